Source: an optimization exercise on an open RTL-to-GDS flow (aim: small area). Production flows keep margins and buffers that such runs may drop.
Only simulation tests tie the RTL to the original design; equivalence was not proved.
Order is by start time. A run may have started before the one above it ended, and the first run may already hold edits.
The series may have gaps, and a smaller design here may also do less where the tests do not look.
The clock input has no modelled driver; a real chip could not lean on it and would need a root buffer or a full tree.

$ cat flow/config.mk
export PLATFORM = sky130hd
export DESIGN_NAME = top
export DESIGN_NICKNAME = top
export VERILOG_FILES = /design/flow/design.v
export SDC_FILE = /design/flow/constraint.sdc
export NUM_CORES = 4
export LEC_CHECK = 0
export CAP_MARGIN = 20
export CORE_MARGIN = 2
export CORE_UTILIZATION = 40
export SLEW_MARGIN = 20
$ cat flow/constraint.sdc
create_clock -name core_clock -period 10.0 [get_ports {clk}]
set_input_delay 2.0000 -clock core_clock [delete_from_list [all_inputs] [get_ports {clk}]]
set_output_delay 2.0000 -clock core_clock [all_outputs]
set_load 0.01 [all_outputs]
$ cat flow/design.v
`timescale 1ns / 1ps
module FlipFlop(clk, rst, en, qbar, d, q);
input wire d;
input clk;
input rst;
input en;
output reg q, qbar;
always @(posedge clk or posedge rst)begin
    if (rst) begin
        q <= 1'b0;
        qbar <= 1'b0;
    end
    else if (en) begin
        q <= d;
        qbar <= ~q;
    end
end
endmodule
`timescale 1ns / 1ps
module clockdivider(
    input clk,
    input rst,
    output reg newclk,
    output wire tick
    );
    integer num;
assign tick = (num == 15) & ~newclk;
always @(posedge clk or posedge rst) begin
    if (rst) begin
        num <= 0;
        newclk <= 1'b0;
    end
    else if (num == 15)begin
        num <= 0;
        newclk <= ~newclk;
    end
    else
        num <= num + 1;
end
endmodule
`timescale 1ns / 1ps
module Clockslow(
    input clk,
    input rst,
    output reg newclk,
    output wire tick
    );
    integer num;
assign tick = (num == 163) & ~newclk;
always @(posedge clk or posedge rst) begin
    if (rst) begin
        num <= 0;
        newclk <= 1'b0;
    end
    else if (num == 163)begin
        num <= 0;
        newclk <= ~newclk;
    end
    else
        num <= num + 1;
end
endmodule
`timescale 1ns / 1ps
module debouncer(
    input btn,
    input clk,
    input rst,
    input en,
    output wire btnsig,
    output wire press
    );
    wire q0, q1, q1d, q2;
    FlipFlop zero(
    .clk(clk),
    .rst(rst),
    .en(en),
    .d(btn),
    .q(q0),
    .qbar());
    FlipFlop one(
    .clk(clk),
    .rst(rst),
    .en(en),
    .d(q0),
    .q(q1),
    .qbar());
    FlipFlop two(
    .clk(clk),
    .rst(rst),
    .en(en),
    .d(q1),
    .q(q1d),
    .qbar(q2));
    assign btnsig = q2 & q1;
    assign press = en & q0 & ~q1d & ~btnsig;
endmodule
`timescale 1ns / 1ps
module scorekeeper(
    input wire clk,
    input wire [2:0] switch,
    input wire btn,
    input wire rst,
    output reg [3:0] ones,
    output reg [3:0] tens,
    output reg [3:0] hundreds
    );
    always @(posedge clk or posedge rst)begin
        if (rst)begin
            ones <= 4'd0;
            tens <= 4'd0;
            hundreds <= 4'd0;
        end   
        else if (btn) begin
        case(switch)
        3'b001 : begin
            if (ones == 9)begin
                ones <= 0;
                if (tens == 9)begin
                    tens <= 0;
                    hundreds <= hundreds + 1;
                end
                else
                    tens <= tens + 1;
            end
            else
                ones <= ones + 1;
        end
        3'b010 : begin
        if (ones == 8) begin
                ones <= 0;
                if (tens == 9)begin
                    tens <= 0;
                    hundreds <= hundreds + 1;
                end
                else
                    tens <= tens + 1;
        end
        else if (ones == 9) begin
                ones <= 1;
                if (tens == 9)begin
                    tens <= 0;
                    hundreds <= hundreds + 1;
                end
                else
                    tens <= tens + 1;
        end
        else
            ones <= ones + 2;
        end
        3'b100 : begin
            if (ones == 7) begin
                    ones <= 0;
                    if (tens == 9)begin
                        tens <= 0;
                        hundreds <= hundreds + 1;
                    end
                    else
                        tens <= tens + 1;
            end
            else if (ones == 8) begin
                    ones <= 1;
                    if (tens == 9)begin
                        tens <= 0;
                        hundreds <= hundreds + 1;
                    end
                    else
                        tens <= tens + 1;
            end
            else if (ones == 9) begin
                    ones <= 2;
                    if (tens == 9)begin
                        tens <= 0;
                        hundreds <= hundreds + 1;
                    end
                    else
                        tens <= tens + 1;
            end
            else
                ones <= ones + 3;
        end
        3'b111 : begin
            if (ones == 0)begin
                if (tens ^ hundreds) begin
                    ones <= 9;
                    if (tens == 0) begin
                        tens <= 9;
                        hundreds <= hundreds - 1;
                    end
                else
                    tens <= tens - 1;
                end
            end
            else
                ones <= ones -1;
        end
        default : ;
    endcase
    end
end
endmodule
`timescale 1ns / 1ps
module display(
    input clk,
    input rst,
    input en,
    input [3:0] ones,
    input [3:0] tens,
    input [3:0] hundreds,
    output reg [3:0] digit,
    output reg [6:0] number    
    );
    reg [1:0] digcontrol;
    wire [1:0] nextcontrol = digcontrol + 2'd1;
    reg [6:0] oneval, tenval, hunval;
    parameter digzero = 7'b1000000;
    parameter digone = 7'b1111001;
    parameter digtwo = 7'b0100100;
    parameter digthree = 7'b0110000;
    parameter digfour = 7'b0011001;
    parameter digfive = 7'b0010010;
    parameter digsix = 7'b0000010;
    parameter digseven = 7'b1111000;
    parameter digeight = 7'b0000000;
    parameter dignine = 7'b0011000;
    parameter digblank = 7'b1111111;
    always@ (ones)
    begin
        case(ones)
            4'd0 : oneval = digzero;
            4'd1 : oneval = digone;
            4'd2 : oneval = digtwo;
            4'd3 : oneval = digthree;
            4'd4 : oneval = digfour;
            4'd5 : oneval = digfive;
            4'd6 : oneval = digsix;
            4'd7 : oneval = digseven;
            4'd8 : oneval = digeight;
            4'd9 : oneval = dignine;
            default : oneval = digblank;
         endcase
     end
    always@ (tens)
    begin
        case(tens)
            4'd0 : tenval = digzero;
            4'd1 : tenval = digone;
            4'd2 : tenval = digtwo;
            4'd3 : tenval = digthree;
            4'd4 : tenval = digfour;
            4'd5 : tenval = digfive;
            4'd6 : tenval = digsix;
            4'd7 : tenval = digseven;
            4'd8 : tenval = digeight;
            4'd9 : tenval = dignine;
            default : tenval = digblank;
         endcase
     end
    always@ (hundreds)
    begin
        case(hundreds)
            4'd0 : hunval = digzero;
            4'd1 : hunval = digone;
            4'd2 : hunval = digtwo;
            4'd3 : hunval = digthree;
            4'd4 : hunval = digfour;
            4'd5 : hunval = digfive;
            4'd6 : hunval = digsix;
            4'd7 : hunval = digseven;
            4'd8 : hunval = digeight;
            4'd9 : hunval = dignine;
            default : hunval = digblank;
         endcase
     end
    always @(posedge clk or posedge rst)begin
        if (rst) begin
            digcontrol <= 2'b00;
            number <= 7'b0000000;
            digit <= 4'b0000;
        end
        else if (en) begin
            digcontrol <= nextcontrol;
            case(nextcontrol)
                2'b00 : begin number <= oneval; digit <= 4'b1110; end
                2'b01 : begin number <= tenval; digit <= 4'b1101; end
                2'b10 : begin number <= hunval; digit <= 4'b1011; end
                2'b11 : begin number <= 7'b1000000; digit <= 4'b0111; end
            endcase
        end
    end
endmodule
`timescale 1ns / 1ps
module top(
    input clk,
    input btnC,
    input [0:2] sw,
    input btnU,
    output [6:0] seg,
    output [3:0] an,
    output [0:2] led
    );
    wire newclk, slowclk, scantick, slowtick, press;
    wire [3:0] ones, tens, hundreds;
    wire b1, b2, b3;
    clockdivider NewClockGen(
    .clk(clk),
    .rst(btnU),
    .newclk(newclk),
    .tick(scantick)
    );
    Clockslow NewSlowClock(
    .clk(clk),
    .rst(btnU),
    .newclk(slowclk),
    .tick(slowtick));
    debouncer one(
    .btn(btnC),
    .clk(clk),
    .rst(btnU),
    .en(slowtick),
    .btnsig(b1),
    .press(press));
    scorekeeper Counter(
    .clk(clk),
    .switch(sw),
    .btn(press),
    .rst(btnU),
    .ones(ones),
    .tens(tens),
    .hundreds(hundreds)
    );
    display SegControl(
    .clk(clk),
    .rst(btnU),
    .en(scantick),
    .ones(ones),
    .tens(tens),
    .hundreds(hundreds),
    .digit(an),
    .number(seg)
    );
    assign led[0] = sw[0];
    assign led[1] = sw[1];
    assign led[2] = sw[2];
endmodule
$ cat flow/run.sh
#!/bin/bash
# synth_recipe.tcl (not shown) runs the flow's synth.tcl, then flattens the netlist and writes it again
# the make line also repeats each setting of config.mk as NAME=value (left out here)
make -C /OpenROAD-flow-scripts/flow DESIGN_CONFIG=/design/flow/config.mk WORK_HOME=/design/flow/orfs CLKGATE_MAP_FILE= SYNTH_SCRIPT=/design/flow/synth_recipe.tcl finish
==> impl_metrics.json, run 1 <==
{
  "status": "no timing/DRC/antenna violations",
  "htreeDepth": 3,
  "syn_area_sq_mm": 0.00580,
  "fin_nets": 672,
  "syn-num-nets": 668,
  "dp.cells": 802,
  "async_flop_share": 1.00,
  "rsz0062_at_grt": "false",
  "min_period_over_period": 0.545,
  "cts_hold_buf": 0,
  "yosysWarnings": 5,
  "area_delta_synth_final_pct": 10.0,
  "crit_required_ps": 8000,
  "first_pass_iters": 5,
  "drtIter0Drc": 335,
  "yosysTopAreaCell": "dfrtp_1",
  "start_kind": "primary input",
  "finalHoldViolations": 0,
  "multi_input_area_sq_mm": 0.00321,
  "io_pins": 20,
  "cts_buffers": 9,
  "final_cell_count_no_fill": 818,
  "cp_cell_sequence": "clkdlybuf4s50_1, clkdlybuf4s50_1",
  "setup_tns_ps": 0,
  "slew_violations": 0,
  "holdCritPathClass": "reg2reg",
  "hpwl_microns": 9050,
  "end_kind": "output pin",
  "dieWidth_microns": 124,
  "dominantRegCellSynth": "dfrtp_1",
  "yosysMostFrequentCell": "dfrtp_1",
  "tritoncts": "yes",
  "syn_area_per_cell_sq_um": 9.21,
  "clkTransAtPathRegs_ps": 70,
  "arrival_ps": 3450,
  "synth_top_area_share": 0.410,
  "grt_pass1_vias": 4582,
  "yosysUniqueCellTypes": 61,
  "place_congestion": 0.932,
  "post-route-drc-count": 0,
  "fp-row-count": 43,
  "route.met2.wl_microns": 5840,
  "slowest_delay_ps": 800,
  "setup_violations": 0,
  "detail_route.wl_per_cell_microns": 15.7,
  "cpMaxStageDelayCell": "clkdlybuf4s50_1",
  "drt-met1-wl_microns": 6140,
  "fp.dieArea_sq_mm": 0.0155,
  "regArea_sq_mm": 0.00238,
  "path_class": "in2out",
  "coreArea_sq_mm": 0.0140,
  "route.detailed.vias_per_inst": 5.66,
  "track_usage": 0.172,
  "num_antenna_cells": 0,
  "clock_path_buffers": 2,
  "post_cts_resized": 0,
  "portBuffers": 19,
  "max_freq_mhz": 184,
  "slew_headroom": 0.423,
  "synth.yosys.seq_area_share": 0.410,
  "fin_skew_ps": 8.97,
  "grt_antenna_before_repair": 0,
  "worstSkewPairLatency_ps": 350,
  "layout-drive-gt1-share": 0.0502,
  "wl_microns": 12800,
  "final.fill_count": 1348,
  "r2r_slack_ps": 7270,
  "period_needed_ps": 5450,
  "clock_sinks": 95,
  "cts_root_buffer": "clkbuf_16",
  "grt-ovfl-total": 0,
  "worst_pin_slew_ps": 862,
  "synth_edf_count": 0,
  "die_y_microns": 124,
  "syn_inst": 629,
  "path_buf_inv": 2,
  "grt_pass1_wl_microns": 22200,
  "netlist_top_cells_count": "dfrtp_1 (95), nand2_1 (74), xnor2_1 (45), nor2_1 (43)",
  "start_util": 0.413,
  "vias": 4626,
  "cp_common_cell": "clkdlybuf4s50_1",
  "cts_setup_buffers": 0,
  "grt_max_degree": 57,
  "path_delay_family": "buffers and inverters",
  "maxCapViolations": 0,
  "synth_area_leaders": "dfrtp_1 (41%), ha_1 (7.1%), xnor2_1 (6.8%)",
  "ys_seq_elements": 95,
  "crit_path_max_fanout": 17,
  "routed.top_layer": "met4",
  "wl_met3_microns": 541,
  "ant_nets": 0
}
path summary, 6_finish.rpt:
| kind | start | end | cells after the start |
|---|---|---|---|
| worst min-delay path | SegControl.number[4]$_DFFE_PP0P_ | SegControl.number[4]$_DFFE_PP0P_ | 1 |
| min in group asynchronous | btnU | NewClockGen.num[27]$_DFF_PP0_ | 2 |
| max in group asynchronous | btnU | NewSlowClock.num[21]$_DFF_PP0_ | 3 |
| worst min register to register | SegControl.number[4]$_DFFE_PP0P_ | SegControl.number[4]$_DFFE_PP0P_ | 1 |
| worst max-delay path | sw[0] | led[0] | 2 |
| worst max register to register | NewSlowClock.num[0]$_DFF_PP0_ | Counter.hundreds[0]$_DFFE_PP0P_ | 7 |
state kept, by name, summed over array words and instances, names as in the netlist:
register / cells
Counter.ones: 4
one.two.q: 1
NewClockGen.newclk: 1
NewSlowClock.newclk: 1
SegControl.number: 7
NewSlowClock.num: 32
SegControl.digcontrol: 2
Counter.hundreds: 4
SegControl.digit: 4
Counter.tens: 4
NewClockGen.num: 32
one.two.qbar: 1
one.one.q: 1
one.zero.q: 1
cells by family (layout without fill, tap and decap cells):
| group | Yosys count | after routing | synth area share |
|---|---|---|---|
| xor gates and xnor gates | 70 | 70 | 0.106 |
| muxes | 9 | 9 | 0.0166 |
| AOI/OAI and AO/OA | 121 | 121 | 0.131 |
| adders and majority gates | 33 | 33 | 0.0712 |
| DFF | 95 | 95 | 0.410 |
| buffers and inverters | 46 | 55 | 0.0365 |
| and+or+nand+nor | 255 | 255 | 0.228 |
per-stage QoR:
step           utilization  cell area (sq um)  setup slack (ps)  hold WS (ps)
3_3_place_gp         0.433               6080              4610           448
4_1_cts              0.454               6380              4560           481
6_report             0.454               6380              4550           480
3_5_place_dp         0.433               6080              4560           457
2_1_floorplan            -               5800              5520           435
5_1_grt              0.454               6380              4490           493
metal layers:
metal | GRT usage | up-vias
met5 | 0 | -
met4 | 0.0747 | 0
met3 | 0.0292 | 26
met2 | 0.264 | 107
met1 | 0.240 | 2256
li1 | - | 2237
layout by cell type, fill, tap and decap left out, types with 7 or more instances in the layout:
cell,n
ha_1,33
nor2_1,43
nor4_1,15
clkbuf_16,9
dfrtp_1,95
inv_1,17
nor2b_1,7
nand2_1,74
o21ai_0,33
xnor2_1,45
and3_1,16
a21oi_1,31
nor3_1,12
clkdlybuf4s50_1,19
o22ai_1,7
nand4_1,16
a31oi_1,9
nand3_1,33
xor2_1,25
area by class of cell:
class | instances | area share
inverters | 19 | 0.0114
flip-flops and latches | 95 | 0.373
clock inverters | 6 | 0.0108
well taps | 180 | 0.0353
multi-input cells | 488 | 0.503
repair buffers | 20 | 0.0310
clock buffers | 10 | 0.0359
Power of run 1 is not shown: the default activity estimate is doubtful for this run.
==> run 2: changes to the inputs <==
==> flow/design.v (replaced) <==
`timescale 1ns / 1ps
module top(
    input clk,
    input btnC,
    input [0:2] sw,
    input btnU,
    output [6:0] seg,
    output [3:0] an,
    output [0:2] led
    );
    reg [6:0] u;
    reg [5:0] c;
    reg q0, q1, q1d, b;
    reg [2:0] pend;
    reg valid;
    reg [3:0] O, T, H;
    wire scantick = &u[4:0];
    wire pre = (u[2:0] == 3'd3);
    wire slowtick = pre & c[5] & c[3];
    wire bn = q0 & ~q1d;
    wire press = slowtick & bn & ~b;
    always @(posedge clk or posedge btnU) begin
        if (btnU) begin
            u <= 7'd16;
            c <= 6'd20;
            q0 <= 1'b0;
            q1 <= 1'b0;
            q1d <= 1'b0;
            b <= 1'b0;
            pend <= 3'd0;
            valid <= 1'b0;
        end
        else begin
            u <= u + 7'd1;
            if (pre)
                c <= slowtick ? 6'd0 : c + 6'd1;
            if (slowtick) begin
                q0 <= btnC;
                q1 <= q0;
                q1d <= q1;
                b <= bn;
            end
            if (press)
                pend <= sw;
            else if (scantick)
                pend <= 3'd0;
            if (scantick)
                valid <= 1'b1;
        end
    end
    always @(posedge clk or posedge btnU) begin
        if (btnU) begin
            O <= 4'd0;
            T <= 4'd0;
            H <= 4'd0;
        end
        else if (scantick) begin
            case (pend)
            3'b001, 3'b010, 3'b100 : begin
                if (O + {2'b00, pend[2] | pend[1], pend[2] | pend[0]} > 4'd9) begin
                    O <= O + {2'b00, pend[2] | pend[1], pend[2] | pend[0]} - 4'd10;
                    if (T == 4'd9) begin
                        T <= 4'd0;
                        H <= H + 4'd1;
                    end
                    else
                        T <= T + 4'd1;
                end
                else
                    O <= O + {2'b00, pend[2] | pend[1], pend[2] | pend[0]};
            end
            3'b111 : begin
                if (O != 4'd0)
                    O <= O - 4'd1;
                else if (T != H) begin
                    O <= 4'd9;
                    if (T == 4'd0) begin
                        T <= 4'd9;
                        H <= H - 4'd1;
                    end
                    else
                        T <= T - 4'd1;
                end
            end
            default : ;
            endcase
        end
    end
    wire [1:0] d = u[6:5];
    reg [3:0] v;
    always @(*) begin
        if (!valid)
            v = 4'd8;
        else case (d)
            2'd0 : v = O;
            2'd1 : v = T;
            2'd2 : v = H;
            default : v = 4'd0;
        endcase
    end
    reg [6:0] pat;
    always @(*) begin
        case (v)
            4'd0 : pat = 7'b1000000;
            4'd1 : pat = 7'b1111001;
            4'd2 : pat = 7'b0100100;
            4'd3 : pat = 7'b0110000;
            4'd4 : pat = 7'b0011001;
            4'd5 : pat = 7'b0010010;
            4'd6 : pat = 7'b0000010;
            4'd7 : pat = 7'b1111000;
            4'd8 : pat = 7'b0000000;
            4'd9 : pat = 7'b0011000;
            default : pat = 7'b1111111;
        endcase
    end
    assign seg = pat;
    assign an = valid ? ~(4'b0001 << d) : 4'b0000;
    assign led = sw;
endmodule
==> run 2 against run 1 <==
  * Via count is 61% lower
  * Core utilization up 0.67 points
  * Largest cell class unchanged
  * Global-route usage down 1.6 points
  * Critical path type unchanged
  * Hold slack got worse by 41 ps
  * Clock-buffer cell count down 4
  * Maximum frequency up 8.5%
  * Sequential share of layout area fell by 6.3 points
  * Clock skew down 2.9 ps
  * Still clean on timing, DRC and antenna
  * Cell count shrank 58%
  * Area after synthesis shrank 59%
==> impl_metrics.json, run 2 <==
{
  "status": "no timing/DRC/antenna violations",
  "area_delta_synth_final_pct": 12.9,
  "layout-drive-gt1-share": 0.112,
  "route.detailed.vias_per_inst": 5.27,
  "maxCapViolations": 0,
  "async_flop_share": 1.00,
  "r2r_end": "T[3]$_DFFE_PP0P_",
  "synth_top_area_share": 0.316,
  "hold_start": "u[0]$_DFF_PP0_",
  "holdCritPathClass": "reg2reg",
  "final_cell_mix": "dfrtp_1 (30), inv_1 (20), nand2_1 (20)",
  "cp_cell_sequence": "clkdlybuf4s50_1, clkdlybuf4s50_1",
  "path_class": "in2out",
  "post-route-drc-count": 0,
  "final.fill_count": 599,
  "end_kind": "output pin",
  "grt-ovfl-total": 0,
  "synth.yosys.seq_area_share": 0.349,
  "top_regs": "u: 7 flops, c: 6 flops",
  "drtIter0Drc": 62,
  "ant_nets": 0,
  "layout.cells.most_common": "dfrtp_1",
  "syn_area_sq_mm": 0.00237,
  "crit_path_max_fanout": 2,
  "fin_nets": 288,
  "portBuffers": 19,
  "r2r-start": "pend[2]$_DFFE_PP0P_",
  "fin_skew_ps": 6.09,
  "syn_area_per_cell_sq_um": 9.46,
  "hpwl_microns": 3260,
  "clock_sinks": 33,
  "path_delay_family": "buffers and inverters",
  "reg2reg_depth": 8,
  "hold_end": "u[0]$_DFF_PP0_",
  "path_buf_inv": 2,
  "start_util": 0.408,
  "netlist_top_cells_count": "dfrtp_1 (30), inv_1 (20), nand2_1 (20), o21ai_0 (15)",
  "yosysMostFrequentCell": "dfrtp_1",
  "worst_pin_slew_ps": 444,
  "dieWidth_microns": 81.1,
  "synth_edf_count": 0,
  "tritoncts": "yes",
  "cts_buffers": 5,
  "max_freq_mhz": 199,
  "cp_common_cell": "clkdlybuf4s50_1",
  "yosysUniqueCellTypes": 57,
  "r2r_slack_ps": 7340,
  "largest_reg_flops": 7,
  "slew_headroom": 0.702,
  "ys_seq_elements": 33,
  "fp-row-count": 28,
  "crit_required_ps": 8000,
  "top_register": "u",
  "cts_setup_buffers": 0,
  "clkTransAtPathRegs_ps": 70,
  "setup_tns_ps": 0,
  "grt_max_degree": 34,
  "vias": 1802,
  "fp.dieArea_sq_mm": 0.00657,
  "detail_route.wl_per_cell_microns": 12.8,
  "num_antenna_cells": 0,
  "arrival_ps": 3020,
  "place_congestion": 0.777,
  "min_period_over_period": 0.502,
  "grt_antenna_before_repair": 0,
  "finalHoldViolations": 0,
  "worst_slack_ps": 4980,
  "start_kind": "primary input",
  "htreeDepth": 2,
  "slowest_delay_ps": 540,
  "coreArea_sq_mm": 0.00582,
  "synth_area_leaders": "dfrtp_1 (32%), ha_1 (7.4%), xnor2_1 (5.2%)",
  "setup_violations": 0,
  "period_needed_ps": 5020,
  "dominantRegCellSynth": "dfrtp_1",
  "preCtsSetupSlack_ps": 4990,
  "grt_pass1_wl_microns": 7850,
  "slew_violations": 0,
  "syn-num-nets": 273,
  "yosysTopAreaCell": "dfrtp_1",
  "grt_pass1_vias": 1669,
  "wl_microns": 4380,
  "yosysWarnings": 1,
  "worstSkewPairLatency_ps": 290,
  "post_cts_resized": 0,
  "io_pins": 20,
  "cts_hold_buf": 0,
  "rsz0062_at_grt": "false",
  "die_y_microns": 81.1,
  "worstHoldPathCells": 1,
  "cpMaxStageDelayCell": "clkdlybuf4s50_1",
  "cts_root_buffer": "clkbuf_8",
  "syn_inst": 251,
  "track_usage": 0.156,
  "first_pass_iters": 4,
  "clock_path_buffers": 2
}
[run 2: cell families (layout without fill, tap and decap cells)]
kind of cell | count (synthesis) | after routing | share of synthesized area
AND/OR/NAND/NOR | 79 | 79 | 0.180
AO/OA/AOI/OAI | 56 | 56 | 0.169
flip-flops | 33 | 33 | 0.349
buffers and inverters | 33 | 49 | 0.0632
XOR/XNOR | 18 | 18 | 0.0727
adder cells (fa/ha/maj) | 16 | 16 | 0.0906
multiplexers | 16 | 16 | 0.0759
[run 2: through the flow]
stage / hold WS [ps] / util / std cells / cell area [sq um]
2_1_floorplan: 415 / - / 251 / 2370
3_3_place_gp: 438 / 0.447 / 334 / 2600
3_5_place_dp: 436 / 0.447 / 334 / 2600
4_1_cts: 446 / 0.461 / 342 / 2680
5_1_grt: 471 / 0.461 / 342 / 2680
6_report: 438 / 0.461 / 342 / 2680
[run 2: cell type report]
class	instances	area, sq um	share of cell area
repair buffers	20	198	0.0738
multi-input cells	185	1400	0.521
well taps	75	93.8	0.0350
flip-flops and latches	33	830	0.310
clock buffers	6	72.6	0.0271
clock inverters	2	10.0	0.00373
inverters	21	81.3	0.0303
[run 2: how the worst max path moves through the flow]
| stage | end | from | slack (ps) | cells after the start |
|---|---|---|---|---|
| 6_report | led[2] | sw[2] | 4980 | 2 |
| 3_5_place_dp | led[2] | sw[2] | 4990 | 2 |
| 5_1_grt | led[2] | sw[2] | 4940 | 2 |
| 4_1_cts | led[2] | sw[2] | 4980 | 2 |
| 2_1_floorplan | led[0] | sw[0] | 5880 | 1 |
| 3_3_place_gp | led[0] | sw[0] | 4990 | 2 |
[run 2: metal layers]
metal,GRT usage,vias to the layer above,wire length (microns)
met2,0.246,34,1980
met5,0,-,0
met4,0.0407,0,57
met3,0.0433,6,180
li1,-,915,-
met1,0.211,847,2170
Power of run 2 is not shown: the default activity estimate is doubtful for this run.
==> run 3: changes to the inputs <==
==> flow/design.v (replaced) <==
`timescale 1ns / 1ps
module top(
    input clk,
    input btnC,
    input [0:2] sw,
    input btnU,
    output [6:0] seg,
    output [3:0] an,
    output [0:2] led
    );
    reg [6:0] u;
    reg [5:0] c;
    reg q0, q1, q1d, b;
    reg [2:0] p;
    reg [3:0] O, T, H;
    wire scantick = &u[4:0];
    wire pre = ~u[2] & u[1] & u[0];
    wire slowtick = pre & c[5] & c[3];
    wire bn = q0 & ~q1d;
    wire press = slowtick & bn & ~b;
    wire w2 = sw[0], w1 = sw[1], w0 = sw[2];
    wire [2:0] op;
    assign op[2] = w2 & w1 & w0;
    assign op[1] = ~w0 & (w2 ^ w1);
    assign op[0] = ~w1 & (w2 ^ w0);
    wire dec = p[2];
    wire [4:0] s = {1'b0, O} + {1'b0, dec, dec, dec | p[1], dec | p[0]};
    wire carryO = ~dec & s[3] & (s[2] | s[1]);     
    wire zeroDec = dec & ~s[4];                     
    wire ne = |(T ^ H);
    wire borrowO = zeroDec & ne;
    wire [3:0] On;
    assign On[3] = ~carryO & (zeroDec ? ne : s[3]);
    assign On[2] = ~carryO & ~zeroDec & s[2];
    assign On[1] = carryO ? s[2] : (~zeroDec & s[1]);
    assign On[0] = zeroDec ? ne : s[0];
    wire T9 = T[3] & T[0];
    wire T0 = ~(T[3] | T[2] | T[1] | T[0]);
    wire [3:0] Tn = carryO ? (T9 ? 4'd0 : T + 4'd1) :
                    borrowO ? (T0 ? 4'd9 : T - 4'd1) : T;
    wire [3:0] Hn = (carryO & T9) ? H + 4'd1 :
                    (borrowO & T0) ? H - 4'd1 : H;
    always @(posedge clk or posedge btnU) begin
        if (btnU) begin
            u <= 7'd16;
            c <= 6'd20;
            q0 <= 1'b0;
            q1 <= 1'b0;
            q1d <= 1'b0;
            b <= 1'b0;
            p <= 3'b111;
            O <= 4'd0;
            T <= 4'd0;
            H <= 4'd0;
        end
        else begin
            u <= u + 7'd1;
            if (pre)
                c <= slowtick ? 6'd0 : c + 6'd1;
            if (slowtick) begin
                q0 <= btnC;
                q1 <= q0;
                q1d <= q1;
                b <= bn;
            end
            if (press)
                p <= op;
            else if (scantick)
                p <= 3'b000;
            if (scantick) begin
                O <= On;
                T <= Tn;
                H <= Hn;
            end
        end
    end
    wire valid = ~(p[2] & p[1]);
    wire [1:0] d = u[6:5];
    reg [3:0] v;
    always @(*) begin
        if (!valid)
            v = 4'd8;
        else case (d)
            2'd0 : v = O;
            2'd1 : v = T;
            2'd2 : v = H;
            default : v = 4'd0;
        endcase
    end
    reg [6:0] pat;
    always @(*) begin
        case (v)
            4'd0 : pat = 7'b1000000;
            4'd1 : pat = 7'b1111001;
            4'd2 : pat = 7'b0100100;
            4'd3 : pat = 7'b0110000;
            4'd4 : pat = 7'b0011001;
            4'd5 : pat = 7'b0010010;
            4'd6 : pat = 7'b0000010;
            4'd7 : pat = 7'b1111000;
            4'd8 : pat = 7'b0000000;
            4'd9 : pat = 7'b0011000;
            default : pat = 7'b1111111;
        endcase
    end
    assign seg = pat;
    assign an = valid ? ~(4'b0001 << d) : 4'b0000;
    assign led = sw;
endmodule
==> run 3 against run 2 <==
  * Clock skew up 1.6 ps
  * Routed wire length down 3.4%
  * First-iteration DRC count up 32%
  * Highest routed layer unchanged
  * Global-route usage down 0.16 points
==> impl_metrics.json, run 3 <==
{
  "status": "no timing/DRC/antenna violations",
  "syn_area_sq_mm": 0.00221,
  "grt_pass1_vias": 1668,
  "grt_pass1_wl_microns": 7560,
  "utilization": 0.463,
  "fin_skew_ps": 7.68,
  "yosysTopAreaCell": "dfrtp_1",
  "slew_headroom": 0.607,
  "setup_tns_ps": 0,
  "synth_top_area_share": 0.294,
  "holdCritPathClass": "reg2reg",
  "slew_violations": 0,
  "r2r_slack_ps": 6480,
  "reg2reg_depth": 16,
  "start_kind": "primary input",
  "grt_antenna_before_repair": 0,
  "syn_area_per_cell_sq_um": 9.18,
  "largest_reg_flops": 7,
  "dieWidth_microns": 78.4,
  "yosysMostFrequentCell": "nand2_1",
  "rsz0062_at_grt": "false",
  "finalHoldViolations": 0,
  "ys_seq_elements": 32,
  "path_class": "in2out",
  "fin_nets": 280,
  "r2r_end": "H[3]$_DFFE_PP0P_",
  "synth_edf_count": 0,
  "synth.yosys.seq_area_share": 0.365,
  "synth_area_leaders": "dfrtp_1 (29%), ha_1 (9.6%), dfstp_2 (7.1%)",
  "crit_path_max_fanout": 4,
  "max_freq_mhz": 195,
  "clkTransAtPathRegs_ps": 60,
  "final_cell_mix": "nand2_1 (30), dfrtp_1 (26), clkdlybuf4s50_1 (19)",
  "vias": 1671,
  "cp_cell_sequence": "clkdlybuf4s50_1, clkdlybuf4s50_1",
  "cts_root_buffer": "clkbuf_8",
  "yosysUniqueCellTypes": 55,
  "drtIter0Drc": 82,
  "hold_end": "q1d$_DFFE_PP0P_",
  "post-route-drc-count": 0,
  "arrival_ps": 3120,
  "area_delta_synth_final_pct": 13.7,
  "portBuffers": 19,
  "clock_sinks": 32,
  "cts_setup_buffers": 0,
  "num_antenna_cells": 0,
  "coreArea_sq_mm": 0.00544,
  "async_flop_share": 1.00,
  "grt_max_degree": 33,
  "first_pass_iters": 4,
  "detail_route.wl_per_cell_microns": 12.9,
  "fp.dieArea_sq_mm": 0.00614,
  "worstHoldPathCells": 2,
  "clock_path_buffers": 2,
  "path_depth": 2,
  "setup_violations": 0,
  "syn_inst": 241,
  "worst_pin_slew_ps": 589,
  "cts_hold_buf": 0,
  "cpMaxStageDelayCell": "clkdlybuf4s50_1",
  "fp-row-count": 27,
  "route.detailed.vias_per_inst": 5.09,
  "postPlaceCellArea_sq_mm": 0.00243,
  "layout-drive-gt1-share": 0.109,
  "track_usage": 0.154,
  "min_period_over_period": 0.512,
  "post_cts_resized": 0,
  "hpwl_microns": 3210,
  "path_delay_family": "buffers and inverters",
  "netlist_top_cells_count": "nand2_1 (30), dfrtp_1 (26), a21oi_1 (17), ha_1 (17), inv_1 (16)",
  "slowest_delay_ps": 570,
  "cp_common_cell": "clkdlybuf4s50_1",
  "die_y_microns": 78.4,
  "top_register": "u",
  "maxCapViolations": 0,
  "grt-ovfl-total": 0,
  "hold_start": "q1$_DFFE_PP0P_",
  "worstSkewPairLatency_ps": 280,
  "crit_required_ps": 8000,
  "ant_nets": 0,
  "r2r-start": "p[2]$_DFFE_PP1P_",
  "place_congestion": 0.784,
  "path_buf_inv": 2,
  "yosysWarnings": 1,
  "top_regs": "u: 7 flops, c: 6 flops",
  "cts_buffers": 5,
  "htreeDepth": 2,
  "dominantRegCellSynth": "dfrtp_1",
  "wl_microns": 4230,
  "end_kind": "output pin",
  "tritoncts": "yes",
  "period_needed_ps": 5120,
  "io_pins": 20,
  "layout.cells.most_common": "nand2_1",
  "syn-num-nets": 266,
  "stdcell_area_sq_mm": 0.00252,
  "start_util": 0.407,
  "final.fill_count": 524
}
run 3: stage by stage:
step | cells | hold slack [ps] | setup WS (ps)
6_report | 328 | 479 | 4880
4_1_cts | 328 | 481 | 4880
2_1_floorplan | 241 | 439 | 5880
3_5_place_dp | 320 | 468 | 4870
5_1_grt | 328 | 506 | 4850
3_3_place_gp | 320 | 456 | 4890
run 3: worst max-delay path by stage:
stage	slack, ps	start	to
after floorplan	5880	sw[0]	led[0]
after global placement	4890	sw[2]	led[2]
after CTS	4880	sw[2]	led[2]
after global routing	4850	sw[2]	led[2]
after detailed placement	4870	sw[2]	led[2]
final	4880	sw[2]	led[2]
run 3: final cells by class:
cell class	instances	area, sq um	area share
multi-input cells	180	1270	0.505
clock buffers	8	90.1	0.0358
inverters	16	60.1	0.0239
repair buffers	20	198	0.0786
flip-flops and latches	32	808	0.321
well taps	72	90.1	0.0358
run 3: layer usage:
| metal | routed length (microns) | share of wire | track usage |
|---|---|---|---|
| met4 | 43 | 0.010 | 0.0474 |
| met3 | 108 | 0.026 | 0.0345 |
| met2 | 2010 | 0.47 | 0.259 |
| met5 | 0 | 0 | 0 |
| met1 | 2080 | 0.49 | 0.199 |
run 3: cell families after synthesis:
logic type,synth area share
AO/OA/AOI/OAI,0.143
adder cells (fa/ha/maj),0.114
AND/OR/NAND/NOR,0.212
flip-flops,0.365
multiplexers,0.0413
XOR/XNOR,0.0633
buffers and inverters,0.0611
run 3: worst min-delay path: stages (launching register included):
cell and delay (ps):
dfrtp_1 350, nand2_1 50, nand2_1 50
Power of run 3 is not shown: the default activity estimate is doubtful for this run.
==> run 4: changes to the inputs <==
==> flow/design.v (replaced) <==
`timescale 1ns / 1ps
module top(
    input clk,
    input btnC,
    input [0:2] sw,
    input btnU,
    output [6:0] seg,
    output [3:0] an,
    output [0:2] led
    );
    reg [6:0] u;
    reg [5:0] c;
    reg q0, q1, q1d, b;
    reg [2:0] p;
    reg [3:0] O, T, H;
    wire scantick = &u[4:0];
    wire pre = ~u[2] & u[1] & u[0];
    wire slowtick = pre & c[5] & c[3];
    wire bn = q0 & ~q1d;
    wire press = slowtick & bn & ~b;
    wire w2 = sw[0], w1 = sw[1], w0 = sw[2];
    wire [2:0] op;
    assign op[2] = w2 & w1 & w0;
    assign op[1] = ~w0 & (w2 ^ w1);
    assign op[0] = ~w1 & (w2 ^ w0);
    wire [2:0] e = p & {3{scantick}};
    wire dec = e[2];
    wire [4:0] s = {1'b0, O} + {1'b0, dec, dec, dec | e[1], dec | e[0]};
    wire carryO = ~dec & s[3] & (s[2] | s[1]);     
    wire zeroDec = dec & ~s[4];                     
    wire ne = |(T ^ H);
    wire borrowO = zeroDec & ne;
    wire [3:0] On;
    assign On[3] = ~carryO & (zeroDec ? ne : s[3]);
    assign On[2] = ~carryO & ~zeroDec & s[2];
    assign On[1] = carryO ? s[2] : (~zeroDec & s[1]);
    assign On[0] = zeroDec ? ne : s[0];
    wire T9 = T[3] & T[0];
    wire T0 = ~(T[3] | T[2] | T[1] | T[0]);
    wire ci = carryO & T9;                           
    wire bi = borrowO & T0;                          
    wire [3:0] st = T + {borrowO, borrowO, borrowO, carryO | borrowO};
    wire [3:0] Tn = {st[3] & ~ci, st[2] & ~bi, st[1] & ~ci & ~bi, st[0]};
    wire [3:0] Hn = H + {bi, bi, bi, ci | bi};
    always @(posedge clk or posedge btnU) begin
        if (btnU) begin
            u <= 7'd16;
            c <= 6'd20;
            q0 <= 1'b0;
            q1 <= 1'b0;
            q1d <= 1'b0;
            b <= 1'b0;
            p <= 3'b110;
            O <= 4'd0;
            T <= 4'd0;
            H <= 4'd0;
        end
        else begin
            u <= u + 7'd1;
            if (pre)
                c <= slowtick ? 6'd0 : c + 6'd1;
            if (slowtick) begin
                q0 <= btnC;
                q1 <= q0;
                q1d <= q1;
                b <= bn;
            end
            if (press)
                p <= op;
            else if (scantick)
                p <= 3'b000;
            O <= On;
            T <= Tn;
            H <= Hn;
        end
    end
    wire valid = ~(p[2] & p[1]);
    wire [1:0] d = u[6:5];
    wire [3:0] v = d[1] ? (d[0] ? 4'd0 : H) : (d[0] ? T : O);
    wire blank = d[1] & ~d[0] & H[3] & (H[2] | H[1]);
    wire [6:0] pat;
    assign pat[0] = ~v[3] & ~v[2] & ~v[1] & v[0] | v[2] & ~v[1] & ~v[0];
    assign pat[1] = v[2] & (v[1] ^ v[0]);
    assign pat[2] = ~v[2] & v[1] & ~v[0];
    assign pat[3] = ~v[2] & ~v[1] & v[0] | v[2] & ~v[1] & ~v[0] | v[2] & v[1] & v[0];
    assign pat[4] = v[0] | v[2] & ~v[1];
    assign pat[5] = ~v[3] & ~v[2] & v[0] | ~v[2] & v[1] | v[1] & v[0];
    assign pat[6] = ~v[3] & ~v[2] & ~v[1] | v[2] & v[1] & v[0];
    assign seg = {7{valid}} & ({7{blank}} | pat);
    assign an = valid ? ~(4'b0001 << d) : 4'b0000;
    assign led = sw;
endmodule
==> flow/flow/run.sh (new file) <==
#!/bin/bash
# Own layout flow: the standard flow, with
#  - synthesis mapped for area (flow/area.abc, no half/full-adder cells),
#  - port buffers of the smallest buffer cell,
#  - a smaller clock tree (one level of clkbuf cells, no dummy loads).
# Each tool's output goes to a log file in the work folder.
set -euo pipefail
W=$PWD
R=$W/orfs/results/$FLOW_PLATFORM/top/base

bash standard.sh synth > std_synth.log 2>&1
cp $R/1_2_yosys.v std_1_2_yosys.v
grep -oE "sky130_fd_sc_hd__(df|sdf|edf)[a-z]+_[0-9]+ +[^ ]+" std_1_2_yosys.v \
  | sed -E 's/_[0-9]+ / /' | sort > std_regs.txt

# 2. the same flow with the area synthesis
sed -e "s#SYNTH_SCRIPT=[^ ]*#SYNTH_SCRIPT=$W/flow/my_synth.tcl ADDER_MAP_FILE=#" standard.sh > own.sh
rm -f $R/1_2_yosys.v $R/1_2_yosys.sdc $R/1_synth.odb $R/1_synth.sdc
export OWN_ABC_SCRIPT=$W/flow/area.abc
bash own.sh synth > own_synth.log 2>&1
grep -oE "sky130_fd_sc_hd__(df|sdf|edf)[a-z]+_[0-9]+ +[^ ]+" $R/1_2_yosys.v \
  | sed -E 's/_[0-9]+ / /' | sort > own_regs.txt
if ! cmp -s std_regs.txt own_regs.txt; then
  echo "registers differ from the standard synthesis" >&2
  exit 1
fi

# 3. the rest of the standard flow
export BUFFER_PORTS_ARGS="-buffer_cell sky130_fd_sc_hd__buf_1"
export CTS_ARGS="-sink_clustering_enable -repair_clock_nets -dont_use_dummy_load -buf_list sky130_fd_sc_hd__clkbuf_4 -root_buf sky130_fd_sc_hd__clkbuf_4"
bash own.sh finish > own_finish.log 2>&1
test -s out/final.def
==> flow/flow/area.abc (new file) <==
strash
dch
amap
mfs2
strash
dch
amap
mfs2
strash
dch
amap
==> flow/flow/my_synth.tcl (new file) <==
# The standard synthesis (synth_recipe.tcl), except that abc maps with
# flow/area.abc instead of ORFS's speed script.  Registers are untouched.
proc synth {args} { yosys synth -nofsm -noshare {*}$args }
proc abc {args} {
  set i [lsearch -exact $args -script]
  if {$i >= 0} { set args [lreplace $args $i [expr {$i + 1}] -script $::env(OWN_ABC_SCRIPT)] }
  yosys abc {*}$args
}
source $::env(SCRIPTS_DIR)/synth.tcl
# left out here: clear keep_hierarchy, flatten, clean up, hide names made inside functions, write 1_2_yosys.v
==> flow/standard.sh (new file) <==
#!/bin/bash
# synth_recipe.tcl (not shown) runs the flow's synth.tcl, then flattens the netlist and writes it again
# the make line also repeats each setting of config.mk as NAME=value (left out here)
make -C /OpenROAD-flow-scripts/flow DESIGN_CONFIG=/design/flow/config.mk WORK_HOME=/design/flow/orfs CLKGATE_MAP_FILE= SYNTH_SCRIPT=/design/flow/synth_recipe.tcl "${@:-finish}"
removed: flow/run.sh
==> run 4 against run 3 <==
  * Still clean
  * Maximum frequency up 17%
  * Register-to-register slack got worse by 460 ps
  * Cell count fell by 11%
  * Largest cell class is now registers
==> impl_metrics.json, run 4 <==
{
  "max_freq_mhz": 229,
  "syn-num-nets": 224,
  "hpwl_microns": 2590,
  "layout.cells.most_common": "nor2_1",
  "place_congestion": 0.762,
  "tritoncts": "yes",
  "regArea_sq_um": 807,
  "cpMaxStageDelayCell": "a222oi_1",
  "rsz0062_at_grt": "false",
  "yosysUniqueCellTypes": 25,
  "hold_start": "u[0]$_DFF_PP0_",
  "io_pins": 20,
  "grt_antenna_before_repair": 0,
  "vias": 1473,
  "netlist_top_cells_count": "nor2_1 (41), clkinv_1 (35), dfrtp_1 (27), o21ai_0 (22), nand2_1 (18)",
  "setup_tns_ps": 0,
  "wl_microns": 3380,
  "slowest_delay_ps": 570,
  "arrival_ps": 2370,
  "period_needed_ps": 4370,
  "worstSkewPairLatency_ps": 340,
  "r2r-start": "u[0]$_DFF_PP0_",
  "route.detailed.vias_per_inst": 5.06,
  "worst_pin_slew_ps": 746,
  "area_delta_synth_final_pct": 9.61,
  "fin_nets": 249,
  "syn_area_sq_mm": 0.00171,
  "crit_required_ps": 8000,
  "hold_end": "u[0]$_DFF_PP0_",
  "top_register": "u",
  "start_util": 0.420,
  "multi_input_area_sq_um": 744,
  "crit_start": "u[5]$_DFF_PP0_",
  "status": "no timing/DRC/antenna violations",
  "yosysMostFrequentCell": "nor2_1",
  "yosysTopAreaCell": "dfrtp_1",
  "cts_hold_buf": 0,
  "setup_violations": 0,
  "r2r_slack_ps": 6020,
  "synth_top_area_share": 0.396,
  "fp.dieArea_sq_mm": 0.00480,
  "worstHoldPathCells": 1,
  "synth_adder_area_share": 0,
  "synth_compound_area_frac": 0.246,
  "cts_root_buffer": "clkbuf_4",
  "top_regs": "u: 7 flops, c: 6 flops",
  "first_pass_iters": 4,
  "synth-simple-area-share": 0.191,
  "dominantRegCellSynth": "dfrtp_1",
  "htreeDepth": 2,
  "grt_pass1_wl_microns": 6190,
  "final_cell_mix": "nor2_1 (41), clkinv_1 (35), dfrtp_1 (27)",
  "path_class": "reg2out",
  "largest_reg_flops": 7,
  "dieWidth_microns": 69.3,
  "cp_cell_sequence": "clkinv_1, nor2_1, a222oi_1, nand2_1, o21ai_0, a21oi_1, o31ai_1, buf_1",
  "post_cts_resized": 0,
  "grt_pass1_vias": 1400,
  "finalHoldViolations": 0,
  "synth_area_leaders": "dfrtp_1 (40%), nor2_1 (9.0%), clkinv_1 (7.7%)",
  "clock_sinks": 32,
  "track_usage": 0.158,
  "holdCritPathClass": "reg2reg",
  "end_kind": "output pin",
  "detail_route.wl_per_cell_microns": 11.6,
  "slew_violations": 0,
  "crit_path_max_fanout": 7,
  "clock_path_buffers": 2,
  "portBuffers": 19,
  "reg2reg_depth": 22,
  "ant_nets": 0,
  "muxShareOfSynthArea": 0,
  "drtIter0Drc": 107,
  "final.fill_count": 416,
  "num_antenna_cells": 0,
  "r2r_end": "H[3]$_DFF_PP0_",
  "synth_top_family_by_area": "compound AO/OA/AOI/OAI gates",
  "fp-row-count": 23,
  "yosysWarnings": 1,
  "synth.yosys.seq_area_share": 0.473,
  "min_period_over_period": 0.437,
  "post-route-drc-count": 0,
  "synth-xor-area-share": 0,
  "syn_inst": 218,
  "async_flop_share": 1.00,
  "grt_max_degree": 33,
  "cts_setup_buffers": 0,
  "syn_area_per_cell_sq_um": 7.82,
  "slew_headroom": 0.499,
  "grt-ovfl-total": 0,
  "ys_seq_elements": 32,
  "fin_skew_ps": 24.1,
  "cts_buffers": 5,
  "synth_edf_count": 0,
  "coreArea_sq_mm": 0.00406,
  "maxCapViolations": 0,
  "clkTransAtPathRegs_ps": 80,
  "start_kind": "flop",
  "die_y_microns": 69.3,
  "layout-drive-gt1-share": 0.0498
}
[run 4: cell types whose count changed in the layout (fill, tap and decap cells not counted), sizes merged, moves of 10 or more]
cell,change
nor2,+25
o22ai,+12
ha,-17
nand2,-13
clkinv,+35
xor2,-10
clkdlybuf4s50,-19
buf,+20
inv,-16
[run 4: cells by family after synthesis]
logic type / count (synthesis)
buf+inv: 38
flops: 32
simple gates: 78
compound gates: 70
[run 4: worst max path at each step]
| stage | to | slack (ps) | cells past startpoint |
|---|---|---|---|
| finish | seg[5] | 5630 | 8 |
| global route | H[3]$_DFF_PP0_ | 5370 | 22 |
| CTS | seg[5] | 5630 | 8 |
| detailed placement | led[2] | 5690 | 2 |
| global placement | led[2] | 5700 | 2 |
| floorplan | led[0] | 5880 | 1 |
[run 4: stage by stage]
step           std cells  area, sq um  setup slack, ps   util  hold WS (ps)
2_1_floorplan        218         1710             5880      -           443
3_3_place_gp         286         1830             5700  0.451           460
3_5_place_dp         286         1830             5690  0.451           456
4_1_cts              291         1870             5630  0.461           477
5_1_grt              291         1870             5370  0.461           498
6_report             291         1870             5630  0.461           472
[run 4: worst max-delay path, delay by kind of cell, from the launching register on]
kind / cells / cell delay [ps]
AO/OA/AOI/OAI: 4 / 1130
buffers and inverters: 2 / 280
flip-flops: 1 / 450
AND/OR/NAND/NOR: 2 / 190
[run 4: cell type report]
type | count | share of cell area
clock buffers | 5 | 0.0201
inverters | 35 | 0.0703
multi-input cells | 148 | 0.398
flip-flops and latches | 32 | 0.432
well taps | 50 | 0.0335
repair buffers | 21 | 0.0462
[run 4: per-layer routing]
metal | vias to the layer above | share of wire | GRT usage
met1 | 639 | 0.53 | 0.225
met3 | 5 | 0.040 | 0.0523
met2 | 28 | 0.42 | 0.226
li1 | 801 | - | -
met4 | 0 | 0.012 | 0.0523
met5 | - | 0 | 0
Power of run 4 is not shown: the default activity estimate is doubtful for this run.
==> run 5: changes to the inputs <==
--- a/flow/design.v
+++ b/flow/design.v
@@ -15,7 +15,8 @@
     reg [3:0] O, T, H;
     wire scantick = &u[4:0];
     wire pre = ~u[2] & u[1] & u[0];
-    wire slowtick = pre & c[5] & c[3];
+    wire slowtick = pre & c[0] & c[2] & ~c[3] & ~c[5];
+    wire cfb = c[5] ^ ~(c[4] | (c[3] & c[1]));
     wire bn = q0 & ~q1d;
     wire press = slowtick & bn & ~b;
     wire w2 = sw[0], w1 = sw[1], w0 = sw[2];
@@ -45,7 +46,7 @@
     always @(posedge clk or posedge btnU) begin
         if (btnU) begin
             u <= 7'd16;
-            c <= 6'd20;
+            c <= 6'b001111;
             q0 <= 1'b0;
             q1 <= 1'b0;
             q1d <= 1'b0;
@@ -57,8 +58,7 @@
         end
         else begin
             u <= u + 7'd1;
-            if (pre)
-                c <= slowtick ? 6'd0 : c + 6'd1;
+            c <= {c[4:0], cfb};
             if (slowtick) begin
                 q0 <= btnC;
                 q1 <= q0;
--- a/flow/flow/run.sh
+++ b/flow/flow/run.sh
@@ -2,7 +2,8 @@
 # Own layout flow: the standard flow, with
 #  - synthesis mapped for area (flow/area.abc, no half/full-adder cells),
 #  - port buffers of the smallest buffer cell,
-#  - a smaller clock tree (one level of clkbuf cells, no dummy loads).
+#  - a smaller clock tree (clkbuf_4 cells, no dummy loads),
+#  - placement that is not timing driven (the design has slack to spare).
 # Each tool's output goes to a log file in the work folder.
 set -euo pipefail
 W=$PWD
@@ -26,6 +27,8 @@
 fi
 
 # 3. the rest of the standard flow
+export GPL_TIMING_DRIVEN=0
+export PRE_GLOBAL_PLACE_TCL=$W/flow/pre_place.tcl
 export BUFFER_PORTS_ARGS="-buffer_cell sky130_fd_sc_hd__buf_1"
 export CTS_ARGS="-sink_clustering_enable -repair_clock_nets -dont_use_dummy_load -buf_list sky130_fd_sc_hd__clkbuf_4 -root_buf sky130_fd_sc_hd__clkbuf_4"
 bash own.sh finish > own_finish.log 2>&1
==> flow/flow/pre_place.tcl (new file) <==
# Remove the buffers synthesis put on the pass-through wires (led = sw);
# global_place.tcl then buffers every port, as in the standard flow.
remove_buffers
==> run 5 against run 4 <==
  * Register-to-register slack got worse by 470 ps
  * Non-clock buffer count decreased by 2
  * Hold slack got worse by 130 ps
  * Worst setup slack got worse by 77 ps
  * Largest cell class unchanged
==> impl_metrics.json, run 5 <==
{
  "grt_pass1_vias": 1248,
  "syn-num-nets": 207,
  "cpMaxStageDelayCell": "dfrtp_1",
  "worst_pin_slew_ps": 878,
  "die_y_microns": 68.2,
  "period_needed_ps": 4450,
  "fin_skew_ps": 31.8,
  "start_util": 0.416,
  "holdCritPathClass": "reg2reg",
  "reg2reg_depth": 23,
  "grt_antenna_before_repair": 0,
  "largest_reg_flops": 7,
  "grt-ovfl-total": 0,
  "clkTransAtPathRegs_ps": 110,
  "cts_hold_buf": 0,
  "yosysTopAreaCell": "dfrtp_1",
  "start_kind": "flop",
  "vias": 1430,
  "crit_start": "u[0]$_DFF_PP0_",
  "worstSkewPairLatency_ps": 350,
  "max_freq_mhz": 225,
  "ant_nets": 0,
  "detail_route.wl_per_cell_microns": 12.0,
  "setup_violations": 0,
  "syn_inst": 201,
  "arrival_ps": 4690,
  "clock_path_buffers": 2,
  "fp.dieArea_sq_mm": 0.00466,
  "syn_area_per_cell_sq_um": 8.21,
  "synth_top_area_share": 0.379,
  "status": "no timing/DRC/antenna violations",
  "num_antenna_cells": 0,
  "first_pass_iters": 4,
  "track_usage": 0.158,
  "rsz0062_at_grt": "false",
  "fin_nets": 230,
  "use_met3": 0.0444,
  "top_register": "u",
  "hpwl_microns": 2480,
  "path_delay_family": "simple AND/OR/NAND/NOR gates",
  "syn_area_sq_mm": 0.00165,
  "synth_compound_area_frac": 0.246,
  "io_pins": 20,
  "synth-simple-area-share": 0.175,
  "top_regs": "u: 7 flops, c: 6 flops",
  "path_depth": 23,
  "slew_headroom": 0.415,
  "dieWidth_microns": 68.2,
  "ys_seq_elements": 32,
  "wl_microns": 3260,
  "synth_adder_area_share": 0,
  "grt_max_degree": 33,
  "final_cell_mix": "clkinv_1 (32), nor2_1 (31), dfrtp_1 (25)",
  "end_kind": "flop",
  "route.detailed.vias_per_inst": 5.26,
  "synth.yosys.seq_area_share": 0.491,
  "post_cts_resized": 0,
  "portBuffers": 19,
  "grtUsageMet1": 0.203,
  "final.fill_count": 415,
  "synth_edf_count": 0,
  "drtIter0Drc": 103,
  "r2r_slack_ps": 5550,
  "netlist_top_cells_count": "clkinv_1 (33), nor2_1 (31), dfrtp_1 (25), o21ai_0 (19), a21oi_1 (18)",
  "post-route-drc-count": 0,
  "use_met2": 0.243,
  "clock_sinks": 32,
  "crit_required_ps": 10250,
  "slowest_delay_ps": 360,
  "cp_cell_sequence": "clkinv_1, nor2b_1, and3_1, nand2_1, nor2_1, clkinv_1, o21ai_0, nand2_1, o21ai_0, clkinv_1, o22ai_1, a21oi_1, a211oi_1, clkinv_1, nor3_1, nor2_1, nor2_1, clkinv_1, nor2_1, a21oi_1, o22ai_1, nor2_1, a21oi_1",
  "layout.cells.most_common": "clkinv_1",
  "slew_violations": 0,
  "setup_tns_ps": 0,
  "grt_pass1_wl_microns": 5380,
  "cts_root_buffer": "clkbuf_4",
  "crit_path_max_fanout": 8,
  "fp-row-count": 23,
  "worstHoldPathCells": 0,
  "synth_area_leaders": "dfrtp_1 (38%), dfstp_2 (11%), clkinv_1 (7.5%)",
  "yosysUniqueCellTypes": 25,
  "endpoint": "H[3]$_DFF_PP0_",
  "path_buf_inv": 5,
  "dominantRegCellSynth": "dfrtp_1",
  "place_congestion": 0.773,
  "synth-xor-area-share": 0,
  "maxCapViolations": 0,
  "area_delta_synth_final_pct": 9.55,
  "synth_top_family_by_area": "compound AO/OA/AOI/OAI gates",
  "htreeDepth": 2,
  "min_period_over_period": 0.445,
  "layout-drive-gt1-share": 0.0631,
  "r2r-start": "u[0]$_DFF_PP0_",
  "cts_buffers": 5,
  "r2r_end": "H[3]$_DFF_PP0_",
  "yosysMostFrequentCell": "clkinv_1",
  "async_flop_share": 1.00,
  "cts_setup_buffers": 0,
  "path_class": "reg2reg",
  "finalHoldViolations": 0,
  "tritoncts": "yes",
  "yosysWarnings": 1,
  "coreArea_sq_mm": 0.00397,
  "muxShareOfSynthArea": 0,
  "busiest_layer": "met2"
}
==> run 5: kinds of logic after synthesis <==
family / count (synthesis)
AND/OR/NAND/NOR: 66
AO/OA/AOI/OAI: 67
buffers and inverters: 36
flip-flops: 32
==> run 5: area by class of cell <==
class | instances | area (sq um) | share of cell area
repair buffers | 19 | 71.3 | 0.0394
clock buffers | 5 | 37.5 | 0.0208
well taps | 50 | 62.6 | 0.0346
flip-flops and latches | 32 | 810 | 0.448
inverters | 33 | 125 | 0.0692
multi-input cells | 133 | 702 | 0.388
==> run 5: metrics by stage <==
stage               utilization  cells  setup slack (ps)  hold WS, ps  cell area [sq um]
floorplan                     -    201              5880          354               1650
global placement          0.444    267              5590          358               1760
detailed placement        0.446    267              5660          356               1770
CTS                       0.455    272              5560          337               1810
global route              0.455    272              4950          347               1810
finish                    0.455    272              5550          345               1810
==> run 5: worst min path at each step <==
stage                   start              to  slack, ps
6_report       c[4]$_DFF_PP0_  c[5]$_DFF_PP0_        340
4_1_cts        c[4]$_DFF_PP0_  c[5]$_DFF_PP0_        340
3_5_place_dp   c[0]$_DFF_PP1_  c[1]$_DFF_PP1_        360
2_1_floorplan  c[1]$_DFF_PP1_  c[2]$_DFF_PP1_        350
5_1_grt        c[4]$_DFF_PP0_  c[5]$_DFF_PP0_        350
3_3_place_gp   c[2]$_DFF_PP1_  c[3]$_DFF_PP1_        360
==> run 5: per-layer routing <==
layer,vias up,share of wire
met2,32,0.44
li1,748,-
met5,-,0
met1,643,0.49
met3,7,0.045
met4,0,0.019
Power of run 5 is not shown: the default activity estimate is doubtful for this run.
==> run 6: changes to the inputs <==
==> flow/flow/area.abc (replaced) <==
strash
&get -n
&deepsyn -T 10
&put
dch
amap
mfs2
strash
dch
amap
mfs2
strash
dch
amap
==> flow/flow/my_synth.tcl (replaced) <==
# The standard synthesis (synth_recipe.tcl), except that abc maps with
# flow/area.abc instead of ORFS's speed script, and with ripple-carry adders.
# Registers are untouched.
proc synth {args} { yosys synth -nofsm -noshare {*}$args }
proc abc {args} {
  set i [lsearch -exact $args -script]
  if {$i >= 0} { set args [lreplace $args $i [expr {$i + 1}] -script $::env(OWN_ABC_SCRIPT)] }
  yosys abc {*}$args
}
# Without this, ORFS maps carry chains with a Kogge-Stone adder (extra-map
# lcu_kogge_stone.v), which is larger than a ripple carry.
set ::env(SYNTH_OPERATIONS_ARGS) "-noshare"
source $::env(SCRIPTS_DIR)/synth.tcl
# left out here: clear keep_hierarchy, flatten, clean up, hide names made inside functions, write 1_2_yosys.v
==> run 6 against run 5 <==
  * Maximum frequency decreased by 9.1%
  * Area after synthesis down 2.0%
  * Largest cell class unchanged
  * Die area down 1.9%
  * Still clean
  * Non-clock buffer count is the same
  * Routed wire length shrank 5.3%
  * Sequential cell count did not move
  * Sequential share of layout area is 1.0 points higher
  * Core utilization is 0.71 points lower
==> impl_metrics.json, run 6 <==
{
  "cts_buffers": 5,
  "worst_pin_slew_ps": 777,
  "final.fill_count": 388,
  "syn-num-nets": 201,
  "fp-row-count": 23,
  "tritoncts": "yes",
  "vias": 1364,
  "layout.cells.most_common": "clkinv_1",
  "die_y_microns": 67.6,
  "grt_antenna_before_repair": 0,
  "syn_area_sq_mm": 0.00162,
  "stdcell_area_sq_mm": 0.00177,
  "htreeDepth": 2,
  "largest_reg_flops": 7,
  "io_pins": 20,
  "maxCapViolations": 0,
  "netlist_top_cells_count": "clkinv_1 (37), nor2_1 (29), dfrtp_1 (25), nand2_1 (18), o21ai_0 (18)",
  "first_pass_iters": 4,
  "async_flop_share": 1.00,
  "post-route-drc-count": 0,
  "worst_slack_ps": 5110,
  "area_delta_synth_final_pct": 9.29,
  "preCtsSetupSlack_ps": 5460,
  "cts_root_buffer": "clkbuf_4",
  "clock_path_buffers": 2,
  "fin_skew_ps": 26.7,
  "yosysWarnings": 1,
  "ys_seq_elements": 32,
  "setup_violations": 0,
  "start_util": 0.410,
  "layout-drive-gt1-share": 0.0602,
  "final_cell_mix": "clkinv_1 (36), nor2_1 (29), dfrtp_1 (25)",
  "num_antenna_cells": 0,
  "finalHoldViolations": 0,
  "grt-ovfl-total": 0,
  "min_period_over_period": 0.489,
  "crit_path_max_fanout": 6,
  "synth.yosys.seq_area_share": 0.501,
  "max_freq_mhz": 205,
  "path_class": "reg2out",
  "cts_hold_buf": 0,
  "synth_area_leaders": "dfrtp_1 (39%), dfstp_2 (11%), clkinv_1 (8.6%)",
  "fp.dieArea_sq_mm": 0.00457,
  "grt_max_degree": 33,
  "yosysTopAreaCell": "dfrtp_1",
  "crit_required_ps": 8000,
  "top_regs": "u: 7 flops, c: 6 flops",
  "period_needed_ps": 4890,
  "top_register": "u",
  "postPlaceCellArea_sq_mm": 0.00173,
  "slew_headroom": 0.482,
  "post_cts_resized": 0,
  "rsz0062_at_grt": "false",
  "portBuffers": 19,
  "hold_ws_ps": 357,
  "route.detailed.vias_per_inst": 5.13,
  "hpwl_microns": 2410,
  "place_congestion": 0.809,
  "grt_pass1_vias": 1200,
  "fin_nets": 224,
  "syn_inst": 195,
  "dominantRegCellSynth": "dfrtp_1",
  "holdCritPathClass": "reg2reg",
  "slew_violations": 0,
  "clkTransAtPathRegs_ps": 110,
  "grt_pass1_wl_microns": 5200,
  "setup_tns_ps": 0,
  "ant_nets": 0,
  "synth_edf_count": 0,
  "clock_sinks": 32,
  "syn_area_per_cell_sq_um": 8.29,
  "yosysMostFrequentCell": "clkinv_1",
  "status": "no timing/DRC/antenna violations",
  "wl_microns": 3090,
  "end_kind": "output pin",
  "dieWidth_microns": 67.6,
  "coreArea_sq_mm": 0.00394,
  "synth_top_area_share": 0.387,
  "drtIter0Drc": 152,
  "track_usage": 0.157,
  "cts_setup_buffers": 0,
  "detail_route.wl_per_cell_microns": 11.6,
  "worstSkewPairLatency_ps": 340,
  "start_kind": "flop",
  "yosysUniqueCellTypes": 27,
  "arrival_ps": 2890
}
==> run 6: worst paths after layout <==
check / endpoint / startpoint / cells after the start / slack (ps)
hold reg to reg: c[3]$_DFF_PP1_ / c[2]$_DFF_PP1_ / 0 / 360
max in group asynchronous: c[2]$_DFF_PP1_ / btnU / 2 / 7970
setup reg to reg: H[3]$_DFF_PP0_ / u[0]$_DFF_PP0_ / 21 / 5820
min in group asynchronous: u[3]$_DFF_PP0_ / btnU / 2 / 1660
setup / recovery: seg[0] / u[6]$_DFF_PP0_ / 10 / 5110
hold / removal: c[3]$_DFF_PP1_ / c[2]$_DFF_PP1_ / 0 / 360
==> run 6: critical path, cell delays in order (launching register included) <==
cell      delay (ps)
dfrtp_1          420
clkinv_1         100
nor2_1            80
a222oi_1         730
or2_0            230
nand2_1           80
or3_1            360
o211ai_1         120
o21bai_1         170
o21a_1           150
buf_1            150
==> run 6: layout make-up <==
class                           count  area [sq um]  share of cell area
Inverter                           37           140              0.0793
Tap cell                           50          62.6              0.0354
Timing Repair Buffer               19          71.3              0.0404
Multi-Input combinational cell    123           646               0.365
Sequential cell                    32           810               0.458
Clock buffer                        5          37.5              0.0212
==> run 6: cell families after synthesis <==
kind of cell,share of synthesized area
and+or+nand+nor,0.163
AOI/OAI and AO/OA,0.231
buffers and inverters,0.0998
DFF,0.501
xor gates and xnor gates,0.00542
==> run 6: metrics by stage <==
| stage | utilization | instances |
|---|---|---|
| floorplan | - | 195 |
| global placement | 0.438 | 261 |
| detailed placement | 0.439 | 261 |
| CTS | 0.448 | 266 |
| global route | 0.448 | 266 |
| finish | 0.448 | 266 |
==> run 6: layer usage <==
layer	vias to the layer above	GRT usage	part of all wire
li1	711	-	-
met1	616	0.189	0.48
met2	31	0.245	0.45
met3	6	0.0683	0.050
met4	0	0.0638	0.017
met5	-	0	0
Power of run 6 is not shown: the default activity estimate is doubtful for this run.
==> run 7: changes to the inputs <==
--- a/flow/design.v
+++ b/flow/design.v
@@ -86,7 +86,7 @@
     assign pat[4] = v[0] | v[2] & ~v[1];
     assign pat[5] = ~v[3] & ~v[2] & v[0] | ~v[2] & v[1] | v[1] & v[0];
     assign pat[6] = ~v[3] & ~v[2] & ~v[1] | v[2] & v[1] & v[0];
-    assign seg = {7{valid}} & ({7{blank}} | pat);
-    assign an = valid ? ~(4'b0001 << d) : 4'b0000;
+    assign seg = {valid & (blank | pat[6]), {6{blank}} | pat[5:0]};
+    assign an = {valid, valid, valid, 1'b1} & ~(4'b0001 << d);
     assign led = sw;
 endmodule
--- a/flow/flow/run.sh
+++ b/flow/flow/run.sh
@@ -1,6 +1,7 @@
 #!/bin/bash
 # Own layout flow: the standard flow, with
-#  - synthesis mapped for area (flow/area.abc, no half/full-adder cells),
+#  - synthesis mapped for area: the best of the flow/abc_*.script mappings,
+#    with ripple-carry adders and no half/full-adder cells,
 #  - port buffers of the smallest buffer cell,
 #  - a smaller clock tree (clkbuf_4 cells, no dummy loads),
 #  - placement that is not timing driven (the design has slack to spare).
@@ -17,7 +18,7 @@
 # 2. the same flow with the area synthesis
 sed -e "s#SYNTH_SCRIPT=[^ ]*#SYNTH_SCRIPT=$W/flow/my_synth.tcl ADDER_MAP_FILE=#" standard.sh > own.sh
 rm -f $R/1_2_yosys.v $R/1_2_yosys.sdc $R/1_synth.odb $R/1_synth.sdc
-export OWN_ABC_SCRIPT=$W/flow/area.abc
+export OWN_FLOW_DIR=$W/flow
 bash own.sh synth > own_synth.log 2>&1
 grep -oE "sky130_fd_sc_hd__(df|sdf|edf)[a-z]+_[0-9]+ +[^ ]+" $R/1_2_yosys.v \
   | sed -E 's/_[0-9]+ / /' | sort > own_regs.txt
==> flow/flow/abc_n1.script (new file) <==
strash
dch
amap
mfs2
strash
dch
amap
mfs2
strash
dch
amap
==> flow/flow/abc_n7.script (new file) <==
strash
dch
amap
mfs2
strash
dch
amap
mfs2
strash
dch
amap
mfs2
strash
dch
amap
mfs2
strash
dch
amap
==> flow/flow/abc_s1.script (new file) <==
strash
&get -n
&deepsyn -T 5 -S 1
&put
dch
amap
mfs2
strash
dch
amap
mfs2
strash
dch
amap
==> flow/flow/abc_s2.script (new file) <==
strash
&get -n
&deepsyn -T 5 -S 2
&put
dch
amap
mfs2
strash
dch
amap
mfs2
strash
dch
amap
==> flow/flow/abc_s3.script (new file) <==
strash
&get -n
&deepsyn -T 5 -S 3
&put
dch
amap
mfs2
strash
dch
amap
mfs2
strash
dch
amap
==> flow/flow/abc_s4.script (new file) <==
strash
&get -n
&deepsyn -T 5 -S 4
&put
dch
amap
mfs2
strash
dch
amap
mfs2
strash
dch
amap
==> flow/flow/abc_s5.script (new file) <==
strash
&get -n
&deepsyn -T 5 -S 5
&put
dch
amap
mfs2
strash
dch
amap
mfs2
strash
dch
amap
==> flow/flow/abc_s6.script (new file) <==
strash
&get -n
&deepsyn -T 5 -S 6
&put
dch
amap
mfs2
strash
dch
amap
mfs2
strash
dch
amap
==> flow/flow/abc_s7.script (new file) <==
strash
&get -n
&deepsyn -T 5 -S 7
&put
dch
amap
mfs2
strash
dch
amap
mfs2
strash
dch
amap
==> flow/flow/abc_s8.script (new file) <==
strash
&get -n
&deepsyn -T 5 -S 8
&put
dch
amap
mfs2
strash
dch
amap
mfs2
strash
dch
amap
==> flow/flow/my_synth.tcl (replaced) <==
# The standard synthesis (synth_recipe.tcl), except for how abc maps the
# logic: it is mapped once with each script flow/abc_*.script (ripple-carry
# adders, no Kogge-Stone) and the mapping with the least cell area is kept.
# Registers are untouched: abc only sees the logic between them.
proc synth {args} { yosys synth -nofsm -noshare {*}$args }
proc abc {args} {
  set scripts [lsort [glob $::env(OWN_FLOW_DIR)/abc_*.script]]
  set i [lsearch -exact $args -script]
  yosys design -save own_pre_abc
  set best_area ""
  set best_script ""
  foreach script $scripts {
    yosys design -load own_pre_abc
    set a [lreplace $args $i [expr {$i + 1}] -script $script]
    yosys abc {*}$a
    set f $::env(OBJECTS_DIR)/own_abc_stat.txt
    yosys tee -q -o $f stat {*}$::own_lib_args
    set fh [open $f r]
    set txt [read $fh]
    close $fh
    if {![regexp {Chip area for module[^:]*:\s*([0-9.]+)} $txt -> area]} { continue }
    if {[regexp {\$lut|\$_} $txt]} { puts "own abc: $script left unmapped cells"; continue }
    puts "own abc: [file tail $script] area $area"
    if {$best_area eq "" || $area < $best_area} {
      set best_area $area
      set best_script $script
      yosys design -save own_best_abc
    }
  }
  if {$best_area eq ""} { error "no abc script mapped the design" }
  puts "own abc: kept [file tail $best_script] with area $best_area"
  yosys design -load own_best_abc
}
set ::own_lib_args {}
foreach lib $::env(LIB_FILES) { lappend ::own_lib_args -liberty $lib }
# Without this, ORFS maps carry chains with a Kogge-Stone adder (extra-map
# lcu_kogge_stone.v), which is larger than a ripple carry.
set ::env(SYNTH_OPERATIONS_ARGS) "-noshare"
source $::env(SCRIPTS_DIR)/synth.tcl
# left out here: clear keep_hierarchy, flatten, clean up, hide names made inside functions, write 1_2_yosys.v
removed: flow/flow/area.abc
==> run 7 against run 6 <==
  * Area after synthesis shrank 1.3%
  * Core utilization grew 1.7 points
  * Critical path depth shrank 2
  * Hold slack gained 9.0 ps
  * Critical endpoint is now seg[5]
  * Global-route usage grew 0.32 points
  * Routed wire length grew 0.52%
  * Still clean on timing, DRC and antenna
  * First-iteration DRC count shrank 70%
==> impl_metrics.json, run 7 <==
{
  "grt_antenna_before_repair": 0,
  "slew_headroom": 0.411,
  "path_class": "reg2out",
  "hpwl_microns": 2330,
  "r2r-start": "u[0]$_DFF_PP0_",
  "fin_nets": 223,
  "syn_area_sq_mm": 0.00160,
  "synth_top_family_by_area": "compound AO/OA/AOI/OAI gates",
  "yosysUniqueCellTypes": 28,
  "area_delta_synth_final_pct": 9.25,
  "r2r_end": "H[3]$_DFF_PP0_",
  "cts_setup_buffers": 0,
  "worstHoldPathCells": 0,
  "io_pins": 20,
  "first_pass_iters": 5,
  "start_kind": "flop",
  "vias": 1343,
  "dieWidth_microns": 67.2,
  "cts_buffers": 5,
  "die_y_microns": 67.2,
  "final.fill_count": 380,
  "clock_path_buffers": 2,
  "layout-drive-gt1-share": 0.0605,
  "synth_edf_count": 0,
  "period_needed_ps": 4560,
  "async_flop_share": 1.00,
  "post-route-drc-count": 0,
  "worst_pin_slew_ps": 876,
  "cts_root_buffer": "clkbuf_4",
  "finalHoldViolations": 0,
  "grt_pass1_vias": 1228,
  "yosysWarnings": 1,
  "setup_tns_ps": 0,
  "status": "no timing/DRC/antenna violations",
  "min_period_over_period": 0.456,
  "fp.dieArea_sq_mm": 0.00451,
  "final_cell_mix": "nor2_1 (37), clkinv_1 (34), dfrtp_1 (25)",
  "syn_area_per_cell_sq_um": 8.22,
  "wl_microns": 3110,
  "tritoncts": "yes",
  "synth.yosys.seq_area_share": 0.507,
  "synth-xor-area-share": 0,
  "setup_violations": 0,
  "track_usage": 0.160,
  "grt_pass1_wl_microns": 5420,
  "largest_reg_flops": 7,
  "reg2reg_depth": 22,
  "max_freq_mhz": 219,
  "fin_skew_ps": 28.9,
  "synth_top_area_share": 0.392,
  "route.detailed.vias_per_inst": 5.11,
  "start_util": 0.426,
  "maxCapViolations": 0,
  "fp-row-count": 22,
  "coreArea_sq_mm": 0.00374,
  "slew_violations": 0,
  "dominantRegCellSynth": "dfrtp_1",
  "portBuffers": 19,
  "netlist_top_cells_count": "nor2_1 (37), clkinv_1 (35), dfrtp_1 (25), o21ai_0 (21), nand2_1 (14)",
  "place_congestion": 0.818,
  "end_kind": "output pin",
  "crit_required_ps": 8000,
  "detail_route.wl_per_cell_microns": 11.8,
  "worstSkewPairLatency_ps": 340,
  "grt-ovfl-total": 0,
  "top_regs": "u: 7 flops, c: 6 flops",
  "syn-num-nets": 200,
  "grt_max_degree": 33,
  "top_register": "u",
  "hold_end": "c[3]$_DFF_PP1_",
  "num_antenna_cells": 0,
  "clock_sinks": 32,
  "hold_start": "c[2]$_DFF_PP1_",
  "clkTransAtPathRegs_ps": 110,
  "synth_compound_area_frac": 0.219,
  "holdCritPathClass": "reg2reg",
  "crit_path_max_fanout": 5,
  "r2r_slack_ps": 5700,
  "synth_area_leaders": "dfrtp_1 (39%), dfstp_2 (12%), nor2_1 (8.7%)",
  "yosysMostFrequentCell": "nor2_1",
  "arrival_ps": 2560,
  "htreeDepth": 2,
  "layout.cells.most_common": "nor2_1",
  "synth-simple-area-share": 0.177,
  "drtIter0Drc": 46,
  "syn_inst": 194,
  "rsz0062_at_grt": "false",
  "ant_nets": 0,
  "yosysTopAreaCell": "dfrtp_1",
  "synth_adder_area_share": 0,
  "ys_seq_elements": 32,
  "cts_hold_buf": 0,
  "post_cts_resized": 0,
  "muxShareOfSynthArea": 0
}
[run 7: worst max-delay path by stage]
stage                           to            from  slack [ps]
finish                      seg[5]  u[5]$_DFF_PP0_        5440
global route        H[3]$_DFF_PP0_  u[0]$_DFF_PP0_        5070
CTS                         seg[5]  u[6]$_DFF_PP0_        5410
detailed placement          led[1]           sw[1]        5670
global placement            led[1]           sw[1]        5670
floorplan                   led[0]           sw[0]        5880
[run 7: kinds of logic after synthesis]
| kind of cell | after synthesis |
|---|---|
| flops | 32 |
| buf+inv | 38 |
| simple gates | 67 |
| compound gates | 57 |
[run 7: critical path: stages (launching register included)]
cell and delay (ps):
dfrtp_1 440, nor2_1 130, a222oi_1 640, clkinv_1 180
a31oi_1 290, nand2b_1 100, a31oi_1 200, o21ai_0 110
buf_1 130
[run 7: metrics by stage]
step                setup WS [ps]  cells  cell area (sq um)  hold WS [ps]   util
floorplan                    5880    194               1600           354      -
global placement             5670    258               1700           356  0.455
detailed placement           5670    258               1710           357  0.456
CTS                          5410    263               1740           364  0.466
global route                 5070    263               1740           380  0.466
finish                       5440    263               1740           366  0.466
[run 7: layout make-up]
type	count	area [sq um]	share of cell area
Sequential cell	32	810	0.464
Multi-Input combinational cell	124	632	0.363
Inverter	35	133	0.0761
Timing Repair Buffer	19	71.3	0.0409
Tap cell	48	60.1	0.0345
Clock buffer	5	37.5	0.0215
[run 7: metal layers]
layer	global-route usage	wire [microns]	up-vias
met5	0	0	-
met4	0.0689	52	0
met3	0.0400	124	7
met2	0.240	1330	27
met1	0.220	1600	595
li1	-	-	714
Power of run 7 is not shown: the default activity estimate is doubtful for this run.
==> run 8: changes to the inputs <==
--- a/flow/flow/run.sh
+++ b/flow/flow/run.sh
@@ -3,7 +3,8 @@
 #  - synthesis mapped for area: the best of the flow/abc_*.script mappings,
 #    with ripple-carry adders and no half/full-adder cells,
 #  - port buffers of the smallest buffer cell,
-#  - a smaller clock tree (clkbuf_4 cells, no dummy loads),
+#  - a smaller clock tree: four clkbuf_4 cells driven by the clock port
+#    (CTS without dummy loads, then flow/post_cts.tcl drops its root buffer),
 #  - placement that is not timing driven (the design has slack to spare).
 # Each tool's output goes to a log file in the work folder.
 set -euo pipefail
@@ -32,5 +33,6 @@
 export PRE_GLOBAL_PLACE_TCL=$W/flow/pre_place.tcl
 export BUFFER_PORTS_ARGS="-buffer_cell sky130_fd_sc_hd__buf_1"
 export CTS_ARGS="-sink_clustering_enable -repair_clock_nets -dont_use_dummy_load -buf_list sky130_fd_sc_hd__clkbuf_4 -root_buf sky130_fd_sc_hd__clkbuf_4"
+export POST_CTS_TCL=$W/flow/post_cts.tcl
 bash own.sh finish > own_finish.log 2>&1
 test -s out/final.def
==> flow/flow/post_cts.tcl (new file) <==
set block [ord::get_db_block]
set root [$block findInst clkbuf_0_clk]
if {$root == "NULL"} { error "no clock root buffer clkbuf_0_clk" }
set in [[$root findITerm A] getNet]
set out [[$root findITerm X] getNet]
set leaves 0
foreach it [$out getITerms] {
  if {[$it getInst] == $root} continue
  if {![string match "sky130_fd_sc_hd__clkbuf*" [[[$it getInst] getMaster] getName]]} {
    error "the clock root buffer drives more than clock buffers"
  }
  incr leaves
}
if {$leaves > 4} { error "$leaves leaf buffers: too many for the clock port to drive" }
foreach it [$out getITerms] {
  if {[$it getInst] == $root} continue
  $it disconnect
  $it connect $in
}
foreach it [$root getITerms] { if {[$it getNet] != "NULL"} { $it disconnect } }
odb::dbInst_destroy $root
odb::dbNet_destroy $out
detailed_placement
check_placement -verbose
estimate_parasitics -placement
report_clock_skew
==> run 8 against run 7 <==
  * First-iteration DRC count shrank 17%
  * Global-route usage down 0.43 points
  * Core utilization decreased by 0.20 points
  * Largest cell class unchanged
==> impl_metrics.json, run 8 <==
{
  "crit_start": "u[5]$_DFF_PP0_",
  "num_antenna_cells": 0,
  "first_pass_iters": 5,
  "holdCritPathClass": "reg2reg",
  "portBuffers": 19,
  "syn_area_per_cell_sq_um": 8.22,
  "fin_skew_ps": 28.7,
  "grt_pass1_wl_microns": 5370,
  "r2r_end": "H[3]$_DFF_PP0_",
  "crit_path_max_fanout": 5,
  "reg2reg_depth": 22,
  "yosysUniqueCellTypes": 28,
  "grt_antenna_before_repair": 0,
  "yosysWarnings": 1,
  "endpoint": "seg[5]",
  "r2r_slack_ps": 5720,
  "synth.yosys.seq_area_share": 0.507,
  "top_regs": "u: 7 flops, c: 6 flops",
  "die_y_microns": 67.2,
  "final_cell_mix": "nor2_1 (37), clkinv_1 (34), dfrtp_1 (25)",
  "setup_violations": 0,
  "clock_sinks": 32,
  "start_util": 0.426,
  "area_delta_synth_final_pct": 8.78,
  "path_class": "reg2out",
  "max_freq_mhz": 227,
  "grt_max_degree": 33,
  "yosysTopAreaCell": "dfrtp_1",
  "fp-row-count": 22,
  "synth_top_family_by_area": "compound AO/OA/AOI/OAI gates",
  "synth_area_leaders": "dfrtp_1 (39%), dfstp_2 (12%), nor2_1 (8.7%)",
  "yosysMostFrequentCell": "nor2_1",
  "rsz0062_at_grt": "false",
  "crit_required_ps": 8000,
  "status": "no timing/DRC/antenna violations",
  "arrival_ps": 2400,
  "detail_route.wl_per_cell_microns": 11.7,
  "top_register": "u",
  "r2r-start": "u[0]$_DFF_PP0_",
  "netlist_top_cells_count": "nor2_1 (37), clkinv_1 (35), dfrtp_1 (25), o21ai_0 (21), nand2_1 (14)",
  "hpwl_microns": 2330,
  "syn_inst": 194,
  "post-route-drc-count": 0,
  "start_kind": "flop",
  "setup_tns_ps": 0,
  "synth_top_area_share": 0.392,
  "maxCapViolations": 0,
  "end_kind": "output pin",
  "track_usage": 0.156,
  "synth_edf_count": 0,
  "slew_violations": 0,
  "fin_nets": 222,
  "slew_headroom": 0.410,
  "wl_microns": 3060,
  "hold_start": "c[2]$_DFF_PP1_",
  "coreArea_sq_mm": 0.00374,
  "syn-num-nets": 200,
  "worst_pin_slew_ps": 877,
  "dominantRegCellSynth": "dfrtp_1",
  "dieWidth_microns": 67.2,
  "synth-xor-area-share": 0,
  "clkTransAtPathRegs_ps": 110,
  "ys_seq_elements": 32,
  "async_flop_share": 1.00,
  "ant_nets": 0,
  "muxShareOfSynthArea": 0,
  "grt-ovfl-total": 0,
  "period_needed_ps": 4400,
  "drtIter0Drc": 38,
  "fp.dieArea_sq_mm": 0.00451,
  "place_congestion": 0.818,
  "min_period_over_period": 0.440,
  "layout-drive-gt1-share": 0.0561,
  "synth_compound_area_frac": 0.219,
  "finalHoldViolations": 0,
  "final.fill_count": 380,
  "io_pins": 20,
  "synth-simple-area-share": 0.177,
  "vias": 1329,
  "worstSkewPairLatency_ps": 170,
  "synth_adder_area_share": 0,
  "layout.cells.most_common": "nor2_1",
  "largest_reg_flops": 7,
  "route.detailed.vias_per_inst": 5.07,
  "grt_pass1_vias": 1215,
  "syn_area_sq_mm": 0.00160
}
run 8: cell counts after synthesis:
Identical to the previous run, type by type.
run 8: worst min-delay path by stage:
stage / endpoint / depth (start not counted)
finish: c[3]$_DFF_PP1_ / 0
floorplan: c[2]$_DFF_PP1_ / 0
detailed placement: c[1]$_DFF_PP1_ / 0
global route: c[1]$_DFF_PP1_ / 0
global placement: c[1]$_DFF_PP1_ / 0
run 8: layout make-up:
| cell class | instances | area [sq um] | share of cell area |
|---|---|---|---|
| flip-flops and latches | 32 | 810 | 0.466 |
| multi-input cells | 124 | 632 | 0.364 |
| well taps | 48 | 60.1 | 0.0346 |
| inverters | 35 | 133 | 0.0764 |
| repair buffers | 19 | 71.3 | 0.0411 |
| clock buffers | 4 | 30.0 | 0.0173 |
run 8: kinds of logic after synthesis:
family / after synthesis
AO/OA/AOI/OAI: 57
flip-flops: 32
buffers and inverters: 38
AND/OR/NAND/NOR: 67
run 8: through the flow:
stage                      util  worst slack, ps  instances  hold slack [ps]  cell area [sq um]
after floorplan               -             5880        194              354               1600
after global placement    0.455             5670        258              356               1700
after detailed placement  0.456             5670        258              357               1710
after global routing      0.464             5070        262              380               1740
final                     0.464             5600        262              366               1740
run 8: worst max-delay path, stage by stage (launching register included):
cell,delay (ps)
dfrtp_1,450
nor2_1,130
a222oi_1,640
clkinv_1,180
a31oi_1,290
nand2b_1,100
a31oi_1,200
o21ai_0,110
buf_1,130
run 8: routing by layer:
metal	GRT usage	wire length (microns)	up-vias
met1	0.220	1590	592
li1	-	-	713
met2	0.240	1330	22
met5	0	0	-
met4	0.0612	29	0
met3	0.0250	117	2
Power of run 8 is not shown: the default activity estimate is doubtful for this run.
==> run 9: changes to the inputs <==
--- a/flow/flow/run.sh
+++ b/flow/flow/run.sh
@@ -2,6 +2,7 @@
 # Own layout flow: the standard flow, with
 #  - synthesis mapped for area: the best of the flow/abc_*.script mappings,
 #    with ripple-carry adders and no half/full-adder cells,
+#  - the reset inverter as an inv_2 (flow/post_synth.tcl),
 #  - port buffers of the smallest buffer cell,
 #  - a smaller clock tree: four clkbuf_4 cells driven by the clock port
 #    (CTS without dummy loads, then flow/post_cts.tcl drops its root buffer),
@@ -20,6 +21,7 @@
 sed -e "s#SYNTH_SCRIPT=[^ ]*#SYNTH_SCRIPT=$W/flow/my_synth.tcl ADDER_MAP_FILE=#" standard.sh > own.sh
 rm -f $R/1_2_yosys.v $R/1_2_yosys.sdc $R/1_synth.odb $R/1_synth.sdc
 export OWN_FLOW_DIR=$W/flow
+export POST_SYNTH_TCL=$W/flow/post_synth.tcl
 bash own.sh synth > own_synth.log 2>&1
 grep -oE "sky130_fd_sc_hd__(df|sdf|edf)[a-z]+_[0-9]+ +[^ ]+" $R/1_2_yosys.v \
   | sed -E 's/_[0-9]+ / /' | sort > own_regs.txt
==> flow/flow/post_synth.tcl (new file) <==
# An inverter or buffer of the smallest kind that drives many pins (the
# reset inverter drives every flip-flop) becomes the inv_2/buf_2 of the
# same footprint class, so that repair_design need not buffer its net.
set block [ord::get_db_block]
foreach inst [$block getInsts] {
  set m [[$inst getMaster] getName]
  if {$m ni {sky130_fd_sc_hd__clkinv_1 sky130_fd_sc_hd__inv_1}} continue
  set out [$inst findITerm Y]
  set net [$out getNet]
  if {$net == "NULL"} continue
  if {[llength [$net getITerms]] - 1 < 16} continue
  puts "own: $m [$inst getName] drives [expr {[llength [$net getITerms]] - 1}] pins: now sky130_fd_sc_hd__inv_2"
  $inst swapMaster [[ord::get_db] findMaster sky130_fd_sc_hd__inv_2]
}
==> run 9 against run 8 <==
  * First-iteration DRC count grew to 2.8 times the previous value
  * Hold slack lost 8.0 ps
  * Synthesized cell count is the same
  * Clock skew shrank 5.7 ps
  * Register-to-register slack is essentially flat
  * Die area is the same
  * Highest routed layer unchanged
==> impl_metrics.json, run 9 <==
{
  "status": "no timing/DRC/antenna violations",
  "clock_sinks": 32,
  "slew_violations": 0,
  "max_freq_mhz": 227,
  "grt_pass1_wl_microns": 5150,
  "syn-num-nets": 200,
  "rsz0062_at_grt": "false",
  "drtIter0Drc": 108,
  "setup_tns_ps": 0,
  "top_register": "u",
  "vias": 1353,
  "detail_route.wl_per_cell_microns": 11.5,
  "grt-ovfl-total": 0,
  "finalHoldViolations": 0,
  "grt_max_degree": 33,
  "crit_path_max_fanout": 5,
  "maxCapViolations": 0,
  "largest_reg_flops": 7,
  "area_delta_synth_final_pct": 8.71,
  "stdcell_area_sq_mm": 0.00173,
  "die_y_microns": 67.2,
  "reg2reg_depth": 22,
  "synth_area_leaders": "dfrtp_1 (39%), dfstp_2 (12%), nor2_1 (8.7%)",
  "yosysUniqueCellTypes": 28,
  "dieWidth_microns": 67.2,
  "yosysWarnings": 1,
  "syn_area_per_cell_sq_um": 8.22,
  "place_congestion": 0.812,
  "layout.cells.most_common": "nor2_1",
  "dominantRegCellSynth": "dfrtp_1",
  "dp.cells": 258,
  "synth_top_area_share": 0.392,
  "final_cell_count_no_fill": 262,
  "clkTransAtPathRegs_ps": 100,
  "fp.dieArea_sq_mm": 0.00451,
  "r2r-start": "u[0]$_DFF_PP0_",
  "top_regs": "u: 7 flops, c: 6 flops",
  "crit_required_ps": 8000,
  "final_cell_mix": "nor2_1 (37), clkinv_1 (34), dfrtp_1 (25)",
  "synth.yosys.seq_area_share": 0.507,
  "crit_start": "u[6]$_DFF_PP0_",
  "end_kind": "output pin",
  "path_class": "reg2out",
  "layout-drive-gt1-share": 0.0561,
  "worstSkewPairLatency_ps": 160,
  "yosysMostFrequentCell": "nor2_1",
  "postPlaceCellArea_sq_mm": 0.00170,
  "grt_pass1_vias": 1149,
  "start_util": 0.426,
  "hpwl_microns": 2340,
  "endpoint": "seg[5]",
  "fp-row-count": 22,
  "arrival_ps": 2410,
  "wl_microns": 3010,
  "route.detailed.vias_per_inst": 5.16,
  "ys_seq_elements": 32,
  "holdCritPathClass": "reg2reg",
  "ant_nets": 0,
  "syn_area_sq_mm": 0.00160,
  "track_usage": 0.149,
  "first_pass_iters": 4,
  "num_antenna_cells": 0,
  "start_kind": "flop",
  "syn_inst": 194,
  "final.fill_count": 404,
  "io_pins": 20,
  "fin_skew_ps": 22.9,
  "coreArea_sq_mm": 0.00374,
  "grt_antenna_before_repair": 0,
  "setup_violations": 0,
  "netlist_top_cells_count": "nor2_1 (37), clkinv_1 (35), dfrtp_1 (25), o21ai_0 (21), nand2_1 (14)",
  "r2r_end": "H[3]$_DFF_PP0_",
  "post-route-drc-count": 0,
  "r2r_slack_ps": 5720,
  "async_flop_share": 1.00,
  "fin_nets": 222,
  "min_period_over_period": 0.441,
  "portBuffers": 19,
  "hold_ws_ps": 358,
  "synth_edf_count": 0,
  "yosysTopAreaCell": "dfrtp_1",
  "period_needed_ps": 4410,
  "slew_headroom": 0.367,
  "worst_pin_slew_ps": 942
}
run 9: cell types whose count changed in the layout (fill, tap and decap cells not counted), sizes merged:
cell / previous run / this run
inv: 0 / 1
clkinv: 35 / 34
run 9: stage by stage:
| step | utilization | setup slack (ps) |
|---|---|---|
| 3_5_place_dp | 0.455 | 5670 |
| 3_3_place_gp | 0.455 | 5670 |
| 5_1_grt | 0.463 | 5070 |
| 6_report | 0.463 | 5590 |
| 2_1_floorplan | - | 5880 |
run 9: worst min path at each step:
stage	startpoint	end	slack (ps)	depth (start not counted)
after floorplan	c[1]$_DFF_PP1_	c[2]$_DFF_PP1_	350	0
after global placement	c[0]$_DFF_PP1_	c[1]$_DFF_PP1_	360	0
after detailed placement	c[1]$_DFF_PP1_	c[2]$_DFF_PP1_	360	0
after global routing	c[4]$_DFF_PP0_	c[5]$_DFF_PP0_	350	0
final	c[4]$_DFF_PP0_	c[5]$_DFF_PP0_	360	0
run 9: logic make-up after synthesis:
group,synth area share
buf+inv,0.0965
flops,0.507
compound gates,0.219
simple gates,0.177
run 9: layout make-up:
class,count,area [sq um],share of cell area
clock buffers,4,30.0,0.0173
inverters,35,131,0.0758
multi-input cells,124,632,0.364
flip-flops and latches,32,810,0.467
well taps,48,60.1,0.0346
repair buffers,19,71.3,0.0411
run 9: critical path, cell delays in order (launching register included):
cell      delay (ps)
dfrtp_1          430
clkinv_1         100
nor2_1            90
a222oi_1         630
clkinv_1         180
a31oi_1          290
nand2b_1         110
a31oi_1          190
o21ai_0          110
buf_1            130
run 9: layer usage:
| layer | GRT usage | part of all wire |
|---|---|---|
| met2 | 0.226 | 0.44 |
| met4 | 0.0434 | 0.013 |
| met5 | 0 | 0 |
| met1 | 0.209 | 0.49 |
| met3 | 0.0383 | 0.055 |
Power of run 9 is not shown: the default activity estimate is doubtful for this run.
==> run 10: changes to the inputs <==
--- a/flow/flow/run.sh
+++ b/flow/flow/run.sh
@@ -1,6 +1,7 @@
 #!/bin/bash
 # Own layout flow: the standard flow, with
-#  - synthesis mapped for area: the best of the flow/abc_*.script mappings,
+#  - synthesis mapped for area: the best of 31 abc mappings (flow/abc_n1.script,
+#    and deepsyn with 30 seeds before it),
 #    with ripple-carry adders and no half/full-adder cells,
 #  - the reset inverter as an inv_2 (flow/post_synth.tcl),
 #  - port buffers of the smallest buffer cell,
@@ -20,9 +21,20 @@
 # 2. the same flow with the area synthesis
 sed -e "s#SYNTH_SCRIPT=[^ ]*#SYNTH_SCRIPT=$W/flow/my_synth.tcl ADDER_MAP_FILE=#" standard.sh > own.sh
 rm -f $R/1_2_yosys.v $R/1_2_yosys.sdc $R/1_synth.odb $R/1_synth.sdc
-export OWN_FLOW_DIR=$W/flow
+# abc scripts: the plain area script, and deepsyn with 30 random seeds
+mkdir -p $W/abc
+cp $W/flow/abc_n1.script $W/abc/
+for S in $(seq 1 30); do
+  { echo strash; echo "&get -n"; echo "&deepsyn -J 20 -S $S"; echo "&put"
+    tail -n +2 $W/flow/abc_n1.script; } > $W/abc/abc_j$S.script
+done
+export OWN_FLOW_DIR=$W/abc
 export POST_SYNTH_TCL=$W/flow/post_synth.tcl
-bash own.sh synth > own_synth.log 2>&1
+if ! bash own.sh synth > own_synth.log 2>&1; then
+  # an abc script failed: map with the plain area script alone
+  rm -f $R/1_2_yosys.v $R/1_2_yosys.sdc $R/1_synth.odb $R/1_synth.sdc
+  OWN_ABC_GLOB=abc_n1.script bash own.sh synth > own_synth_fallback.log 2>&1
+fi
 grep -oE "sky130_fd_sc_hd__(df|sdf|edf)[a-z]+_[0-9]+ +[^ ]+" $R/1_2_yosys.v \
   | sed -E 's/_[0-9]+ / /' | sort > own_regs.txt
 if ! cmp -s std_regs.txt own_regs.txt; then
--- a/flow/flow/my_synth.tcl
+++ b/flow/flow/my_synth.tcl
@@ -1,10 +1,12 @@
 # The standard synthesis (synth_recipe.tcl), except for how abc maps the
-# logic: it is mapped once with each script flow/abc_*.script (ripple-carry
+# logic: it is mapped once with each script $OWN_FLOW_DIR/abc_*.script (ripple-carry
 # adders, no Kogge-Stone) and the mapping with the least cell area is kept.
 # Registers are untouched: abc only sees the logic between them.
 proc synth {args} { yosys synth -nofsm -noshare {*}$args }
 proc abc {args} {
-  set scripts [lsort [glob $::env(OWN_FLOW_DIR)/abc_*.script]]
+  set pattern abc_*.script
+  if {[info exists ::env(OWN_ABC_GLOB)]} { set pattern $::env(OWN_ABC_GLOB) }
+  set scripts [lsort [glob $::env(OWN_FLOW_DIR)/$pattern]]
   set i [lsearch -exact $args -script]
   yosys design -save own_pre_abc
   set best_area ""
@@ -12,7 +14,10 @@
   foreach script $scripts {
     yosys design -load own_pre_abc
     set a [lreplace $args $i [expr {$i + 1}] -script $script]
-    yosys abc {*}$a
+    if {[catch {yosys abc {*}$a} err]} {
+      puts "own abc: [file tail $script] failed: $err"
+      continue
+    }
     set f $::env(OBJECTS_DIR)/own_abc_stat.txt
     yosys tee -q -o $f stat {*}$::own_lib_args
     set fh [open $f r]
removed: flow/flow/abc_n7.script
removed: flow/flow/abc_s1.script
removed: flow/flow/abc_s2.script
removed: flow/flow/abc_s3.script
removed: flow/flow/abc_s4.script
removed: flow/flow/abc_s5.script
removed: flow/flow/abc_s6.script
removed: flow/flow/abc_s7.script
removed: flow/flow/abc_s8.script
==> run 10 against run 9 <==
  * Hold slack improved by 16 ps
  * Maximum frequency increased by 0.59%
  * Sequential cell count unchanged
  * Routed wire length increased by 5.9%
  * Critical path depth unchanged
  * Sequential share of layout area increased by 0.48 points
  * Clock-buffer cell count unchanged
  * Die area decreased by 1.0%
  * Area after synthesis decreased by 1.1%
  * Via count increased by 2.3%
  * Cell count decreased by 2.3%
  * Design area decreased by 1.0%
  * Critical endpoint unchanged
==> impl_metrics.json, run 10 <==
{
  "rsz0062_at_grt": "false",
  "num_antenna_cells": 0,
  "coreArea_sq_mm": 0.00372,
  "netlist_top_cells_count": "nor2_1 (34), clkinv_1 (32), dfrtp_1 (25), o21ai_0 (19), nand2_1 (15)",
  "drtIter0Drc": 95,
  "layout-drive-gt1-share": 0.0577,
  "layout.cells.most_common": "nor2_1",
  "worst_slack_ps": 5610,
  "yosysMostFrequentCell": "nor2_1",
  "synth_top_area_share": 0.397,
  "path_class": "reg2out",
  "place_congestion": 0.877,
  "fin_nets": 216,
  "io_pins": 20,
  "worst_pin_slew_ps": 925,
  "route.detailed.vias_per_inst": 5.41,
  "track_usage": 0.158,
  "grt_pass1_wl_microns": 5420,
  "hpwl_microns": 2460,
  "die_y_microns": 66.8,
  "end_kind": "output pin",
  "fp.dieArea_sq_mm": 0.00446,
  "syn_area_per_cell_sq_um": 8.39,
  "grt_max_degree": 33,
  "top_register": "u",
  "finalHoldViolations": 0,
  "syn_area_sq_mm": 0.00158,
  "ant_nets": 0,
  "detail_route.wl_per_cell_microns": 12.5,
  "vias": 1384,
  "final.fill_count": 383,
  "grt_antenna_before_repair": 0,
  "dominantRegCellSynth": "dfrtp_1",
  "syn_inst": 188,
  "setup_tns_ps": 0,
  "yosysWarnings": 1,
  "crit_required_ps": 8000,
  "clock_sinks": 32,
  "wl_microns": 3190,
  "preCtsSetupSlack_ps": 5660,
  "clkTransAtPathRegs_ps": 110,
  "crit_path_max_fanout": 5,
  "grt-ovfl-total": 0,
  "largest_reg_flops": 7,
  "fp-row-count": 22,
  "synth_area_leaders": "dfrtp_1 (40%), dfstp_2 (12%), nor2_1 (8.1%)",
  "synth.yosys.seq_area_share": 0.513,
  "slew_headroom": 0.377,
  "synth_edf_count": 0,
  "top_regs": "u: 7 flops, c: 6 flops",
  "arrival_ps": 2390,
  "dieWidth_microns": 66.8,
  "min_period_over_period": 0.439,
  "slew_violations": 0,
  "start_kind": "flop",
  "max_freq_mhz": 228,
  "area_delta_synth_final_pct": 8.80,
  "grt_pass1_vias": 1264,
  "maxCapViolations": 0,
  "final_cell_mix": "nor2_1 (34), clkinv_1 (31), dfrtp_1 (25)",
  "post-route-drc-count": 0,
  "portBuffers": 19,
  "yosysTopAreaCell": "dfrtp_1",
  "hold_ws_ps": 374,
  "setup_violations": 0,
  "start_util": 0.425,
  "syn-num-nets": 194,
  "ys_seq_elements": 32,
  "status": "no timing/DRC/antenna violations",
  "first_pass_iters": 4,
  "async_flop_share": 1.00,
  "fin_skew_ps": 36.2,
  "worstSkewPairLatency_ps": 170,
  "holdCritPathClass": "reg2reg",
  "period_needed_ps": 4390,
  "yosysUniqueCellTypes": 26
}
[run 10: cell count changes after synthesis, moves of 2 or more]
cell	before	now
clkinv_1	35	32
nor2_1	37	34
a21oi_1	12	10
nor4_1	1	3
o21ai_0	21	19
o311a_1	0	2
[run 10: path summary, 6_finish.rpt]
path | start | endpoint | slack, ps | depth (start not counted)
max | u[5]$_DFF_PP0_ | seg[5] | 5610 | 9
min | c[0]$_DFF_PP1_ | c[1]$_DFF_PP1_ | 370 | 0
max reg2reg | u[0]$_DFF_PP0_ | H[3]$_DFF_PP0_ | 6120 | 19
min reg2reg | c[0]$_DFF_PP1_ | c[1]$_DFF_PP1_ | 370 | 0
max in group asynchronous | btnU | u[1]$_DFF_PP0_ | 7650 | 2
min in group asynchronous | btnU | O[3]$_DFF_PP0_ | 1880 | 2
[run 10: kinds of logic after synthesis]
group	count (synthesis)	synth area share
simple gates	66	0.178
buf+inv	35	0.0904
flops	32	0.513
compound gates	55	0.219
[run 10: critical path, stage by stage, from the launching register on]
cell,delay [ps]
dfrtp_1,440
clkinv_1,90
nor2_1,90
a222oi_1,530
clkinv_1,150
or2_0,250
o21ai_0,240
a31oi_1,100
o21ai_0,170
buf_1,170
[run 10: final cells by class]
type                            instances  area, sq um  area share
Multi-Input combinational cell        121          626       0.364
Sequential cell                        32          810       0.472
Inverter                               32          120      0.0700
Tap cell                               48         60.1      0.0350
Timing Repair Buffer                   19         71.3      0.0415
Clock buffer                            4         30.0      0.0175
[run 10: layer usage]
layer  GRT usage  wire length (microns)  vias to the layer above
li1            -                      -                      700
met2       0.261                   1500                       39
met1       0.205                   1480                      641
met3      0.0389                    176                        4
met4      0.0434                     34                        0
met5           0                      0                        -
[run 10: metrics by stage]
stage | util | instance area [sq um] | cells
after detailed placement | 0.454 | 1690 | 252
final | 0.462 | 1720 | 256
after floorplan | - | 1580 | 188
after global placement | 0.454 | 1690 | 252
after global routing | 0.462 | 1720 | 256
Power of run 10 is not shown: the default activity estimate is doubtful for this run.
==> run 11: changes to the inputs <==
--- a/flow/design.v
+++ b/flow/design.v
@@ -8,13 +8,16 @@
     output [3:0] an,
     output [0:2] led
     );
-    reg [6:0] u;
+    reg [2:0] x;
+    reg [1:0] m, d;
     reg [5:0] c;
     reg q0, q1, q1d, b;
     reg [2:0] p;
     reg [3:0] O, T, H;
-    wire scantick = &u[4:0];
-    wire pre = ~u[2] & u[1] & u[0];
+    wire xfb = x[2] ^ (x[1] | ~x[0]);
+    wire x7 = x[2] & ~x[1] & ~x[0];                 
+    wire pre = x[2] & ~x[1] & x[0];                 
+    wire scantick = x7 & m[1] & m[0];
     wire slowtick = pre & c[0] & c[2] & ~c[3] & ~c[5];
     wire cfb = c[5] ^ ~(c[4] | (c[3] & c[1]));
     wire bn = q0 & ~q1d;
@@ -45,7 +48,9 @@
     wire [3:0] Hn = H + {bi, bi, bi, ci | bi};
     always @(posedge clk or posedge btnU) begin
         if (btnU) begin
-            u <= 7'd16;
+            x <= 3'b000;
+            m <= 2'd2;
+            d <= 2'd0;
             c <= 6'b001111;
             q0 <= 1'b0;
             q1 <= 1'b0;
@@ -57,7 +62,9 @@
             H <= 4'd0;
         end
         else begin
-            u <= u + 7'd1;
+            x <= {x[1:0], xfb};
+            m <= m + {1'b0, x7};
+            d <= d + {1'b0, scantick};
             c <= {c[4:0], cfb};
             if (slowtick) begin
                 q0 <= btnC;
@@ -75,7 +82,6 @@
         end
     end
     wire valid = ~(p[2] & p[1]);
-    wire [1:0] d = u[6:5];
     wire [3:0] v = d[1] ? (d[0] ? 4'd0 : H) : (d[0] ? T : O);
     wire blank = d[1] & ~d[0] & H[3] & (H[2] | H[1]);
     wire [6:0] pat;
==> run 11 against run 10 <==
  * Routed wire length fell by 1.6%
  * Non-clock buffer count did not move
  * Clock skew fell by 9.3 ps
  * Critical path depth fell by 1
  * Sequential cell count did not move
  * First-iteration DRC count fell by 42%
  * Via count rose by 0.43%
  * Design area rose by 0.29%
  * Sequential share of layout area fell by 0.14 points
  * Worst setup slack got worse by 160 ps
  * Critical path type unchanged
==> impl_metrics.json, run 11 <==
{
  "period_needed_ps": 4550,
  "post-route-drc-count": 0,
  "layout-drive-gt1-share": 0.0566,
  "final_cell_mix": "nor2_1 (42), clkinv_1 (30), dfrtp_1 (25)",
  "ant_nets": 0,
  "grt_pass1_wl_microns": 5180,
  "end_kind": "output pin",
  "holdCritPathClass": "reg2reg",
  "num_antenna_cells": 0,
  "grt_antenna_before_repair": 0,
  "ys_seq_elements": 32,
  "path_class": "reg2out",
  "worstSkewPairLatency_ps": 170,
  "area_delta_synth_final_pct": 8.77,
  "rsz0062_at_grt": "false",
  "yosysWarnings": 1,
  "async_flop_share": 1.00,
  "syn_inst": 192,
  "final_cell_count_no_fill": 260,
  "maxCapViolations": 0,
  "top_register": "c",
  "setup_violations": 0,
  "worst_pin_slew_ps": 950,
  "crit_path_max_fanout": 4,
  "place_congestion": 0.783,
  "detail_route.wl_per_cell_microns": 12.1,
  "grt-ovfl-total": 0,
  "route.detailed.vias_per_inst": 5.35,
  "dominantRegCellSynth": "dfrtp_1",
  "io_pins": 20,
  "syn-num-nets": 198,
  "dieWidth_microns": 66.9,
  "start_kind": "flop",
  "vias": 1390,
  "grt_max_degree": 33,
  "grt_pass1_vias": 1186,
  "clkTransAtPathRegs_ps": 110,
  "layout.cells.most_common": "nor2_1",
  "utilization": 0.460,
  "start_util": 0.423,
  "coreArea_sq_mm": 0.00374,
  "yosysTopAreaCell": "dfrtp_1",
  "fin_skew_ps": 26.9,
  "hold_ws_ps": 333,
  "first_pass_iters": 4,
  "synth.yosys.seq_area_share": 0.511,
  "syn_area_sq_mm": 0.00158,
  "final.fill_count": 368,
  "max_freq_mhz": 220,
  "dp.cells": 256,
  "syn_area_per_cell_sq_um": 8.24,
  "arrival_ps": 2550,
  "netlist_top_cells_count": "nor2_1 (42), clkinv_1 (31), dfrtp_1 (25), o21ai_0 (17), a21oi_1 (14)",
  "yosysMostFrequentCell": "nor2_1",
  "portBuffers": 19,
  "drtIter0Drc": 55,
  "crit_required_ps": 8000,
  "clock_sinks": 32,
  "finalHoldViolations": 0,
  "fp.dieArea_sq_mm": 0.00448,
  "wl_microns": 3140,
  "slew_violations": 0,
  "min_period_over_period": 0.455,
  "synth_area_leaders": "dfrtp_1 (40%), dfstp_2 (12%), nor2_1 (10%)",
  "track_usage": 0.153,
  "slew_headroom": 0.361,
  "synth_edf_count": 0,
  "fp-row-count": 22,
  "hpwl_microns": 2400,
  "largest_reg_flops": 6,
  "setup_tns_ps": 0,
  "fin_nets": 220,
  "synth_top_area_share": 0.395,
  "yosysUniqueCellTypes": 24,
  "status": "no timing/DRC/antenna violations",
  "die_y_microns": 66.9
}
## run 11: critical path, stage by stage, from the launching register on
cell,delay (ps)
dfrtp_1,420
clkinv_1,90
nor2_1,80
a222oi_1,480
clkinv_1,190
a2111oi_0,660
nor3_1,140
nor3_1,160
buf_1,170
## run 11: metal layers
layer,GRT usage,wire length [microns]
met3,0.0456,184
met4,0.0306,25
met5,0,0
met2,0.251,1410
met1,0.201,1520
## run 11: kinds of logic (layout without fill, tap and decap cells)
logic type             after synthesis  count (layout)  synth area share
buffers and inverters               34              54            0.0877
DFF                                 32              32             0.511
AOI/OAI and AO/OA                   52              52             0.202
and+or+nand+nor                     74              74             0.198
## run 11: path summary, 6_finish.rpt
kind | from | end | slack [ps] | cells after the start
max reg2reg | x[1]$_DFF_PP0_ | H[3]$_DFF_PP0_ | 6160 | 18
max | d[1]$_DFF_PP0_ | seg[6] | 5450 | 8
min reg2reg | c[2]$_DFF_PP1_ | c[3]$_DFF_PP1_ | 330 | 0
min in group asynchronous | btnU | q1$_DFFE_PP0P_ | 1890 | 2
min | c[2]$_DFF_PP1_ | c[3]$_DFF_PP1_ | 330 | 0
max in group asynchronous | btnU | T[2]$_DFF_PP0_ | 7650 | 2
## run 11: layout make-up
class                           count  area [sq um]  share of cell area
Clock buffer                        4          30.0              0.0174
Multi-Input combinational cell    126           634               0.368
Timing Repair Buffer               19          71.3              0.0414
Sequential cell                    32           810               0.470
Tap cell                           48          60.1              0.0349
Inverter                           31           116              0.0676
## run 11: metrics by stage
step | cell area, sq um | setup WS, ps
floorplan | 1580 | 5750
global placement | 1690 | 5670
detailed placement | 1690 | 5620
global route | 1720 | 5150
finish | 1720 | 5450
Power of run 11 is not shown: the default activity estimate is doubtful for this run.
==> run 12: changes to the inputs <==
--- a/flow/design.v
+++ b/flow/design.v
@@ -11,8 +11,7 @@
     reg [2:0] x;
     reg [1:0] m, d;
     reg [5:0] c;
-    reg q0, q1, q1d, b;
-    reg [2:0] p;
+    reg q0, q1, q1d, b, pend;
     reg [3:0] O, T, H;
     wire xfb = x[2] ^ (x[1] | ~x[0]);
     wire x7 = x[2] & ~x[1] & ~x[0];                 
@@ -23,13 +22,13 @@
     wire bn = q0 & ~q1d;
     wire press = slowtick & bn & ~b;
     wire w2 = sw[0], w1 = sw[1], w0 = sw[2];
-    wire [2:0] op;
-    assign op[2] = w2 & w1 & w0;
-    assign op[1] = ~w0 & (w2 ^ w1);
-    assign op[0] = ~w1 & (w2 ^ w0);
-    wire [2:0] e = p & {3{scantick}};
-    wire dec = e[2];
-    wire [4:0] s = {1'b0, O} + {1'b0, dec, dec, dec | e[1], dec | e[0]};
+    wire op_any = w2 ^ w1 ^ w0;
+    wire op_q1 = ~(w0 & ~(w2 ^ w1));
+    wire op_b = ~(w1 & ~(w2 ^ w0));
+    wire apply = scantick & pend;
+    wire dec = apply & ~q1 & ~b;
+    wire [1:0] k = {q1, b} & {2{apply}};
+    wire [4:0] s = {1'b0, O} + {1'b0, dec, dec, dec | k[1], dec | k[0]};
     wire carryO = ~dec & s[3] & (s[2] | s[1]);     
     wire zeroDec = dec & ~s[4];                     
     wire ne = |(T ^ H);
@@ -39,12 +38,14 @@
     assign On[2] = ~carryO & ~zeroDec & s[2];
     assign On[1] = carryO ? s[2] : (~zeroDec & s[1]);
     assign On[0] = zeroDec ? ne : s[0];
-    wire T9 = T[3] & T[0];
-    wire T0 = ~(T[3] | T[2] | T[1] | T[0]);
-    wire ci = carryO & T9;                           
-    wire bi = borrowO & T0;                          
-    wire [3:0] st = T + {borrowO, borrowO, borrowO, carryO | borrowO};
-    wire [3:0] Tn = {st[3] & ~ci, st[2] & ~bi, st[1] & ~ci & ~bi, st[0]};
+    wire inc = carryO, dcr = borrowO;
+    wire ci = (T[0] & T[3] & inc);
+    wire bi = (~T[0] & ~T[1] & ~T[2] & ~T[3] & dcr);
+    wire [3:0] Tn;
+    assign Tn[0] = (~T[0] & inc) | (~T[0] & dcr) | (T[0] & ~inc & ~dcr);
+    assign Tn[1] = (~T[0] & T[1] & ~dcr) | (T[0] & T[1] & ~inc) | (T[0] & ~T[1] & ~T[3] & inc) | (~T[0] & T[3] & dcr) | (~T[0] & ~T[1] & T[2] & dcr);
+    assign Tn[2] = (T[2] & ~inc & ~dcr) | (~T[0] & T[2] & inc) | (T[1] & T[2] & dcr) | (T[0] & ~T[1] & T[2]) | (~T[0] & T[3] & dcr) | (T[0] & T[1] & ~T[2] & inc);
+    assign Tn[3] = (~T[0] & T[3] & ~dcr) | (T[0] & T[3] & ~inc) | (T[0] & T[1] & T[2] & inc) | (~T[0] & ~T[1] & ~T[2] & ~T[3] & dcr);
     wire [3:0] Hn = H + {bi, bi, bi, ci | bi};
     always @(posedge clk or posedge btnU) begin
         if (btnU) begin
@@ -55,8 +56,8 @@
             q0 <= 1'b0;
             q1 <= 1'b0;
             q1d <= 1'b0;
-            b <= 1'b0;
-            p <= 3'b110;
+            b <= 1'b1;
+            pend <= 1'b0;
             O <= 4'd0;
             T <= 4'd0;
             H <= 4'd0;
@@ -68,20 +69,28 @@
             c <= {c[4:0], cfb};
             if (slowtick) begin
                 q0 <= btnC;
-                q1 <= q0;
                 q1d <= q1;
-                b <= bn;
+                if (press) begin
+                    q1 <= op_q1;
+                    b <= op_b;
+                    pend <= op_any;
+                end
+                else begin
+                    q1 <= q0;
+                    b <= bn;
+                end
             end
-            if (press)
-                p <= op;
-            else if (scantick)
-                p <= 3'b000;
+            else if (scantick) begin
+                q1 <= q1 | pend;
+                b <= pend | (b & q1);
+                pend <= 1'b0;
+            end
             O <= On;
             T <= Tn;
             H <= Hn;
         end
     end
-    wire valid = ~(p[2] & p[1]);
+    wire valid = ~(~pend & ~q1 & b);
     wire [3:0] v = d[1] ? (d[0] ? 4'd0 : H) : (d[0] ? T : O);
     wire blank = d[1] & ~d[0] & H[3] & (H[2] | H[1]);
     wire [6:0] pat;
==> run 12 against run 11 <==
  * Still clean on timing, DRC and antenna
  * Sequential cell count is 2 lower
  * Routed wire length rose by 0.22%
  * Design area fell by 2.6%
  * Register-to-register slack worse by 220 ps
==> impl_metrics.json, run 12 <==
{
  "muxShareOfSynthArea": 0,
  "final_cell_mix": "nor2_1 (36), clkinv_1 (29), dfrtp_1 (24)",
  "clkTransAtPathRegs_ps": 100,
  "min_period_over_period": 0.472,
  "wl_microns": 3150,
  "yosysTopAreaCell": "dfrtp_1",
  "cp_common_cell": "o21ai_0",
  "yosysMostFrequentCell": "nor2_1",
  "synth.yosys.seq_area_share": 0.493,
  "worstHoldPathCells": 0,
  "synth_top_area_share": 0.391,
  "grt-ovfl-total": 0,
  "grt_pass1_wl_microns": 5420,
  "synth-simple-area-share": 0.194,
  "drtIter0Drc": 115,
  "slew_headroom": 0.409,
  "r2r_end": "H[3]$_DFF_PP0_",
  "layout-drive-gt1-share": 0.0526,
  "num_antenna_cells": 0,
  "layout.cells.most_common": "nor2_1",
  "first_pass_iters": 4,
  "dominantRegCellSynth": "dfrtp_1",
  "start_kind": "flop",
  "yosysWarnings": 1,
  "path_class": "reg2out",
  "place_congestion": 0.895,
  "synth_top_family_by_area": "compound AO/OA/AOI/OAI gates",
  "ys_seq_elements": 30,
  "clock_sinks": 30,
  "fp-row-count": 22,
  "holdCritPathClass": "reg2reg",
  "cpMaxStageDelayCell": "dfrtp_1",
  "end_kind": "output pin",
  "die_y_microns": 66,
  "finalHoldViolations": 0,
  "synth-xor-area-share": 0,
  "reg2reg_depth": 19,
  "slew_violations": 0,
  "yosysUniqueCellTypes": 28,
  "rsz0062_at_grt": "false",
  "grt_max_degree": 31,
  "largest_reg_flops": 6,
  "dieWidth_microns": 66,
  "cp_cell_sequence": "clkinv_1, nor2_1, a222oi_1, clkinv_1, or2_0, o21ai_0, a31o_1, o21ai_0, o21ai_0, nand2_1, a21oi_1, buf_1",
  "grt_antenna_before_repair": 0,
  "post-route-drc-count": 0,
  "ant_nets": 0,
  "synth_area_leaders": "dfrtp_1 (39%), dfstp_2 (10%), nor2_1 (8.8%)",
  "grt_pass1_vias": 1293,
  "detail_route.wl_per_cell_microns": 12.2,
  "setup_tns_ps": 0,
  "async_flop_share": 1.00,
  "arrival_ps": 2720,
  "route.detailed.vias_per_inst": 5.42,
  "area_delta_synth_final_pct": 9.03,
  "synth_compound_area_frac": 0.225,
  "syn_area_per_cell_sq_um": 8.14,
  "slowest_delay_ps": 410,
  "portBuffers": 19,
  "synth_edf_count": 0,
  "hpwl_microns": 2440,
  "fp.dieArea_sq_mm": 0.00436,
  "syn_area_sq_mm": 0.00154,
  "fin_skew_ps": 21.9,
  "track_usage": 0.160,
  "fin_nets": 217,
  "syn_inst": 189,
  "status": "no timing/DRC/antenna violations",
  "crit_start": "d[1]$_DFF_PP0_",
  "worstSkewPairLatency_ps": 160,
  "r2r_slack_ps": 5940,
  "syn-num-nets": 195,
  "crit_required_ps": 8000,
  "io_pins": 20,
  "coreArea_sq_mm": 0.00369,
  "max_freq_mhz": 212,
  "hold_ws_ps": 373,
  "vias": 1393,
  "netlist_top_cells_count": "nor2_1 (36), clkinv_1 (30), dfrtp_1 (24), nand2_1 (20)",
  "start_util": 0.417,
  "r2r-start": "x[1]$_DFF_PP0_",
  "hold_start": "c[2]$_DFF_PP1_",
  "period_needed_ps": 4720,
  "crit_path_max_fanout": 4,
  "synth_adder_area_share": 0,
  "maxCapViolations": 0,
  "top_register": "c",
  "setup_violations": 0,
  "worst_pin_slew_ps": 878,
  "endpoint": "seg[6]"
}
-- run 12: changes by cell type after synthesis, moves of 2 or more --
cell	before	now
nand2_1	12	20
a222oi_1	3	5
o41ai_1	2	0
nor3_1	9	4
a221oi_1	0	2
o22ai_1	9	3
nand3_1	3	1
or2_0	0	3
nor2_1	42	36
a21oi_1	14	17
-- run 12: cells by family after synthesis --
kind of cell / Yosys count
simple gates: 71
buf+inv: 33
compound gates: 55
flops: 30
-- run 12: per-layer routing --
layer	wire, microns	vias up	track usage
met5	0	-	0
met1	1450	642	0.200
met2	1510	50	0.274
met4	19	0	0.0510
li1	-	697	-
met3	166	4	0.0375
-- run 12: worst min path at each step --
stage | endpoint | slack (ps)
global route | c[3]$_DFF_PP1_ | 380
floorplan | c[2]$_DFF_PP1_ | 350
finish | c[3]$_DFF_PP1_ | 370
global placement | c[3]$_DFF_PP1_ | 360
detailed placement | c[3]$_DFF_PP1_ | 360
-- run 12: layout make-up --
type                    instances  area [sq um]
fillers                       376          2010
multi-input cells             126           644
inverters                      30           113
well taps                      48          60.1
flip-flops and latches         30           758
repair buffers                 19          71.3
clock buffers                   4          30.0
-- run 12: critical path, delay by kind of cell (launching register included) --
kind,cells,cell delay (ps)
and+or+nand+nor,3,400
DFF,1,410
AOI/OAI and AO/OA,6,1310
buffers and inverters,3,440
-- run 12: through the flow --
step | instance area, sq um | util | instances | setup WS, ps
6_report | 1680 | 0.455 | 257 | 5280
5_1_grt | 1680 | 0.455 | 257 | 4930
3_5_place_dp | 1650 | 0.446 | 253 | 5450
3_3_place_gp | 1650 | 0.446 | 253 | 5500
2_1_floorplan | 1540 | - | 189 | 5390
Power of run 12 is not shown: the default activity estimate is doubtful for this run.
==> run 13: changes to the inputs <==
--- a/flow/design.v
+++ b/flow/design.v
@@ -23,11 +23,18 @@
     wire press = slowtick & bn & ~b;
     wire w2 = sw[0], w1 = sw[1], w0 = sw[2];
     wire op_any = w2 ^ w1 ^ w0;
-    wire op_q1 = ~(w0 & ~(w2 ^ w1));
-    wire op_b = ~(w1 & ~(w2 ^ w0));
+    wire op_q1 = (~w2 & ~w1 & ~w0) | (~w2 & ~w1 & w0) | (~w2 & w1 & ~w0) | (~w2 & w1 & w0) | (w2 & ~w1 & w0) | (w2 & w1 & ~w0);
+    wire op_b = (~w2 & ~w1 & ~w0) | (~w2 & ~w1 & w0) | (~w2 & w1 & w0) | (w2 & ~w1 & ~w0) | (w2 & ~w1 & w0) | (w2 & w1 & ~w0);
     wire apply = scantick & pend;
-    wire dec = apply & ~q1 & ~b;
-    wire [1:0] k = {q1, b} & {2{apply}};
+    wire dec = apply & (({q1, b}) == 2'd0);
+    reg [1:0] kk;
+    always @(*) case ({q1, b})
+        2'd3: kk = 2'd1;
+        2'd2: kk = 2'd2;
+        2'd1: kk = 2'd3;
+        default: kk = 2'd0;
+    endcase
+    wire [1:0] k = kk & {2{apply}};
     wire [4:0] s = {1'b0, O} + {1'b0, dec, dec, dec | k[1], dec | k[0]};
     wire carryO = ~dec & s[3] & (s[2] | s[1]);     
     wire zeroDec = dec & ~s[4];                     
==> run 13 against run 12 <==
  * Clock-buffer cell count is the same
  * Routed wire length grew 0.16%
  * Global-route usage grew 0.63 points
  * Largest cell class unchanged
  * Synthesized cell count shrank 2.6%
  * Still clean on timing, DRC and antenna
  * Non-clock buffer count is the same
  * Clock skew grew 3.3 ps
  * Sequential cell count is the same
  * Critical path depth is the same
  * Critical endpoint is now seg[1]
  * Register-to-register slack is essentially flat
  * Hold slack is essentially flat
  * Via count shrank 4.4%
  * First-iteration DRC count grew 0.87%
==> impl_metrics.json, run 13 <==
{
  "async_flop_share": 1.00,
  "syn_area_per_cell_sq_um": 8.24,
  "clkTransAtPathRegs_ps": 100,
  "area_delta_synth_final_pct": 9.16,
  "period_needed_ps": 4720,
  "syn-num-nets": 190,
  "worstSkewPairLatency_ps": 160,
  "synth_edf_count": 0,
  "vias": 1332,
  "fin_nets": 212,
  "dominantRegCellSynth": "dfrtp_1",
  "place_congestion": 0.885,
  "syn_inst": 184,
  "fp-row-count": 22,
  "final_cell_count_no_fill": 252,
  "post-route-drc-count": 0,
  "num_antenna_cells": 0,
  "netlist_top_cells_count": "nor2_1 (30), clkinv_1 (28), dfrtp_1 (24), nand2_1 (19), o21ai_0 (19)",
  "rsz0062_at_grt": "false",
  "holdCritPathClass": "reg2reg",
  "final.fill_count": 363,
  "syn_area_sq_mm": 0.00152,
  "wl_microns": 3150,
  "start_kind": "flop",
  "yosysWarnings": 1,
  "synth_area_leaders": "dfrtp_1 (40%), dfstp_2 (10%), nor2_1 (7.4%)",
  "end_kind": "output pin",
  "yosysUniqueCellTypes": 28,
  "top_register": "c",
  "finalHoldViolations": 0,
  "path_class": "reg2out",
  "start_util": 0.414,
  "layout-drive-gt1-share": 0.0539,
  "setup_tns_ps": 0,
  "max_freq_mhz": 212,
  "detail_route.wl_per_cell_microns": 12.5,
  "dp.cells": 248,
  "yosysTopAreaCell": "dfrtp_1",
  "crit_path_max_fanout": 6,
  "layout.cells.most_common": "nor2_1",
  "status": "no timing/DRC/antenna violations",
  "grt_max_degree": 31,
  "grt_pass1_vias": 1211,
  "grt_antenna_before_repair": 0,
  "setup_violations": 0,
  "hpwl_microns": 2420,
  "grt_pass1_wl_microns": 5430,
  "largest_reg_flops": 6,
  "min_period_over_period": 0.472,
  "io_pins": 20,
  "dieWidth_microns": 65.6,
  "coreArea_sq_mm": 0.00366,
  "synth_top_area_share": 0.396,
  "crit_required_ps": 8000,
  "die_y_microns": 65.6,
  "fin_skew_ps": 25.2,
  "maxCapViolations": 0,
  "first_pass_iters": 5,
  "synth.yosys.seq_area_share": 0.500,
  "ys_seq_elements": 30,
  "worst_pin_slew_ps": 857,
  "ant_nets": 0,
  "yosysMostFrequentCell": "nor2_1",
  "route.detailed.vias_per_inst": 5.29,
  "portBuffers": 19,
  "hold_ws_ps": 373,
  "grt-ovfl-total": 0,
  "track_usage": 0.167,
  "clock_sinks": 30,
  "drtIter0Drc": 116,
  "arrival_ps": 2720,
  "slew_headroom": 0.424,
  "fp.dieArea_sq_mm": 0.00430,
  "slew_violations": 0,
  "final_cell_mix": "nor2_1 (30), clkinv_1 (27), dfrtp_1 (24)"
}
[run 13: final cells by class]
class / instances / area (sq um) / share of cell area
sequential: 30 / 758 / 0.458
timing repair buffer: 19 / 71.3 / 0.0431
inverter: 28 / 105 / 0.0635
clock buffer: 4 / 30.0 / 0.0181
multi-input combinational: 123 / 631 / 0.381
tap: 48 / 60.1 / 0.0363
[run 13: critical path: stages (launching register included)]
cell,delay (ps)
dfrtp_1,420
clkinv_1,70
nor2_1,100
a222oi_1,660
nand2_1,200
nand3_1,170
clkinv_1,90
a31oi_1,220
nand2_1,70
nor2_1,140
clkinv_1,100
o21ai_0,160
buf_1,170
[run 13: metal layers]
| layer | share of wire | vias to the layer above | global-route usage |
|---|---|---|---|
| met1 | 0.48 | 599 | 0.210 |
| li1 | - | 690 | - |
| met3 | 0.053 | 3 | 0.0514 |
| met2 | 0.46 | 40 | 0.276 |
| met5 | 0 | - | 0 |
| met4 | 0.0086 | 0 | 0.0495 |
[run 13: cells by family after synthesis]
logic type,synth area share
flops,0.500
buf+inv,0.0842
compound gates,0.228
simple gates,0.188
[run 13: per-stage QoR]
| step | utilization | setup WS, ps | cell area, sq um |
|---|---|---|---|
| finish | 0.452 | 5280 | 1660 |
| floorplan | - | 5790 | 1520 |
| global placement | 0.444 | 5650 | 1630 |
| global route | 0.452 | 4990 | 1660 |
| detailed placement | 0.444 | 5520 | 1630 |
[run 13: final timing paths]
path                            slack [ps]  depth (start not counted)             end      startpoint
worst max-delay path                  5280                         12          seg[1]  d[1]$_DFF_PP0_
min in group asynchronous             1880                          2  x[2]$_DFF_PP0_            btnU
worst min register to register         370                          0  c[1]$_DFF_PP1_  c[0]$_DFF_PP1_
max in group asynchronous             7680                          2  d[0]$_DFF_PP0_            btnU
worst min-delay path                   370                          0  c[1]$_DFF_PP1_  c[0]$_DFF_PP1_
worst max register to register        5940                         20  H[3]$_DFF_PP0_  x[1]$_DFF_PP0_
Power of run 13 is not shown: the default activity estimate is doubtful for this run.

==> static timing again, ports no longer ideal <==
How much do the figures lean on ideal ports? The routed layouts below were timed once more, with nothing changed but the port constraints. Step 1, drivers: a clkbuf_16 drives clk and a buf_2 each remaining input, both assumed. Step 2 moves the port delays by t, midway between the first and last clock arrival at a register: inputs arrive t later, outputs are due t later. That takes back most of the time a late clock gives input paths. a / b / c = ideal / step 1 / step 2; a / b = the first two.
run	t, ns	setup WS [ns]	worst setup path after step 2	worst data-port slew with drivers (ns)	pins driven straight from the clock port
run 1	0.384	4.554 / 4.529 / 4.529	input to output	0.03	1
run 2	0.309	4.983 / 4.959 / 4.959	input to output	0.03	1
run 3	0.307	4.882 / 4.857 / 4.857	input to output	0.03	1
run 4	0.353	5.631 / 5.606 / 5.679	input to output	0.03	1
run 5	0.352	5.554 / 5.554 / 5.554	register to register	0.03	1
run 6	0.346	5.110 / 5.088 / 5.434	register to output	0.03	1
run 7	0.351	5.436 / 5.414 / 5.647	input to output	0.03	1
run 8	0.193	5.604 / 5.562 / 5.647	input to output	0.03	4
run 9	0.186	5.585 / 5.547 / 5.653	input to output	0.03	4
run 10	0.192	5.611 / 5.571 / 5.630	input to output	0.03	4
run 11	0.196	5.453 / 5.411 / 5.606	register to output	0.03	4
run 12	0.186	5.279 / 5.239 / 5.425	register to output	0.03	4
run 13	0.194	5.284 / 5.239 / 5.433	register to output	0.03	4
After both steps every run listed still meets setup and hold.
